Background: an optimization exercise with open tools, aiming at small area, a short achievable clock period and few clock cycles. Do not read the settings as production practice.
Where RTL was checked, it was by simulation tests only, not by an equivalence proof against the original.
Order is by start time. A run may have started before the one above it ended, and the first run may already hold edits.
The series may have gaps, and a smaller design here may also do less where the tests do not look.
No functional check of the RTL was part of runs 4 to 13.
The flow treats the clock pin as an ideal source, which a real chip does not have.
Power and IR drop assume default switching activity.

File: design.v
module pool1_top (
    input  wire        clk,
    input  wire        rst,
    input  wire [31:0] in_data,
    input  wire        in_valid,
    output wire        in_read,
    output wire [31:0] out_data,
    output wire        out_write,
    input  wire        out_ready
);
    localparam W = 29;
    reg  [8:0]        cnt;       
    reg               odd;       
    reg  [16*W-1:0]   seg_a;
    reg  [192*W-1:0]  seg_b;
    reg  [16*W-1:0]   seg_c;
    reg  [W-1:0]      res;
    reg               res_v;
    wire ph = cnt[4];            
    wire ok   = ~(odd & ph) | ~res_v | out_ready;
    wire fire = in_valid & ok;
    assign in_read   = fire;
    assign out_write = res_v & out_ready;
    assign out_data  = {3'b000, res};
    wire [W-1:0] x = in_data[31] ? {W{1'b0}} :
                     (|in_data[30:29]) ? {W{1'b1}} : in_data[W-1:0];
    wire [W-1:0] a15  = seg_a[16*W-1 -: W];
    wire [W-1:0] c223 = seg_c[16*W-1 -: W];
    wire [W-1:0] m_a  = (a15  >= x) ? a15  : x;
    wire [W-1:0] m_c  = (c223 >= x) ? c223 : x;
    wire en_a = fire & (~odd | ph);
    wire en_b = fire & ~(odd ^ ph);
    wire en_c = fire & (odd | ~ph);
    always @(posedge clk) begin
        if (rst) begin
            cnt   <= 9'd0;
            odd   <= 1'b0;
            res_v <= 1'b0;
        end else begin
            if (fire) begin
                if (cnt == 9'd447) begin
                    cnt <= 9'd0;
                    odd <= ~odd;
                end else begin
                    cnt <= cnt + 9'd1;
                end
            end
            res_v <= (fire & odd & ph) | (res_v & ~out_ready);
        end
    end
    always @(posedge clk) begin
        if (en_a)
            seg_a <= {seg_a[15*W-1:0], ph ? m_a : x};
        if (en_b)
            seg_b <= {seg_b[191*W-1:0], a15};
        if (en_c)
            seg_c <= {seg_c[15*W-1:0], (odd & ~ph) ? m_c : seg_b[192*W-1 -: W]};
        if (fire & odd & ph)
            res <= (m_c[W-1 -: 3] == 3'b111) ? {W{1'b0}} : m_c;
    end
endmodule
File: run.sh
#!/bin/bash
# synth_recipe.tcl (not shown) runs the flow's synth.tcl, then flattens the netlist and writes it again
# the make line also repeats each setting of config.mk as NAME=value (left out here)
make -C /OpenROAD-flow-scripts/flow DESIGN_CONFIG=/design/flow/config.mk WORK_HOME=/design/flow/orfs CLKGATE_MAP_FILE= SYNTH_SCRIPT=/design/flow/synth_recipe.tcl finish
File: config.mk
export PLATFORM = sky130hd
export DESIGN_NAME = pool1_top
export DESIGN_NICKNAME = pool1_top
export VERILOG_FILES = /design/flow/design.v
export SDC_FILE = /design/flow/constraint.sdc
export NUM_CORES = 8
export LEC_CHECK = 0
export CAP_MARGIN = 20
export CORE_MARGIN = 2
export CORE_UTILIZATION = 40
export SLEW_MARGIN = 20
File: constraint.sdc
create_clock -name core_clock -period 11.0 [get_ports {clk}]
set_input_delay 2.2000 -clock core_clock [delete_from_list [all_inputs] [get_ports {clk}]]
set_output_delay 2.2000 -clock core_clock [all_outputs]
set_load 0.01 [all_outputs]
==> flow_summary.yaml, run 1 <==
critical_path:
  crit_path_end_kind: "primary output"
  critPathRequiredTime_ns: 8.80
  cp_common_cell: "clkdlybuf4s50_1"
  critPathKind: "input port to primary output"
  cp.arrival_ns: 4.03
  slowest_stage: "clkdlybuf4s50_1"
  cp_top_family: "buffers and inverters"
  cp_max_fo: 7
  slowest_delay_ns: 0.57
  cp_cell_sequence: "clkdlybuf4s50_1 -> nand3b_1 -> nand2_1 -> clkinv_1 -> clkdlybuf4s50_1"
  critPathBufInv: 3
  start_kind: "input port"
finish:
  syn_to_final_growth_pct: 14.4
  drive_gt1_share_pct: 10.7
  fin_nets: 7881
  fin_cells: 14915
clocking:
  cts_sinks: 6536
  cts_resized: 0
  clkTransAtPathRegs_ns: 0.06
  hold_buffers: 0
  post_cts_buffers: 0
  cts_root_buffer: "clkbuf_16"
  clk_latency_ns: 1.03
  cts-buffers-inserted: 619
  cts_max_path_buffers: 4
  cts_tree: "built"
  ctsHtreeMaxLevel: 6
sta:
  period_share_pct: 56.7
  post-route-min-period_ns: 6.23
  hold_viol: 0
  rsz0062_at_grt: "no"
  setup_violations: 0
  finalSetupTns_ns: 0
  worst_pin_slew_ns: 1.14
  slew_violations: 0
  finClkSkew_ns: 0.104
  slew_headroom_pct: 24.3
  fmax_mhz: 160
power:
  power_frac_seq_pct: 57.8
  irDropWorstVdd_mv: 0.179
  switching_share_pct: 19.3
  p_int_mw: 39.2
  clkPwrFrac_pct: 40.9
  pwr-share-comb_pct: 1.3
  p_sw_mw: 9.36
  power_density_nw_per_um2: 213
  leakagePower_nw: 62.7
placed_design:
  dp_cells: 13815
  routabilityCongestion: 0.780
  dp_hpwl_mm: 135
  io_buffers: 66
grt:
  antenna_found_initial: 23
  grt_max_degree: 218
  grt_pass1_wl_mm: 408
  grt_use_total_pct: 10.4
  grt_pass1_vias: 66369
  grt.overflow.total: 0
synthesis:
  synthTopCellsByArea: "edfxtp_1 98%, ha_1 0.39%, nor2_1 0.19%, a221o_1 0.15%, mux2i_1 0.14%"
  yosysTopAreaCell: "edfxtp_1"
  yosysSeqAreaShare_pct: 98.2
  synth_most_common_cell: "edfxtp_1"
  synth_seq_cells: 6536
  yosysUniqueCellTypes: 47
  syn_inst: 7069
  synth_area_um2: 200000
  netlist.area_leader.share_pct: 98.1
  syn_avg_cell_area_um2: 28.3
  ys.flop_type: "edfxtp_1"
  synth_edf_count: 6525
  yosys-top-cells-count: "6525 x edfxtp_1, 102 x nor2_1, 62 x ha_1"
  async_reset_ff_share_pct: 0
  yosysWarnings: 1
status:
  status: "complete, no violations"
routing:
  wirelength_mm: 276
  first_pass_iters: 6
  wire_per_inst_um: 18.5
  drcViolationCount: 0
  detail_route.iter0.violations: 7358
  drtAntennaViolNets: 0
  vias: 67576
  vias_per_cell: 4.53
hold_path:
  hold_class: "flip-flop to flip-flop"
floorplanning:
  core_um2: 497000
  start_util_pct: 40.2
  boundaryPins: 70
  rows: 259
  die_area_um2: 505000
  die_h_um: 711
  dieWidth_um: 711
flow_run:
  maxCapViolCount: 0
[power by group through the flow]
stage / Clock, mW / Combinational (mW) / Sequential [mW]
after CTS: 20.6 / 0.674 / 28.1
after global placement: 0 / 0.655 / 28.6
after detailed placement: 0 / 0.679 / 28.6
after global routing: 21.6 / 0.738 / 28.1
final: 19.9 / 0.656 / 28.1
after floorplan: 0 / 0.448 / 30.1
[cell families after synthesis]
logic type               after synthesis  share of synthesized area, %
AND/OR/NAND/NOR                      190                         0.431
adder cells (fa/ha/maj)               62                         0.388
XOR/XNOR                               8                        0.0351
AO/OA/AOI/OAI                        168                         0.626
buffers and inverters                 77                         0.172
other                                  1                       0.00188
flip-flops                          6536                          98.2
multiplexers                          27                         0.135
[placed cells by master, fill, tap and decap left out, types with 27 or more instances in the layout]
cell,instances
clkdlybuf4s50_1,66
a22o_1,29
ha_1,61
clkinv_2,84
nor2_1,100
inv_1,33
clkbuf_16,631
a221o_1,29
bufinv_16,29
a21oi_1,49
buf_12,29
edfxtp_1,6525
clkinv_1,129
mux2i_1,27
clkbuf_1,162
buf_4,35
nand3_1,39
o31ai_1,27
[through the flow]
step	setup WS, ns	instance area, um^2	utilization (%)	power (mW)	hold slack, ns
floorplan	-30.52	200000	-	30.6	0.400
global placement	4.08	209000	42.1	29.3	0.400
detailed placement	4.12	209000	42.1	29.3	0.405
CTS	4.79	228000	45.9	49.4	0.338
global route	4.67	229000	45.9	50.4	0.349
finish	4.77	229000	45.9	48.6	0.343
[final cells by class]
class / instances / area (um^2)
sequential: 6536 / 196000
antenna: 7 / 17.5
tap: 6655 / 8330
fill: 39963 / 269000
multi-input combinational: 458 / 3300
clock inverter: 298 / 2600
inverter: 34 / 128
clock buffer: 793 / 16400
timing repair buffer: 134 / 1600
[registers in the layout (all words and copies together) (netlist names)]
signal and count:
cnt 9, odd 1, res 29, res_v 1, seg_a 464, seg_b 5568, seg_c 464
[final timing paths]
kind / cells past startpoint / startpoint / slack (ns) / to
max reg2reg: 5 / odd$_SDFFE_PP0P_ / 7.16 / seg_b[1153]$_DFFE_PP_
min: 0 / seg_b[4632]$_DFFE_PP_ / 0.34 / seg_b[4661]$_DFFE_PP_
min reg2reg: 0 / seg_b[4632]$_DFFE_PP_ / 0.34 / seg_b[4661]$_DFFE_PP_
max: 5 / out_ready / 4.77 / in_read
[metal layers]
layer | GRT usage (%) | vias up | routed length [um]
met4 | 3.83 | 0 | 8440
met5 | 0 | - | 0
met1 | 16.6 | 35372 | 140000
met3 | 2.04 | 573 | 12700
met2 | 14.1 | 1321 | 114000
li1 | - | 30310 | -
Testbench counts, summed over its fixed seeds: cycles 301,064.
==> inputs of run 2 (changes only) <==
--- a/config.mk
+++ b/config.mk
@@ -9,3 +9,4 @@
 export CORE_MARGIN = 2
 export CORE_UTILIZATION = 40
+export SETUP_SLACK_MARGIN = 5
 export SLEW_MARGIN = 20
==> run 2 against run 1 <==
  * First-iteration DRC count is 0.46% higher
  * Critical path type unchanged
  * Total power hardly changed
  * Worst setup slack improved by 0.33 ns
  * Combinational power barely moved
==> flow_summary.yaml, run 2 <==
status:
  status: "complete, no violations"
placed_design:
  dp_hpwl_mm: 135
  dp_cells: 13815
  routabilityCongestion: 0.780
  io_buffers: 66
critical_path:
  cp.arrival_ns: 3.70
  r2r_cells: 5
  cp_cell_sequence: "clkdlybuf4s50_1 -> nand3b_1 -> nand2_4 -> clkinv_2 -> clkdlybuf4s50_1"
  critPathRequiredTime_ns: 8.80
  crit_path_end_kind: "primary output"
  critPathKind: "input port to primary output"
  critPathBufInv: 3
  slowest_stage: "clkdlybuf4s50_1"
  slowest_delay_ns: 0.51
  cp.depth: 5
  cp_top_family: "buffers and inverters"
  start_kind: "input port"
  cp_max_fo: 7
  cp_common_cell: "clkdlybuf4s50_1"
sta:
  finClkSkew_ns: 0.105
  fmax_mhz: 169
  worst_pin_slew_ns: 1.21
  period_share_pct: 53.7
  slew_violations: 0
  setup_violations: 0
  finalSetupTns_ns: 0
  rsz0062_at_grt: "no"
  post-route-min-period_ns: 5.90
  hold_viol: 0
  slew_headroom_pct: 19.4
grt:
  grt_pass1_wl_mm: 408
  grt_pass1_vias: 66369
  grt_use_total_pct: 10.4
  antenna_found_initial: 23
  grt.overflow.total: 0
  grt_max_degree: 218
power:
  irDropWorstVdd_mv: 0.179
  pwr-share-comb_pct: 1.3
  clkPwrFrac_pct: 40.9
  p_sw_mw: 9.36
  leakagePower_nw: 62.7
  p_int_mw: 39.2
  power_density_nw_per_um2: 213
  power_frac_seq_pct: 57.8
  switching_share_pct: 19.3
finish:
  syn_to_final_growth_pct: 14.4
  final_cell_mix: "6525 x edfxtp_1, 631 x clkbuf_16, 162 x clkbuf_1"
  drive_gt1_share_pct: 10.7
  fin_nets: 7881
  top_regs: "seg_b (5568), seg_a (464), seg_c (464)"
  fillers: 39965
  final_common_cell: "edfxtp_1"
  fin_cells: 14917
  largest_reg_flops: 5568
  top_register: "seg_b"
clocking:
  cts_root_buffer: "clkbuf_16"
  ctsHtreeMaxLevel: 6
  cts_max_path_buffers: 4
  cts_tree: "built"
  post_cts_buffers: 0
  cts-buffers-inserted: 619
  clk_latency_ns: 1.03
  hold_buffers: 0
  cts_sinks: 6536
  clkTransAtPathRegs_ns: 0.06
synthesis:
  synth_seq_cells: 6536
  yosysWarnings: 1
  synth_edf_count: 6525
  yosysTopAreaCell: "edfxtp_1"
  synth_compound_area_share_pct: 0.626
  synth_xor_area_share_pct: 0.0351
  yosys-top-cells-count: "6525 x edfxtp_1, 102 x nor2_1, 62 x ha_1"
  synth-simple-area-share_pct: 0.431
  synthAdderAreaFrac_pct: 0.388
  yosysSeqAreaShare_pct: 98.2
  synthTopCellsByArea: "edfxtp_1 98%, ha_1 0.39%, nor2_1 0.19%, a221o_1 0.15%, mux2i_1 0.14%"
  synth_most_common_cell: "edfxtp_1"
  async_reset_ff_share_pct: 0
  synth_top_family_by_area: "compound AO/OA/AOI/OAI gates"
  syn_avg_cell_area_um2: 28.3
  syn_inst: 7069
  synth_area_um2: 200000
  netlist.area_leader.share_pct: 98.1
  yosysUniqueCellTypes: 47
  ys.flop_type: "edfxtp_1"
  synth_mux_area_share_pct: 0.135
routing:
  first_pass_iters: 7
  drcViolationCount: 0
  wire_per_inst_um: 18.5
  vias_per_cell: 4.52
  detail_route.iter0.violations: 7392
  drtAntennaViolNets: 0
  vias: 67494
  wirelength_mm: 275
floorplanning:
  core_um2: 497000
  boundaryPins: 70
  dieWidth_um: 711
  die_area_um2: 505000
  die_h_um: 711
  rows: 259
  start_util_pct: 40.2
flow_run:
  maxCapViolCount: 0
hold_path:
  holdPathStages: 0
  hold_class: "flip-flop to flip-flop"
run 2: cell counts after synthesis:
No cell type changed its count.
run 2: area by class of cell:
type                    count  area, um^2  area share (%)
multi-input cells         458        3310            1.45
clock inverters           298        2600            1.14
well taps                6655        8330            3.64
inverters                  34         129          0.0564
clock buffers             793       16400            7.17
repair buffers            134        1610           0.702
flip-flops and latches   6536      196000            85.8
diodes                      9        22.5         0.00985
run 2: final timing paths:
kind | startpoint | to | slack, ns
max | out_ready | in_read | 5.10
min | seg_b[4632]$_DFFE_PP_ | seg_b[4661]$_DFFE_PP_ | 0.34
max reg2reg | odd$_SDFFE_PP0P_ | seg_b[1616]$_DFFE_PP_ | 7.18
min reg2reg | seg_b[4632]$_DFFE_PP_ | seg_b[4661]$_DFFE_PP_ | 0.34
run 2: per-stage QoR:
stage / worst slack, ns / util, % / hold slack, ns / area [um^2] / total power, mW
final: 5.10 / 45.9 / 0.342 / 229000 / 48.6
after global routing: 5.01 / 45.9 / 0.349 / 229000 / 50.4
after CTS: 5.05 / 45.9 / 0.338 / 228000 / 49.4
after detailed placement: 4.12 / 42.1 / 0.405 / 209000 / 29.3
after global placement: 4.08 / 42.1 / 0.400 / 209000 / 29.3
after floorplan: -30.52 / - / 0.400 / 200000 / 30.6
run 2: kinds of logic after synthesis:
kind of cell,Yosys count
flip-flops,6536
AND/OR/NAND/NOR,190
AO/OA/AOI/OAI,168
buffers and inverters,77
adder cells (fa/ha/maj),62
multiplexers,27
XOR/XNOR,8
other,1
run 2: repair_timing:
action,in CTS,in global routing
gates cloned,0,0
setup endpoints to repair,1,2
gates resized for setup,2,2
run 2: power by group through the flow:
stage | sequential, mW | clock [mW] | combinational [mW]
floorplan | 30.1 | 0 | 0.448
global placement | 28.6 | 0 | 0.655
detailed placement | 28.6 | 0 | 0.679
CTS | 28.1 | 20.6 | 0.674
global route | 28.1 | 21.6 | 0.738
finish | 28.1 | 19.9 | 0.656
run 2: layer usage:
layer / routed length (um) / up-vias / share of wire (%) / track usage, %
li1: - / 30304 / - / -
met1: 140000 / 35277 / 51 / 16.6
met2: 114000 / 1332 / 41 / 14.1
met3: 13000 / 581 / 4.7 / 2.04
met5: 0 / - / 0 / 0
met4: 8450 / 0 / 3.1 / 3.83
run 2: worst register-to-register path, stage by stage (launching register included):
cell,delay [ns]
dfxtp_1,0.44
inv_1,0.11
ha_1,0.30
and3_4,0.70
buf_4,0.87
buf_12,0.72
==> inputs of run 3 (changes only) <==
--- a/config.mk
+++ b/config.mk
@@ -9,4 +9,5 @@
 export CORE_MARGIN = 2
 export CORE_UTILIZATION = 40
-export SETUP_SLACK_MARGIN = 5
+export CTS_BUF_LIST = sky130_fd_sc_hd__clkbuf_4 sky130_fd_sc_hd__clkbuf_8
+export CTS_CLUSTER_SIZE = 30
 export SLEW_MARGIN = 20
==> run 3 against run 2 <==
  * Still clean
  * First-iteration DRC count decreased by 4.7%
  * Sequential power barely moved
  * Die area did not move
  * Sequential share of layout area grew 0.36 points
  * Wire length grew 2.1%
  * Total power decreased by 3.4%
  * Synthesized area is the same
  * Critical path type unchanged
  * Largest power group unchanged
==> flow_summary.yaml, run 3 <==
finish:
  drive_gt1_share_pct: 17.1
  final_cell_mix: "6525 x edfxtp_1, 945 x clkbuf_8, 304 x clkbuf_4"
  final_common_cell: "edfxtp_1"
  syn_to_final_growth_pct: 13.9
  top_register: "seg_b"
  largest_reg_flops: 5568
  top_regs: "seg_b (5568), seg_a (464), seg_c (464)"
  fin_nets: 8200
  utilization_pct: 45.8
placed_design:
  dp_hpwl_mm: 135
  routabilityCongestion: 0.780
  io_buffers: 66
  pre_cts_ws_ns: 4.12
sta:
  finClkSkew_ns: 0.180
  rsz0062_at_grt: "no"
  post-route-min-period_ns: 6.24
  finalSetupTns_ns: 0
  period_share_pct: 56.7
  slew_violations: 0
  fmax_mhz: 160
  hold_viol: 0
  worst_pin_slew_ns: 1.22
  slew_headroom_pct: 18.7
  worst_slack_ns: 4.76
  setup_violations: 0
synthesis:
  netlist.area_leader.share_pct: 98.1
  syn_avg_cell_area_um2: 28.3
  yosysTopAreaCell: "edfxtp_1"
  synth_seq_cells: 6536
  syn_inst: 7069
  yosysUniqueCellTypes: 47
  yosysWarnings: 1
  synth_most_common_cell: "edfxtp_1"
  yosys-top-cells-count: "6525 x edfxtp_1, 102 x nor2_1, 62 x ha_1"
  yosysSeqAreaShare_pct: 98.2
  synth_area_um2: 200000
  async_reset_ff_share_pct: 0
  synthTopCellsByArea: "edfxtp_1 98%, ha_1 0.39%, nor2_1 0.19%, a221o_1 0.15%, mux2i_1 0.14%"
  ys.flop_type: "edfxtp_1"
  synth_edf_count: 6525
critical_path:
  cp_common_cell: "clkdlybuf4s50_1"
  critPathBufInv: 3
  cp_top_family: "buffers and inverters"
  cp_cell_sequence: "clkdlybuf4s50_1 -> nand3b_1 -> nand2_1 -> clkinv_1 -> clkdlybuf4s50_1"
  cp_max_fo: 7
  start_kind: "input port"
  slowest_delay_ns: 0.57
  critPathKind: "input port to primary output"
  slowest_stage: "clkdlybuf4s50_1"
  critPathRequiredTime_ns: 8.80
  cp.arrival_ns: 4.04
  crit_path_end_kind: "primary output"
  reg2reg_slack_ns: 7.05
routing:
  wire_per_inst_um: 18.1
  wirelength_mm: 281
  first_pass_iters: 7
  drcViolationCount: 0
  vias: 69357
  vias_per_cell: 4.47
  detail_route.iter0.violations: 7048
  drtAntennaViolNets: 0
floorplanning:
  rows: 259
  boundaryPins: 70
  die_area_um2: 505000
  dieWidth_um: 711
  die_h_um: 711
  start_util_pct: 40.2
  core_um2: 497000
power:
  power_density_nw_per_um2: 206
  leakagePower_nw: 63.0
  irDropWorstVdd_mv: 0.164
clocking:
  clk_latency_ns: 1.24
  hold_buffers: 0
  cts_root_buffer: "clkbuf_8"
  cts_max_path_buffers: 4
  cts_resized: 0
  cts_tree: "built"
  clkTransAtPathRegs_ns: 0.06
  cts_sinks: 6536
  post_cts_buffers: 0
  cts-buffers-inserted: 938
  ctsHtreeMaxLevel: 6
grt:
  grt_max_degree: 218
  antenna_found_initial: 21
  grt.overflow.total: 0
  grt_pass1_wl_mm: 418
  grt_pass1_vias: 69445
  grt_use_total_pct: 10.6
hold_path:
  hold_class: "flip-flop to flip-flop"
flow_run:
  maxCapViolCount: 0
status:
  status: "complete, no violations"
run 3: cell counts after synthesis:
No cell type changed its count.
run 3: per-layer routing:
layer,routed length (um),GRT usage (%)
met1,143000,16.8
met2,118000,14.4
met3,12900,2.30
met4,7170,3.78
met5,85,0
run 3: metrics by stage:
stage	std cells	total power [mW]	instance area, um^2	hold slack (ns)
final	15525	46.9	228000	0.299
after global routing	15523	48.9	228000	0.281
after CTS	15520	47.8	228000	0.274
after detailed placement	13815	29.3	209000	0.405
after global placement	13812	29.3	209000	0.400
after floorplan	7071	30.6	200000	0.400
run 3: cell families (layout without fill, tap and decap cells):
kind of cell,after synthesis,after routing,share of synthesized area [%]
flops,6536,6536,98.2
mux,27,27,0.135
compound gates,168,168,0.626
other cells,1,6,0.00188
xor+xnor,8,8,0.0351
simple gates,190,190,0.431
buf+inv,77,1873,0.172
fa+ha+maj,62,62,0.388
run 3: cell type report:
type	count	area (um^2)
Multi-Input combinational cell	458	3300
Inverter	34	128
Sequential cell	6536	196000
Timing Repair Buffer	134	1600
Tap cell	6655	8330
Clock buffer	1249	15300
Antenna cell	3	7.51
Fill cell	40238	270000
Clock inverter	456	2780
run 3: path summary, 6_finish.rpt:
path | from | to | cells past startpoint
max | out_ready | in_read | 5
min | seg_b[294]$_DFFE_PP_ | seg_b[323]$_DFFE_PP_ | 0
max reg2reg | odd$_SDFFE_PP0P_ | seg_b[1061]$_DFFE_PP_ | 5
min reg2reg | seg_b[294]$_DFFE_PP_ | seg_b[323]$_DFFE_PP_ | 0
run 3: worst register-to-register path, cell delays in order, from the launching register on:
cell and delay [ns]:
dfxtp_1 0.46, inv_1 0.12, ha_1 0.30, and3_4 0.70
buf_12 0.66, buf_12 1.01
run 3: power breakdown:
part | switching [mW] | total (mW) | internal [mW]
sequential | 0.188 | 28.1 | 27.9
clock | 8.68 | 18.2 | 9.52
combinational | 0.551 | 0.655 | 0.104
total | 9.42 | 46.9 | 37.5
==> inputs of run 4 (changes only) <==
--- a/design.v
+++ b/design.v
@@ -17,19 +17,27 @@
     reg  [W-1:0]      res;
     reg               res_v;
+    reg               blk;       
     wire ph = cnt[4];            
-    wire ok   = ~(odd & ph) | ~res_v | out_ready;
-    wire fire = in_valid & ok;
+    wire fire = in_valid & (~blk | out_ready);
     assign in_read   = fire;
     assign out_write = res_v & out_ready;
     assign out_data  = {3'b000, res};
-    wire [W-1:0] x = in_data[31] ? {W{1'b0}} :
-                     (|in_data[30:29]) ? {W{1'b1}} : in_data[W-1:0];
+    wire [W-1:0] xr   = in_data[W-1:0];
+    wire         xneg = in_data[31];
+    wire         xsat = ~in_data[31] & (in_data[30] | in_data[29]);
+    wire [W-1:0] x    = xneg ? {W{1'b0}} : xsat ? {W{1'b1}} : xr;
     wire [W-1:0] a15  = seg_a[16*W-1 -: W];
     wire [W-1:0] c223 = seg_c[16*W-1 -: W];
-    wire [W-1:0] m_a  = (a15  >= x) ? a15  : x;
-    wire [W-1:0] m_c  = (c223 >= x) ? c223 : x;
+    wire         ge_a = a15  >= xr;
+    wire         ge_c = c223 >= xr;
+    wire [W-1:0] m_a  = xsat ? {W{1'b1}} : (xneg | ge_a) ? a15  : xr;
+    wire [W-1:0] m_c  = xsat ? {W{1'b1}} : (xneg | ge_c) ? c223 : xr;
     wire en_a = fire & (~odd | ph);
     wire en_b = fire & ~(odd ^ ph);
     wire en_c = fire & (odd | ~ph);
+    wire       wrap    = cnt == 9'd447;
+    wire [8:0] cnt_n   = ~fire ? cnt : wrap ? 9'd0 : cnt + 9'd1;
+    wire       odd_n   = odd ^ (fire & wrap);
+    wire       res_v_n = (fire & odd & ph) | (res_v & ~out_ready);
     always @(posedge clk) begin
         if (rst) begin
@@ -37,14 +45,10 @@
             odd   <= 1'b0;
             res_v <= 1'b0;
+            blk   <= 1'b0;
         end else begin
-            if (fire) begin
-                if (cnt == 9'd447) begin
-                    cnt <= 9'd0;
-                    odd <= ~odd;
-                end else begin
-                    cnt <= cnt + 9'd1;
-                end
-            end
-            res_v <= (fire & odd & ph) | (res_v & ~out_ready);
+            cnt   <= cnt_n;
+            odd   <= odd_n;
+            res_v <= res_v_n;
+            blk   <= odd_n & cnt_n[4] & res_v_n;
         end
     end
==> flow/run.sh (new file) <==
#!/bin/bash
# Own layout flow: the standard flow, with port buffers of a plain buffer cell,
# larger clock-tree sink clusters and a larger setup repair margin.
export BUFFER_PORTS_ARGS="-buffer_cell sky130_fd_sc_hd__buf_4"
export CTS_ARGS="-sink_clustering_enable -repair_clock_nets -sink_clustering_size 24 -sink_clustering_max_diameter 80 -buf_list sky130_fd_sc_hd__clkbuf_16"
bash standard.sh SETUP_SLACK_MARGIN=7 finish > standard.log 2>&1
==> standard.sh (new file) <==
#!/bin/bash
# synth_recipe.tcl (not shown) runs the flow's synth.tcl, then flattens the netlist and writes it again
# the make line also repeats each setting of config.mk as NAME=value (left out here)
make -C /OpenROAD-flow-scripts/flow DESIGN_CONFIG=/design/flow/config.mk WORK_HOME=/design/flow/orfs CLKGATE_MAP_FILE= SYNTH_SCRIPT=/design/flow/synth_recipe.tcl "${@:-finish}"
--- a/config.mk
+++ b/config.mk
@@ -9,5 +9,4 @@
 export CORE_MARGIN = 2
 export CORE_UTILIZATION = 40
-export CTS_BUF_LIST = sky130_fd_sc_hd__clkbuf_4 sky130_fd_sc_hd__clkbuf_8
-export CTS_CLUSTER_SIZE = 30
+export SETUP_SLACK_MARGIN = 5
 export SLEW_MARGIN = 20
removed: run.sh
==> run 4 against run 3 <==
  * Synthesized area about the same
  * Largest cell class unchanged
  * Synthesized cell count grew 0.47%
  * Flip-flop and latch count is 1 higher
  * Critical path depth is 1 lower
  * Clock power shrank 33%
  * Final area decreased by 4.1%
  * Wire length decreased by 2.6%
  * Utilization decreased by 1.8 points
  * Count of clock-buffer cells in the layout shrank 929
  * Critical path type unchanged
  * Worst setup slack gained 1.5 ns
  * Maximum frequency grew 30%
  * First-iteration DRC count grew 10%
==> flow_summary.yaml, run 4 <==
sta:
  period_share_pct: 43.5
  post-route-min-period_ns: 4.78
  hold_viol: 0
  rsz0062_at_grt: "yes"
  worst_pin_slew_ns: 1.08
  fmax_mhz: 209
  slew_headroom_pct: 27.8
  setup_violations: 0
  finClkSkew_ns: 0.100
  finalSetupTns_ns: 0
  slew_violations: 0
synthesis:
  synth_edf_count: 6525
  ys.flop_type: "edfxtp_1"
  syn_avg_cell_area_um2: 28.1
  async_reset_ff_share_pct: 0
  synth_most_common_cell: "edfxtp_1"
  yosysWarnings: 1
  yosysSeqAreaShare_pct: 98.3
  synth_area_um2: 200000
  syn_inst: 7102
  synthTopCellsByArea: "edfxtp_1 98%, ha_1 0.38%, nand2_1 0.24%, nand3_1 0.16%, a221o_1 0.15%"
  synth_seq_cells: 6537
  yosysUniqueCellTypes: 45
  yosysTopAreaCell: "edfxtp_1"
  yosys-top-cells-count: "6525 x edfxtp_1, 129 x nand2_1, 63 x nand3_1"
  netlist.area_leader.share_pct: 98.2
grt:
  grt_use_total_pct: 10.3
  grt_pass1_vias: 62738
  grt_max_degree: 213
  antenna_found_initial: 23
  grt_pass1_wl_mm: 402
  grt.overflow.total: 0
finish:
  top_register: "seg_b"
  final_common_cell: "edfxtp_1"
  drive_gt1_share_pct: 6.97
  final_cell_mix: "6525 x edfxtp_1, 328 x clkbuf_16, 129 x nand2_1"
  fillers: 40757
  top_regs: "seg_b (5568), seg_a (464), seg_c (464)"
  fin_nets: 7637
  largest_reg_flops: 5568
  syn_to_final_growth_pct: 9.43
power:
  power.total_mw: 40.9
  irDropWorstVdd_mv: 0.151
  leakagePower_nw: 57.2
  power_density_nw_per_um2: 187
critical_path:
  critPathKind: "input port to primary output"
  reg2reg_slack_ns: 7.73
  crit_start: "out_ready"
  crit_path_end_kind: "primary output"
  critPathRequiredTime_ns: 8.80
  cp.arrival_ns: 2.58
  crit_path_end: "in_read"
  cp_max_fo: 3
  r2r_start: "cnt[4]$_SDFF_PP0_"
  r2r_cells: 6
  start_kind: "input port"
  reg2reg_to: "seg_a[88]$_DFFE_PP_"
routing:
  first_pass_iters: 18
  drtAntennaViolNets: 0
  vias: 65846
  wirelength_mm: 274
  wire_per_inst_um: 19.2
  vias_per_cell: 4.62
  detail_route.iter0.violations: 7785
  drcViolationCount: 0
placed_design:
  io_buffers: 66
  dp_hpwl_mm: 136
  routabilityCongestion: 0.780
status:
  status: "complete, no violations"
clocking:
  clk_latency_ns: 0.95
  cts_sinks: 6537
  cts-buffers-inserted: 313
  clkTransAtPathRegs_ns: 0.09
  cts_max_path_buffers: 4
  hold_buffers: 0
  cts_root_buffer: "clkbuf_16"
  cts_tree: "built"
  ctsHtreeMaxLevel: 5
floorplanning:
  core_um2: 497000
  die_area_um2: 505000
  die_h_um: 710
  start_util_pct: 40.1
  rows: 259
  dieWidth_um: 710
  boundaryPins: 70
hold_path:
  hold_class: "flip-flop to flip-flop"
flow_run:
  maxCapViolCount: 0
-- run 4: changes by cell type after synthesis, moves of 26 or more --
cell,delta
a31oi_1,+29
a22o_1,-29
o31ai_1,-26
mux2i_1,-26
nand2_1,+116
nor2_1,-56
-- run 4: per-stage QoR --
stage	area [um^2]	instances	hold WS (ns)	setup WS, ns	utilization (%)
2_1_floorplan	200000	7104	0.400	-30.36	-
3_3_place_gp	209000	13850	0.400	5.02	42.1
3_5_place_dp	209000	13850	0.405	4.94	42.1
4_1_cts	218000	14221	0.315	6.20	43.9
5_1_grt	218000	14237	0.311	6.20	43.9
6_report	218000	14241	0.336	6.22	43.9
-- run 4: cells by family after synthesis --
kind of cell,share of synthesized area [%]
simple gates,0.579
flops,98.3
compound gates,0.501
other cells,0.00188
fa+ha+maj,0.382
buf+inv,0.183
xor+xnor,0.0351
mux,0.00502
-- run 4: where the power goes --
part	switching, mW	internal [mW]
Combinational	0.542	0.106
Sequential	0.177	27.8
Clock	6.97	5.28
-- run 4: final cells by class --
| class | instances | area [um^2] | share of cell area [%] |
|---|---|---|---|
| clock buffer | 320 | 8010 | 3.67 |
| sequential | 6537 | 196000 | 89.8 |
| antenna | 7 | 17.5 | 0.00802 |
| inverter | 40 | 153 | 0.0699 |
| tap | 6655 | 8330 | 3.81 |
| timing repair buffer | 159 | 2090 | 0.957 |
| multi-input combinational | 489 | 3170 | 1.45 |
| clock inverter | 34 | 432 | 0.198 |
-- run 4: layer usage --
metal / up-vias / part of all wire [%] / track usage (%)
li1: 29320 / - / -
met1: 35093 / 52 / 16.9
met2: 1029 / 42 / 14.2
met3: 404 / 4.2 / 1.63
met4: 0 / 2.5 / 2.78
met5: - / 0 / 0
-- run 4: worst min-delay path by stage --
stage	start	to	cells after the start
floorplan	seg_a[71]$_DFFE_PP_	seg_a[100]$_DFFE_PP_	0
global route	seg_b[1046]$_DFFE_PP_	seg_b[1075]$_DFFE_PP_	0
global placement	seg_b[2300]$_DFFE_PP_	seg_b[2329]$_DFFE_PP_	0
finish	seg_b[4380]$_DFFE_PP_	seg_b[4409]$_DFFE_PP_	0
CTS	seg_b[4061]$_DFFE_PP_	seg_b[4090]$_DFFE_PP_	0
detailed placement	seg_a[159]$_DFFE_PP_	seg_a[188]$_DFFE_PP_	0
-- run 4: worst max-delay path: stages --
cell and delay (ns):
buf_8 0.08, inv_4 0.03, a21boi_4 0.15, buf_6 0.12
-- run 4: what timing repair did --
item	in CTS	in global routing
pin swaps	5	3
buffers inserted	12	3
resized for setup	53	19
setup endpoints to repair	4458	2612
cloned	5	9
==> inputs of run 5 (changes only) <==
==> flow/run.sh (replaced) <==
#!/bin/bash
# Own layout flow: the standard flow, with port buffers of a plain buffer cell,
# larger clock-tree sink clusters and a larger setup repair margin.
export BUFFER_PORTS_ARGS="-buffer_cell sky130_fd_sc_hd__buf_4"
export CTS_ARGS="-sink_clustering_enable -repair_clock_nets -sink_clustering_size 30 -sink_clustering_max_diameter 100 -buf_list sky130_fd_sc_hd__clkbuf_16"
bash standard.sh SETUP_SLACK_MARGIN=7 finish > standard.log 2>&1
==> run 5 against run 4 <==
  * Highest routed layer is now met5
  * Still clean on timing, DRC and antenna
  * Sequential power barely moved
  * Clock power fell by 12%
  * Worst setup slack improved by 0.012 ns
  * Critical path depth did not move
==> flow_summary.yaml, run 5 <==
status:
  status: "complete, no violations"
critical_path:
  slowest_delay_ns: 0.14
  slowest_stage: "a21boi_4"
  start_kind: "input port"
  cp_cell_sequence: "buf_8 -> inv_4 -> a21boi_4 -> buf_6"
  cp_max_fo: 2
  reg2reg_to: "seg_b[2146]$_DFFE_PP_"
  r2r_cells: 5
  critPathKind: "input port to primary output"
  reg2reg_slack_ns: 7.72
  cp_top_family: "buffers and inverters"
  cp.arrival_ns: 2.57
  critPathRequiredTime_ns: 8.80
  crit_path_end_kind: "primary output"
  critPathBufInv: 3
  r2r_start: "cnt[4]$_SDFF_PP0_"
clocking:
  cts_root_buffer: "clkbuf_16"
  cts_max_path_buffers: 4
  cts_sinks: 6537
  cts_tree: "built"
  clkTransAtPathRegs_ns: 0.11
  cts-buffers-inserted: 243
  clk_latency_ns: 0.98
  ctsHtreeMaxLevel: 4
  hold_buffers: 0
sta:
  finClkSkew_ns: 0.117
  fmax_mhz: 210
  setup_violations: 0
  hold_viol: 0
  slew_headroom_pct: 29.9
  period_share_pct: 43.4
  post-route-min-period_ns: 4.77
  finalSetupTns_ns: 0
  slew_violations: 0
  rsz0062_at_grt: "yes"
  worst_pin_slew_ns: 1.05
hold_path:
  min_to: "seg_b[5106]$_DFFE_PP_"
  hold_start: "seg_b[5077]$_DFFE_PP_"
  hold_class: "flip-flop to flip-flop"
  holdPathStages: 0
power:
  power.total_mw: 39.3
  power_density_nw_per_um2: 182
  irDropWorstVdd_mv: 0.195
  leakagePower_nw: 56.3
finish:
  fillers: 40949
  final_common_cell: "edfxtp_1"
  top_register: "seg_b"
  largest_reg_flops: 5568
  syn_to_final_growth_pct: 8.44
  fin_nets: 7562
  drive_gt1_share_pct: 5.85
  top_regs: "seg_b (5568), seg_a (464), seg_c (464)"
  final_cell_mix: "6525 x edfxtp_1, 246 x clkbuf_16, 129 x nand2_1"
routing:
  wire_per_inst_um: 19.2
  drcViolationCount: 0
  vias_per_cell: 4.62
  wirelength_mm: 272
  drtAntennaViolNets: 0
  vias: 65420
  detail_route.iter0.violations: 7355
  first_pass_iters: 18
grt:
  grt_pass1_vias: 61958
  antenna_found_initial: 32
  grt_max_degree: 213
  grt_use_total_pct: 10.3
  grt.overflow.total: 0
  grt_pass1_wl_mm: 400
synthesis:
  syn_inst: 7102
  yosys-top-cells-count: "6525 x edfxtp_1, 129 x nand2_1, 63 x nand3_1"
  netlist.area_leader.share_pct: 98.2
  async_reset_ff_share_pct: 0
  synth_edf_count: 6525
  synthTopCellsByArea: "edfxtp_1 98%, ha_1 0.38%, nand2_1 0.24%, nand3_1 0.16%, a221o_1 0.15%"
  ys.flop_type: "edfxtp_1"
  synth_most_common_cell: "edfxtp_1"
  syn_avg_cell_area_um2: 28.1
  yosysUniqueCellTypes: 45
  synth_area_um2: 200000
  yosysWarnings: 1
  yosysSeqAreaShare_pct: 98.3
  synth_seq_cells: 6537
  yosysTopAreaCell: "edfxtp_1"
flow_run:
  maxCapViolCount: 0
floorplanning:
  die_area_um2: 505000
  rows: 259
  dieWidth_um: 710
  start_util_pct: 40.1
  boundaryPins: 70
  core_um2: 497000
  die_h_um: 710
placed_design:
  routabilityCongestion: 0.780
  io_buffers: 66
  dp_hpwl_mm: 136
## run 5: changes by cell type in the layout (fill, tap and decap cells not counted), sizes merged
cell,change
and2,+1
bufinv,+1
clkbuf,-82
diode,+1
clkinv,-4
clkinvlp,-2
buf,-5
inv,+5
bufbuf,+5
## run 5: cell type report
type                    instances  area (um^2)  area share [%]
diodes                          8         20.0         0.00925
clock buffers                 244         6110            2.82
clock inverters                34          357           0.165
inverters                      40          153          0.0705
multi-input cells             490         3180            1.47
flip-flops and latches       6537       196000            90.7
well taps                    6655         8330            3.85
repair buffers                153         2060           0.954
## run 5: report_power, final
part,switching (mW),leakage [nW],total (mW),internal (mW)
clock network,6.64,3.22,10.7,4.06
registers,0.178,50.3,28.0,27.8
logic,0.542,2.81,0.650,0.108
total,7.36,56.3,39.3,32.0
## run 5: worst max path at each step
stage	cells past startpoint	startpoint	end	slack (ns)
4_1_cts	4	out_ready	in_read	6.22
6_report	4	out_ready	in_read	6.23
3_3_place_gp	6	out_ready	seg_b[3194]$_DFFE_PP_	5.02
5_1_grt	4	out_ready	in_read	6.22
3_5_place_dp	6	out_ready	seg_b[3136]$_DFFE_PP_	4.94
2_1_floorplan	3	in_valid	seg_b[0]$_DFFE_PP_	-30.36
## run 5: per-stage QoR
stage / util, % / hold WS, ns / area (um^2) / setup WS [ns] / std cells
after floorplan: - / 0.400 / 200000 / -30.36 / 7104
after global placement: 42.1 / 0.400 / 209000 / 5.02 / 13850
after detailed placement: 42.1 / 0.405 / 209000 / 4.94 / 13850
after CTS: 43.5 / 0.309 / 216000 / 6.22 / 14147
after global routing: 43.5 / 0.333 / 216000 / 6.22 / 14158
final: 43.5 / 0.326 / 216000 / 6.23 / 14161
## run 5: logic make-up after synthesis
kind of cell             after synthesis  synth area share, %
multiplexers                           1              0.00502
adder cells (fa/ha/maj)               61                0.382
AND/OR/NAND/NOR                      267                0.579
AO/OA/AOI/OAI                        145                0.501
XOR/XNOR                               8               0.0351
flip-flops                          6537                 98.3
other                                  1              0.00188
buffers and inverters                 82                0.183
## run 5: layer usage
layer	share of wire, %	track usage (%)
met2	42	14.2
met1	51	16.8
met4	2.3	2.57
met3	4.5	1.75
met5	0.0048	0
## run 5: repair_timing
| item | CTS | global route |
|---|---|---|
| pin swaps | 5 | 3 |
| gates cloned | 12 | 2 |
| resized for setup | 65 | 12 |
| endpoints found under the setup margin | 4458 | 774 |
| endpoints found under the hold margin | 0 | 0 |
| setup buffers | 7 | 3 |
==> inputs of run 6 (changes only) <==
==> design.v (replaced) <==
module pool1_top (
    input  wire        clk,
    input  wire        rst,
    input  wire [31:0] in_data,
    input  wire        in_valid,
    output wire        in_read,
    output wire [31:0] out_data,
    output wire        out_write,
    input  wire        out_ready
);
    localparam W  = 29;
    localparam NR = 14;          
    localparam RW = 16 * W;      
    reg  [NR*RW-1:0]  lb;        
    reg  [8:0]        cnt;       
    reg               odd;       
    reg  [W-1:0]      res;       
    reg               res_v;
    reg  [W-1:0]      sk;        
    reg               sk_v;
    reg  [3:0]        pause;     
    reg               go;        
    wire ph   = cnt[4];          
    wire free = ~odd & (cnt == 9'd0);
    wire run = in_valid & go;
    assign in_read   = run;
    assign out_write = res_v & out_ready;
    assign out_data  = {3'b000, res};
    wire [W-1:0] xr   = in_data[W-1:0];
    wire         xneg = in_data[31];
    wire         xsat = ~in_data[31] & (in_data[30] | in_data[29]);
    wire [W-1:0] x    = xneg ? {W{1'b0}} : xsat ? {W{1'b1}} : xr;
    wire [W-1:0] first = lb[RW-1 -: W];          
    wire [W-1:0] last  = lb[NR*RW-1 -: W];       
    wire         ge_f  = first >= xr;
    wire         ge_l  = last  >= xr;
    wire [W-1:0] m_f   = xsat ? {W{1'b1}} : (xneg | ge_f) ? first : xr;
    wire [W-1:0] m_l   = xsat ? {W{1'b1}} : (xneg | ge_l) ? last  : xr;
    wire shift = run & ~(odd ^ ph);              
    reg  [W-1:0] ring_in [0:NR-1];
    integer k;
    always @(*) begin
        ring_in[0] = (run & ~odd) ? (ph ? m_f : x) : first;
        for (k = 1; k < NR; k = k + 1)
            ring_in[k] = shift ? lb[k*RW-1 -: W] : lb[(k+1)*RW-1 -: W];
        if (run & odd & ~ph)
            ring_in[NR-1] = m_l;
    end
    always @(posedge clk)
        for (k = 0; k < NR; k = k + 1)
            lb[k*RW +: RW] <= {lb[k*RW +: RW-W], ring_in[k]};
    wire         new_r    = run & odd & ph;
    wire [W-1:0] r        = (m_l[W-1 -: 3] == 3'b111) ? {W{1'b0}} : m_l;
    wire         res_free = ~res_v | out_ready;
    always @(posedge clk) begin
        if (res_free)
            res <= sk_v ? sk : r;
        if (new_r & ~(res_free & ~sk_v))
            sk <= r;
    end
    wire       wrap    = cnt == 9'd447;
    wire [8:0] cnt_n   = ~run ? cnt : wrap ? 9'd0 : cnt + 9'd1;
    wire       odd_n   = odd ^ (run & wrap);
    wire       res_v_n = res_free ? (sk_v | new_r) : 1'b1;
    wire       sk_v_n  = res_free ? (sk_v & new_r) : (sk_v | new_r);
    wire [3:0] pause_n = stop ? 4'd15 : (pause != 4'd0) ? pause - 4'd1 : 4'd0;
    wire       stop    = (pause == 4'd0) & ~run & ~free;
    always @(posedge clk) begin
        if (rst) begin
            cnt   <= 9'd0;
            odd   <= 1'b0;
            res_v <= 1'b0;
            sk_v  <= 1'b0;
            pause <= 4'd0;
            go    <= 1'b1;
        end else begin
            cnt   <= cnt_n;
            odd   <= odd_n;
            res_v <= res_v_n;
            sk_v  <= sk_v_n;
            pause <= pause_n;
            go    <= (pause_n == 4'd0) & ~(odd_n & cnt_n[4] & sk_v_n);
        end
    end
endmodule
==> flow/run.sh (replaced) <==
#!/bin/bash
# Own layout flow: the standard flow, with port buffers of a plain buffer cell,
# larger clock-tree sink clusters and a larger setup repair margin.
export BUFFER_PORTS_ARGS="-buffer_cell sky130_fd_sc_hd__buf_4"
export CTS_ARGS="-sink_clustering_enable -repair_clock_nets -sink_clustering_size 24 -sink_clustering_max_diameter 80 -buf_list sky130_fd_sc_hd__clkbuf_16"
bash standard.sh SETUP_SLACK_MARGIN=7 finish > standard.log 2>&1
==> run 6 against run 5 <==
  * Utilization increased by 1.3 points
  * Worst setup slack improved by 0.017 ns
  * Combinational power increased by 12%
  * Highest routed layer unchanged
  * Maximum frequency increased by 0.36%
  * Synthesized area decreased by 30%
  * Register-to-register slack got worse by 0.02 ns
  * Still clean on timing, DRC and antenna
==> flow_summary.yaml, run 6 <==
status:
  status: "complete, no violations"
sta:
  worst_pin_slew_ns: 1.01
  post-route-min-period_ns: 4.76
  finalSetupTns_ns: 0
  setup_violations: 0
  hold_viol: 0
  rsz0062_at_grt: "yes"
  slew_headroom_pct: 32.5
  finClkSkew_ns: 0.100
  period_share_pct: 43.2
  fmax_mhz: 210
  slew_violations: 0
  worst_slack_ns: 6.24
clocking:
  cts_max_path_buffers: 4
  hold_buffers: 0
  ctsHtreeMaxLevel: 5
  clk_latency_ns: 0.92
  cts_tree: "built"
  cts_sinks: 6571
  clkTransAtPathRegs_ns: 0.09
  cts-buffers-inserted: 316
  cts_root_buffer: "clkbuf_16"
synthesis:
  netlist.area_leader.share_pct: 92.8
  synth_seq_cells: 6571
  ys.flop_type: "dfxtp_1"
  yosysTopAreaCell: "dfxtp_1"
  yosysUniqueCellTypes: 55
  synth_area_um2: 140000
  yosys-top-cells-count: "6513 x dfxtp_1, 349 x mux2_2, 78 x nand2_1"
  synth_most_common_cell: "dfxtp_1"
  synth_edf_count: 58
  syn_inst: 7578
  yosysWarnings: 2
  yosysSeqAreaShare_pct: 94.1
  syn_avg_cell_area_um2: 18.5
  synthTopCellsByArea: "dfxtp_1 93%, mux2_2 2.8%, edfxtp_1 1.2%, ha_1 0.53%, mux2i_1 0.42%"
  async_reset_ff_share_pct: 0
grt:
  antenna_found_initial: 19
  grt.overflow.total: 0
  grt_pass1_vias: 49615
  grt_use_total_pct: 10.0
  grt_max_degree: 96
  grt_pass1_wl_mm: 285
flow_run:
  maxCapViolCount: 0
finish:
  utilization_pct: 44.8
  final_common_cell: "dfxtp_1"
  syn_to_final_growth_pct: 11.5
  top_register: "lb"
  drive_gt1_share_pct: 12.0
  final_cell_mix: "6511 x dfxtp_1, 349 x mux2_2, 325 x clkbuf_16"
  top_regs: "lb (6496), res (29), sk (29)"
  fin_cells: 12568
  largest_reg_flops: 6496
  fin_nets: 8014
critical_path:
  reg2reg_slack_ns: 7.70
  cp_top_family: "buffers and inverters"
  cp_max_fo: 2
  slowest_stage: "buf_8"
  cp_common_cell: "buf_8"
  reg2reg_to: "lb[2803]$_DFF_P_"
  slowest_delay_ns: 0.11
  r2r_start: "cnt[4]$_SDFF_PP0_"
  start_kind: "input port"
  critPathKind: "input port to primary output"
  r2r_cells: 6
  critPathBufInv: 3
  critPathRequiredTime_ns: 8.80
  crit_path_end_kind: "primary output"
  cp_cell_sequence: "buf_8 -> nand2_8 -> clkinv_8 -> buf_8"
  cp.arrival_ns: 2.56
routing:
  wirelength_mm: 181
  wire_per_inst_um: 14.4
  vias: 48890
  drtAntennaViolNets: 0
  detail_route.iter0.violations: 2586
  first_pass_iters: 4
  drcViolationCount: 0
  vias_per_cell: 3.89
hold_path:
  hold_class: "flip-flop to flip-flop"
  hold_start: "lb[2626]$_DFF_P_"
  min_to: "lb[2655]$_DFF_P_"
  holdPathStages: 0
power:
  power_density_nw_per_um2: 248
  leakagePower_nw: 62.3
  irDropWorstVdd_mv: 0.175
  power.total_mw: 38.9
placed_design:
  pre_cts_ws_ns: 5.19
  routabilityCongestion: 0.781
  dp_hpwl_mm: 101
  dp_cells: 12173
  io_buffers: 66
floorplanning:
  start_util_pct: 40.2
  dieWidth_um: 597
  rows: 217
  die_h_um: 597
  die_area_um2: 356000
  core_um2: 349000
  boundaryPins: 70
-- run 6: layout make-up --
class                   count  area, um^2
fillers                 29437      193000
flip-flops and latches   6571      132000
multi-input cells         881        8750
clock buffers             322        8060
well taps                4599        5750
repair buffers            112        1170
clock inverters            42         597
inverters                  36         203
diodes                      5        12.5
-- run 6: worst max-delay path by stage --
stage / start / end / cells past startpoint
4_1_cts: in_valid / in_read / 4
6_report: in_valid / in_read / 4
3_3_place_gp: in_data[20] / res[2]$_DFFE_PN_ / 11
3_5_place_dp: in_data[20] / res[5]$_DFFE_PN_ / 11
2_1_floorplan: in_valid / in_read / 2
5_1_grt: in_valid / in_read / 4
-- run 6: report_power, final --
| part | total [mW] | internal [mW] | switching [mW] | leakage [nW] |
|---|---|---|---|---|
| clock network | 12.1 | 5.34 | 6.80 | 4.27 |
| logic | 0.729 | 0.342 | 0.387 | 4.64 |
| registers | 26.0 | 25.4 | 0.623 | 53.4 |
-- run 6: through the flow --
stage               cell area, um^2  hold WS [ns]
detailed placement           147000         0.312
CTS                          156000         0.252
floorplan                    141000         0.310
finish                       157000         0.259
global placement             147000         0.310
global route                 157000         0.268
-- run 6: logic make-up after synthesis --
kind of cell	Yosys count	share of synthesized area (%)
flip-flops	6571	94.1
multiplexers	409	3.23
AO/OA/AOI/OAI	218	1.10
AND/OR/NAND/NOR	181	0.593
buffers and inverters	129	0.412
adder cells (fa/ha/maj)	60	0.534
XOR/XNOR	9	0.0561
other	1	0.00267
-- run 6: per-layer routing --
layer	vias to the layer above	GRT usage [%]	wire [um]
li1	24537	-	-
met1	23376	15.1	95500
met2	643	14.3	71900
met3	326	2.32	8700
met4	8	3.04	4880
met5	-	0	51
-- run 6: repair_timing --
action | 4_1_cts | 5_1_grt
pin swaps | 5 | 9
gates resized for setup | 41 | 36
cloned | 3 | 3
setup endpoints to repair | 418 | 58
buffers inserted | 11 | 8
==> inputs of run 7 (changes only) <==
--- a/design.v
+++ b/design.v
@@ -24,6 +24,6 @@
     wire free = ~odd & (cnt == 9'd0);
     wire run = in_valid & go;
-    assign in_read   = run;
-    assign out_write = res_v & out_ready;
+    pool1_and u_in_read   (.a(in_valid), .b(go),        .y(in_read));
+    pool1_and u_out_write (.a(res_v),    .b(out_ready), .y(out_write));
     assign out_data  = {3'b000, res};
     wire [W-1:0] xr   = in_data[W-1:0];
@@ -84,2 +84,9 @@
     end
 endmodule
+module pool1_and (
+    input  wire a,
+    input  wire b,
+    output wire y
+);
+    assign y = a & b;
+endmodule
--- a/config.mk
+++ b/config.mk
@@ -11,2 +11,3 @@
 export SETUP_SLACK_MARGIN = 5
 export SLEW_MARGIN = 20
+export SYNTH_HIERARCHICAL = 1
==> run 7 against run 6 <==
  * Critical path depth fell by 1
  * Die area rose by 0.62%
  * Final area increased by 1.0%
  * Combinational power down 6.6%
  * Global-route usage is 0.11 points higher
  * Sequential power shrank 4%
  * First-iteration DRC count decreased by 16%
  * Sequential share of layout area decreased by 0.86 points
  * Total power shrank 2.5%
  * Hold slack gained 0.033 ns
  * Synthesized area up 0.63%
  * Via count is 1.8% higher
  * Critical endpoint unchanged
  * Largest power group unchanged
==> flow_summary.yaml, run 7 <==
synthesis:
  syn_inst: 7769
  yosysTopAreaCell: "dfxtp_1"
  synth_area_um2: 141000
  yosysUniqueCellTypes: 45
  netlist.area_leader.share_pct: 92.2
  synthTopCellsByArea: "dfxtp_1 92%, mux2_2 3.2%, edfxtp_1 1.2%, ha_1 0.53%, o21ai_0 0.35%"
  yosysSeqAreaShare_pct: 93.5
  ys.flop_type: "dfxtp_1"
  synth_seq_cells: 6571
  syn_avg_cell_area_um2: 18.2
  synth_edf_count: 58
  synth_most_common_cell: "dfxtp_1"
  yosys-top-cells-count: "6513 x dfxtp_1, 399 x mux2_2, 114 x nor2_1"
  yosysWarnings: 8
  async_reset_ff_share_pct: 0
sta:
  setup_violations: 0
  fmax_mhz: 211
  finalSetupTns_ns: 0
  slew_headroom_pct: 22.7
  worst_pin_slew_ns: 1.16
  period_share_pct: 43.2
  hold_viol: 0
  slew_violations: 0
  rsz0062_at_grt: "yes"
  finClkSkew_ns: 0.0525
  hold_slack_ns: 0.292
  worst_slack_ns: 6.25
  post-route-min-period_ns: 4.75
hold_path:
  hold_class: "flip-flop to flip-flop"
  hold_start: "lb[2878]$_DFF_P_"
placed_design:
  routabilityCongestion: 0.821
  dp_hpwl_mm: 103
  io_buffers: 66
  pre_cts_ws_ns: 4.48
floorplanning:
  start_util_pct: 40.1
  rows: 218
  dieWidth_um: 598
  die_h_um: 598
  boundaryPins: 70
  core_um2: 352000
  die_area_um2: 358000
critical_path:
  cp_max_fo: 2
  critPathKind: "input port to primary output"
  slowest_delay_ns: 0.14
  crit_start: "in_valid"
  slowest_stage: "and2_4"
  cp_top_family: "buffers and inverters"
  reg2reg_slack_ns: 7.79
  cp.arrival_ns: 2.55
  critPathRequiredTime_ns: 8.80
  r2r_start: "lb[6494]$_DFF_P_"
  start_kind: "input port"
  critPathBufInv: 2
  cp_cell_sequence: "buf_12 -> and2_4 -> buf_6"
  crit_path_end_kind: "primary output"
clocking:
  cts-buffers-inserted: 319
  clkTransAtPathRegs_ns: 0.09
  clk_latency_ns: 0.94
  cts_root_buffer: "clkbuf_16"
  cts_max_path_buffers: 4
  cts_tree: "built"
  cts_sinks: 6571
  ctsHtreeMaxLevel: 5
routing:
  wirelength_mm: 185
  drcViolationCount: 0
  first_pass_iters: 5
  wire_per_inst_um: 14.3
  vias_per_cell: 3.85
  drtAntennaViolNets: 0
  vias: 49749
  detail_route.iter0.violations: 2185
finish:
  largest_reg_flops: 6496
  top_regs: "lb (6496), res (29), sk (29)"
  fillers: 29790
  utilization_pct: 45.0
  fin_nets: 8203
  final_cell_mix: "6512 x dfxtp_1, 375 x mux2_2, 327 x clkbuf_16"
  top_register: "lb"
  drive_gt1_share_pct: 12.6
  final_common_cell: "dfxtp_1"
  syn_to_final_growth_pct: 12.0
grt:
  grt_pass1_vias: 51400
  grt_pass1_wl_mm: 290
  grt_max_degree: 112
  grt.overflow.total: 0
  antenna_found_initial: 17
  grt_use_total_pct: 10.1
status:
  status: "complete, no violations"
power:
  power.total_mw: 37.9
  power_density_nw_per_um2: 240
  irDropWorstVdd_mv: 0.154
  leakagePower_nw: 62.5
flow_run:
  maxCapViolCount: 0
[run 7: cell count changes after synthesis, sizes merged, moves of 37 or more]
cell | before | now
buf | 50 | 13
clkbuf | 43 | 97
mux2 | 349 | 399
mux2i | 60 | 10
nor2 | 24 | 114
o21ai | 43 | 99
[run 7: power by group]
part | leakage (nW) | total [mW] | switching [mW] | internal (mW)
registers | 53.2 | 24.9 | 0.281 | 24.6
logic | 4.91 | 0.681 | 0.393 | 0.288
clock network | 4.38 | 12.4 | 6.97 | 5.42
total | 62.5 | 37.9 | 7.64 | 30.3
[run 7: layout make-up]
cell class | count | area, um^2 | share of cell area, %
Clock buffer | 322 | 8060 | 5.09
Sequential cell | 6571 | 132000 | 83.5
Antenna cell | 13 | 32.5 | 0.0206
Clock inverter | 55 | 862 | 0.545
Timing Repair Buffer | 125 | 1360 | 0.859
Inverter | 36 | 165 | 0.104
Tap cell | 4730 | 5920 | 3.74
Multi-Input combinational cell | 1054 | 9770 | 6.17
[run 7: layer usage]
metal | up-vias | track usage (%) | share of wire (%)
li1 | 25156 | - | -
met2 | 564 | 15.4 | 42
met5 | - | 0 | 0.0070
met4 | 2 | 4.59 | 5.0
met3 | 357 | 2.17 | 4.0
met1 | 23670 | 14.0 | 49
[run 7: per-stage QoR]
step                      instance area, um^2  cells
after floorplan                        142000   7771
after global placement                 148000  12483
after detailed placement               148000  12484
after CTS                              158000  12877
after global routing                   158000  12903
final                                  158000  12906
[run 7: cells by family after synthesis]
logic type	synth area share [%]
xor+xnor	0.0558
simple gates	1.20
other cells	0.00265
buf+inv	0.402
compound gates	1.07
mux	3.25
flops	93.5
fa+ha+maj	0.538
[run 7: repair_timing]
action                                 in CTS  in global routing
gates cloned                                3                  6
resized for setup                          72                 76
hold buffers                                0                  0
endpoints found under the hold margin       0                  0
setup buffers                              13                 10
pin swaps                                  12                 21
setup endpoints to repair                 125                 77
[run 7: modules after synthesis (local to each module, per instance)]
| module | cells | area (um^2) | flip-flops and latches |
|---|---|---|---|
| pool1_and | 1 | 6.26 | 0 |
| pool1_top | 7767 | 141000 | 6571 |
[run 7: worst paths after layout]
kind	endpoint	cells after the start
worst max register to register	res[19]$_DFFE_PN_	11
worst min-delay path	lb[2907]$_DFF_P_	0
worst min register to register	lb[2907]$_DFF_P_	0
worst max-delay path	in_read	3
==> inputs of run 8 (changes only) <==
==> design.v (replaced) <==
module pool1_top (
    input  wire        clk,
    input  wire        rst,
    input  wire [31:0] in_data,
    input  wire        in_valid,
    output wire        in_read,
    output wire [31:0] out_data,
    output wire        out_write,
    input  wire        out_ready
);
    localparam W  = 29;
    localparam NR = 14;          
    localparam RW = 16 * W;      
    reg  [NR*RW-1:0]  lb;        
    reg  [8:0]        cnt;       
    reg               odd;       
    reg  [W-1:0]      res;       
    reg               res_v;
    reg  [3:0]        pause;     
    reg               att;       
    reg               nblk;      
    wire ph   = cnt[4];          
    wire free = ~odd & (cnt == 9'd0);
    wire run = in_valid & att & (nblk | out_ready);
    pool1_rd  u_in_read   (.v(in_valid), .r(out_ready), .n(nblk), .g(att),
                           .y(in_read));
    pool1_and u_out_write (.a(res_v),    .b(out_ready), .y(out_write));
    assign out_data  = {3'b000, res};
    wire [W-1:0] xr   = in_data[W-1:0];
    wire         xneg = in_data[31];
    wire         xsat = ~in_data[31] & (in_data[30] | in_data[29]);
    wire [W-1:0] first = lb[RW-1 -: W];          
    wire [W-1:0] last  = lb[NR*RW-1 -: W];       
    wire [W-1:0] op    = odd ? last : ph ? first : {W{1'b0}};
    wire         ge    = op >= xr;
    wire [W-1:0] m     = xsat ? {W{1'b1}} : (xneg | ge) ? op : xr;
    wire shift = run & ~(odd ^ ph);              
    wire [NR*W-1:0] ring_in;
    wire shift_n = ~shift;
    genvar g, i;
    generate
        for (g = 1; g < NR - 1; g = g + 1) begin : g_mid
            for (i = 0; i < W; i = i + 1) begin : g_bit
                pool1_sel u_sel (
                    .a(lb[(g-1)*RW + (RW-W) + i]), .b(lb[g*RW + (RW-W) + i]),
                    .sa(shift), .sb(shift_n), .y(ring_in[g*W + i])
                );
            end
        end
    endgenerate
    assign ring_in[W-1:0] = (run & ~odd) ? m : first;
    assign ring_in[NR*W-1 -: W] = shift ? lb[(NR-1)*RW-1 -: W] :
                                  (run & odd & ~ph) ? m : last;
    integer k;
    always @(posedge clk)
        for (k = 0; k < NR; k = k + 1)
            lb[k*RW +: RW] <= {lb[k*RW +: RW-W], ring_in[k*W +: W]};
    wire         new_r   = run & odd & ph;
    always @(posedge clk)
        if (new_r)
            res <= (m[W-1 -: 3] == 3'b111) ? {W{1'b0}} : m;
    wire       wrap    = cnt == 9'd447;
    wire [8:0] cnt_n   = ~run ? cnt : wrap ? 9'd0 : cnt + 9'd1;
    wire       odd_n   = odd ^ (run & wrap);
    wire       res_v_n = new_r | (res_v & ~out_ready);
    wire       stop    = att & ~run & ~free;
    wire [3:0] pause_n = stop ? 4'd15 : (pause != 4'd0) ? pause - 4'd1 : 4'd0;
    always @(posedge clk) begin
        if (rst) begin
            cnt   <= 9'd0;
            odd   <= 1'b0;
            res_v <= 1'b0;
            pause <= 4'd0;
            att   <= 1'b1;
            nblk  <= 1'b1;
        end else begin
            cnt   <= cnt_n;
            odd   <= odd_n;
            res_v <= res_v_n;
            pause <= pause_n;
            att   <= pause_n == 4'd0;
            nblk  <= ~(odd_n & cnt_n[4] & res_v_n);
        end
    end
endmodule
module pool1_rd (
    input  wire v,
    input  wire r,
    input  wire n,
    input  wire g,
    output wire y
);
    assign y = v & g & (r | n);
endmodule
module pool1_and (
    input  wire a,
    input  wire b,
    output wire y
);
    assign y = a & b;
endmodule
module pool1_sel (
    input  wire a,
    input  wire b,
    input  wire sa,
    input  wire sb,
    output wire y
);
    assign y = (a & sa) | (b & sb);
endmodule
==> flow/run.sh (replaced) <==
#!/bin/bash
# Own layout flow: the standard flow, with port buffers of a plain buffer cell,
# larger clock-tree sink clusters and a larger setup repair margin.
export BUFFER_PORTS_ARGS="-buffer_cell sky130_fd_sc_hd__buf_1"
export CTS_ARGS="-sink_clustering_enable -repair_clock_nets -sink_clustering_size 32 -sink_clustering_max_diameter 80 -buf_list sky130_fd_sc_hd__clkbuf_16 -dont_use_dummy_load"
bash standard.sh SETUP_SLACK_MARGIN=6.4 finish > standard.log 2>&1
==> run 8 against run 7 <==
  * Die area shrank 2.9%
  * Total power decreased by 3.5%
  * Clock skew rose by 0.043 ns
  * Global-route usage down 0.64 points
  * Utilization is 1.3 points lower
  * Highest routed layer is now met4
  * Critical path depth unchanged
  * Combinational power down 19%
  * Final cell count shrank 5.2%
  * Synthesized cell count down 5.0%
  * Final area down 5.7%
  * Hold slack lost 0.029 ns
==> flow_summary.yaml, run 8 <==
sta:
  finClkSkew_ns: 0.0954
  post-route-min-period_ns: 4.84
  worst_slack_ns: 6.16
  slew_headroom_pct: 24.6
  hold_viol: 0
  hold_slack_ns: 0.263
  period_share_pct: 44.0
  rsz0062_at_grt: "yes"
  fmax_mhz: 207
  setup_violations: 0
  worst_pin_slew_ns: 1.13
  slew_violations: 0
  finalSetupTns_ns: 0
synthesis:
  yosys-top-cells-count: "6513 x dfxtp_1, 375 x a22o_1, 77 x a21oi_1"
  yosysWarnings: 7
  yosysTopAreaCell: "dfxtp_1"
  netlist.area_leader.share_pct: 95.0
  synthTopCellsByArea: "dfxtp_1 95%, a22o_1 2.4%, edfxtp_1 0.63%, ha_1 0.28%, a21oi_1 0.28%"
  synth_edf_count: 29
  synth_most_common_cell: "dfxtp_1"
  synth_area_um2: 137000
  yosysSeqAreaShare_pct: 95.6
  syn_inst: 7378
  ys.flop_type: "dfxtp_1"
  yosysUniqueCellTypes: 45
  synth_seq_cells: 6542
  async_reset_ff_share_pct: 0
  syn_avg_cell_area_um2: 18.6
critical_path:
  slowest_stage: "o211a_4"
  critPathKind: "input port to primary output"
  cp_top_family: "buffers and inverters"
  cp.arrival_ns: 2.64
  critPathBufInv: 2
  critPathRequiredTime_ns: 8.80
  start_kind: "input port"
  slowest_delay_ns: 0.22
  cp_cell_sequence: "buf_8 -> o211a_4 -> buf_6"
  cp_max_fo: 4
  crit_path_end_kind: "primary output"
finish:
  final_cell_mix: "6512 x dfxtp_1, 375 x a22o_1, 230 x clkbuf_16"
  top_regs: "lb (6496), res (29), cnt (9)"
  largest_reg_flops: 6496
  final_common_cell: "dfxtp_1"
  fin_nets: 7739
  fin_cells: 12233
  top_register: "lb"
  fin_area_um2: 149000
  utilization_pct: 43.6
  drive_gt1_share_pct: 3.82
  syn_to_final_growth_pct: 8.75
placed_design:
  dp_hpwl_mm: 91.1
  io_buffers: 66
  placed_area_um2: 143000
  dp_cells: 11985
  pre_cts_ws_ns: 4.64
  routabilityCongestion: 0.766
clocking:
  ctsHtreeMaxLevel: 4
  cts_tree: "built"
  cts-buffers-inserted: 230
  hold_buffers: 0
  clkTransAtPathRegs_ns: 0.11
  cts_max_path_buffers: 4
  clk_latency_ns: 0.90
  cts_root_buffer: "clkbuf_16"
  cts_sinks: 6542
grt:
  grt_use_total_pct: 9.51
  antenna_found_initial: 5
  grt_pass1_vias: 47950
  grt_pass1_wl_mm: 268
  grt.overflow.total: 0
  grt_max_degree: 102
hold_path:
  hold_class: "flip-flop to flip-flop"
routing:
  first_pass_iters: 5
  detail_route.iter0.violations: 2445
  drtAntennaViolNets: 0
  vias_per_cell: 3.88
  drcViolationCount: 0
  wirelength_mm: 170
  vias: 47524
  wire_per_inst_um: 13.9
power:
  irDropWorstVdd_mv: 0.141
  power.total_mw: 36.6
  power_density_nw_per_um2: 245
  leakagePower_nw: 58.7
status:
  status: "complete, no violations"
floorplanning:
  die_h_um: 590
  rows: 215
  dieWidth_um: 590
  start_util_pct: 40.1
  core_um2: 342000
  die_area_um2: 348000
  boundaryPins: 70
flow_run:
  maxCapViolCount: 0
==> run 8: cell count changes in the layout (fill, tap and decap cells not counted), sizes merged, moves of 30 or more <==
cell | before | now
nor3 | 62 | 6
clkbuf | 328 | 232
nand2 | 108 | 18
mux2 | 399 | 0
inv | 68 | 32
nor2 | 114 | 43
o21ai | 99 | 39
a2111oi | 30 | 0
a21oi | 34 | 77
a22o | 0 | 375
==> run 8: what timing repair did <==
item / in CTS / in global routing
resized for setup: 11 / 11
pin swaps: 1 / 3
buffers inserted: 2 / 5
endpoints found under the setup margin: 262 / 68
cloned: 2 / 2
==> run 8: metal layers <==
metal  share of wire (%)  vias to the layer above  GRT usage (%)
li1                    -                    23894              -
met1                  51                    22817           13.6
met2                  42                      468           14.4
met3                 3.2                      345           1.63
met4                 4.4                        0           3.65
met5                   0                        -              0
==> run 8: layout make-up <==
class / count / area [um^2]
antenna: 6 / 15.0
clock buffer: 230 / 5760
fill: 29457 / 193000
inverter: 33 / 128
multi-input combinational: 765 / 5860
sequential: 6542 / 131000
tap: 4557 / 5700
timing repair buffer: 98 / 561
timing repair inverter: 2 / 10.0
==> run 8: path summary, 6_finish.rpt <==
path / start / to / slack [ns] / cells past startpoint
min: lb[4922]$_DFF_P_ / lb[4951]$_DFF_P_ / 0.26 / 0
min reg2reg: lb[4922]$_DFF_P_ / lb[4951]$_DFF_P_ / 0.26 / 0
max: out_ready / in_read / 6.16 / 3
max reg2reg: cnt[4]$_SDFF_PP0_ / lb[6037]$_DFF_P_ / 6.44 / 10
==> run 8: Yosys stat by module (local to each module, per instance) <==
module     copies in the design  flip-flops and latches  area (um^2)  cells inside
pool1_top                     1                    6542       134000          7028
pool1_rd                      1                       0         10.0             1
pool1_sel                   348                       0         8.76             1
pool1_and                     1                       0         6.26             1
==> run 8: power breakdown <==
part	leakage, nW	internal [mW]	total, mW	switching [mW]
Clock	2.83	3.77	10.0	6.24
Sequential	53.2	25.5	26.0	0.532
Combinational	2.72	0.153	0.553	0.400
Total	58.7	29.4	36.6	7.17
==> run 8: logic make-up after synthesis <==
family          Yosys count  synth area share [%]
mux                      29                 0.211
xor+xnor                  7                0.0447
fa+ha+maj                31                 0.283
compound gates          540                  3.06
other cells               1               0.00273
flops                  6542                  95.6
buf+inv                  75                 0.228
simple gates            153                 0.560
==> run 8: worst register-to-register path: cells and delay by family, from the launching register on <==
kind	cells	cell delay, ns
compound gates	6	2.67
fa+ha+maj	1	0.28
buf+inv	1	0.33
flops	1	0.56
mux	1	0.32
simple gates	1	0.22
==> inputs of run 9 (changes only) <==
--- a/design.v
+++ b/design.v
@@ -19,10 +19,12 @@
     reg  [3:0]        pause;     
     reg               att;       
-    reg               nblk;      
+    reg               go;        
     wire ph   = cnt[4];          
     wire free = ~odd & (cnt == 9'd0);
-    wire run = in_valid & att & (nblk | out_ready);
-    pool1_rd  u_in_read   (.v(in_valid), .r(out_ready), .n(nblk), .g(att),
-                           .y(in_read));
+    wire run = in_valid & (go | (att & out_ready));
+    wire rd_a, rd_b;
+    pool1_nand2 u_rd_a (.a(in_valid), .b(go),               .y(rd_a));
+    pool1_nand3 u_rd_b (.a(in_valid), .b(att), .c(out_ready), .y(rd_b));
+    pool1_nand2 u_rd   (.a(rd_a),     .b(rd_b),             .y(in_read));
     pool1_and u_out_write (.a(res_v),    .b(out_ready), .y(out_write));
     assign out_data  = {3'b000, res};
@@ -73,5 +75,5 @@
             pause <= 4'd0;
             att   <= 1'b1;
-            nblk  <= 1'b1;
+            go    <= 1'b1;
         end else begin
             cnt   <= cnt_n;
@@ -80,16 +82,22 @@
             pause <= pause_n;
             att   <= pause_n == 4'd0;
-            nblk  <= ~(odd_n & cnt_n[4] & res_v_n);
+            go    <= (pause_n == 4'd0) & ~(odd_n & cnt_n[4] & res_v_n);
         end
     end
 endmodule
-module pool1_rd (
-    input  wire v,
-    input  wire r,
-    input  wire n,
-    input  wire g,
+module pool1_nand2 (
+    input  wire a,
+    input  wire b,
     output wire y
 );
-    assign y = v & g & (r | n);
+    assign y = ~(a & b);
+endmodule
+module pool1_nand3 (
+    input  wire a,
+    input  wire b,
+    input  wire c,
+    output wire y
+);
+    assign y = ~(a & b & c);
 endmodule
 module pool1_and (
==> flow/run.sh (replaced) <==
#!/bin/bash
# Own layout flow: the standard flow (standard.sh, its synthesis
# unchanged), with these settings:
# - port buffers of the smallest plain buffer; timing repair resizes the
#   ones on critical paths,
# - larger clock-tree sink clusters, of clkbuf_16 only, and no dummy loads,
# - a setup repair margin of 6.4 ns, which reaches only the paths from the
#   handshake inputs to the handshake outputs.
# Every tool's output is in the ORFS logs under orfs/logs; make's own output
# is in standard.log.
export BUFFER_PORTS_ARGS="-buffer_cell sky130_fd_sc_hd__buf_1"
export CTS_ARGS="-sink_clustering_enable -repair_clock_nets -sink_clustering_size 32 -sink_clustering_max_diameter 80 -buf_list sky130_fd_sc_hd__clkbuf_16 -dont_use_dummy_load"
bash standard.sh SETUP_SLACK_MARGIN=6.4 finish > standard.log 2>&1
==> run 9 against run 8 <==
  * Clock power barely moved
  * Combinational power fell by 18%
  * Count of clock-buffer cells in the layout is 2 higher
  * Largest cell class unchanged
  * Critical endpoint is now out_write
  * Critical path type unchanged
==> flow_summary.yaml, run 9 <==
grt:
  grt_use_total_pct: 9.44
  grt_pass1_vias: 48086
  grt.overflow.total: 0
  grt_pass1_wl_mm: 267
  antenna_found_initial: 5
  grt_max_degree: 77
synthesis:
  synth_most_common_cell: "dfxtp_1"
  yosysWarnings: 7
  synthAdderAreaFrac_pct: 0.283
  yosysUniqueCellTypes: 43
  synth_mux_area_share_pct: 0.211
  yosys-top-cells-count: "6513 x dfxtp_1, 375 x a22o_1, 77 x a21oi_1"
  syn_avg_cell_area_um2: 18.6
  async_reset_ff_share_pct: 0
  synth-simple-area-share_pct: 0.570
  yosysSeqAreaShare_pct: 95.6
  yosysTopAreaCell: "dfxtp_1"
  synth_xor_area_share_pct: 0.0510
  synth_compound_area_share_pct: 3.04
  netlist.area_leader.share_pct: 95.0
  synthTopCellsByArea: "dfxtp_1 95%, a22o_1 2.4%, edfxtp_1 0.63%, ha_1 0.28%, a21oi_1 0.28%"
  syn_inst: 7382
  synth_edf_count: 29
  synth_area_um2: 137000
  ys.flop_type: "dfxtp_1"
  synth_seq_cells: 6542
  synth_top_family_by_area: "compound AO/OA/AOI/OAI gates"
placed_design:
  placed_area_um2: 143000
  pre_cts_ws_ns: 4.87
  dp_cells: 11987
  io_buffers: 66
  dp_hpwl_mm: 89.7
  routabilityCongestion: 0.780
finish:
  syn_to_final_growth_pct: 8.71
  fillers: 29419
  utilization_pct: 43.6
  top_regs: "lb (6496), res (29), cnt (9)"
  drive_gt1_share_pct: 3.69
  largest_reg_flops: 6496
  final_cell_mix: "6512 x dfxtp_1, 374 x a22o_1, 232 x clkbuf_16"
  fin_area_um2: 149000
  top_register: "lb"
  fin_cells: 12227
  final_common_cell: "dfxtp_1"
  fin_nets: 7735
power:
  power_density_nw_per_um2: 242
  leakagePower_nw: 58.7
  irDropWorstVdd_mv: 0.157
  power.total_mw: 36.1
critical_path:
  cp.arrival_ns: 2.54
  cp_max_fo: 4
  critPathRequiredTime_ns: 8.80
  slowest_delay_ns: 0.13
  critPathKind: "input port to primary output"
  critPathBufInv: 2
  start_kind: "input port"
  crit_path_end_kind: "primary output"
  cp_top_family: "buffers and inverters"
  cp_cell_sequence: "buf_8 -> and2_4 -> buf_6"
  slowest_stage: "and2_4"
routing:
  detail_route.iter0.violations: 2365
  vias: 47401
  first_pass_iters: 4
  drtAntennaViolNets: 0
  wire_per_inst_um: 13.6
  vias_per_cell: 3.88
  wirelength_mm: 167
  drcViolationCount: 0
hold_path:
  hold_class: "flip-flop to flip-flop"
clocking:
  cts_sinks: 6542
  cts_max_path_buffers: 4
  cts_tree: "built"
  clkTransAtPathRegs_ns: 0.11
  cts_root_buffer: "clkbuf_16"
  hold_buffers: 0
  ctsHtreeMaxLevel: 4
  clk_latency_ns: 1.01
  cts-buffers-inserted: 232
sta:
  slew_headroom_pct: 38.6
  rsz0062_at_grt: "yes"
  finalSetupTns_ns: 0
  hold_slack_ns: 0.207
  worst_slack_ns: 6.26
  finClkSkew_ns: 0.157
  worst_pin_slew_ns: 0.921
  hold_viol: 0
  fmax_mhz: 211
  slew_violations: 0
  period_share_pct: 43.1
  setup_violations: 0
  post-route-min-period_ns: 4.74
floorplanning:
  dieWidth_um: 590
  rows: 215
  boundaryPins: 70
  die_h_um: 590
  die_area_um2: 348000
  start_util_pct: 40.1
  core_um2: 342000
flow_run:
  maxCapViolCount: 0
status:
  status: "complete, no violations"
## run 9: area by class of cell
type	count	area [um^2]	area share, %
antenna	4	10.0	0.00671
clock buffer	232	5810	3.89
inverter	34	131	0.0880
multi-input combinational	766	5820	3.90
sequential	6542	131000	87.9
tap	4557	5700	3.82
timing repair buffer	92	522	0.350
## run 9: path summary, 6_finish.rpt
check | start | to | slack (ns) | depth (start not counted)
max | out_ready | out_write | 6.26 | 3
max reg2reg | cnt[4]$_SDFF_PP0_ | lb[14]$_DFF_P_ | 6.62 | 11
min | lb[2018]$_DFF_P_ | lb[2047]$_DFF_P_ | 0.21 | 0
min reg2reg | lb[2018]$_DFF_P_ | lb[2047]$_DFF_P_ | 0.21 | 0
## run 9: cells by family after synthesis
kind of cell,after synthesis
adders and majority gates,31
DFF,6542
muxes,29
AOI/OAI and AO/OA,538
and+or+nand+nor,156
other,1
xor gates and xnor gates,8
buffers and inverters,77
## run 9: layer usage
layer,vias to the layer above,part of all wire (%),GRT usage (%)
li1,23900,-,-
met1,22764,51,13.5
met2,427,41,14.5
met3,310,3.2,1.63
met4,0,4.0,3.16
met5,-,0,0
## run 9: timing repair
action,CTS,global route
endpoints found under the hold margin,0,0
gates resized for setup,15,6
setup buffers,2,0
cloned,0,1
pin swaps,4,1
endpoints found under the setup margin,111,82
## run 9: Yosys stat by module, one instance, submodules excluded
module / copies in the design / area, um^2
pool1_nand2: 2 / 3.75
pool1_nand3: 1 / 5.00
pool1_sel: 348 / 8.76
pool1_top: 1 / 134000
pool1_and: 1 / 6.26
## run 9: report_power, final
| part | total [mW] | switching (mW) | internal, mW |
|---|---|---|---|
| Clock | 10.1 | 6.26 | 3.80 |
| Combinational | 0.455 | 0.326 | 0.128 |
| Sequential | 25.6 | 0.448 | 25.2 |
==> inputs of run 10 (changes only) <==
--- a/design.v
+++ b/design.v
@@ -27,5 +27,7 @@
     pool1_nand3 u_rd_b (.a(in_valid), .b(att), .c(out_ready), .y(rd_b));
     pool1_nand2 u_rd   (.a(rd_a),     .b(rd_b),             .y(in_read));
-    pool1_and u_out_write (.a(res_v),    .b(out_ready), .y(out_write));
+    wire wr_n;
+    pool1_nand2 u_wr_n (.a(res_v), .b(out_ready), .y(wr_n));
+    pool1_inv   u_wr   (.a(wr_n), .y(out_write));
     assign out_data  = {3'b000, res};
     wire [W-1:0] xr   = in_data[W-1:0];
@@ -101,10 +103,9 @@
     assign y = ~(a & b & c);
 endmodule
-module pool1_and (
+module pool1_inv (
     input  wire a,
-    input  wire b,
     output wire y
 );
-    assign y = a & b;
+    assign y = ~a;
 endmodule
 module pool1_sel (
--- a/flow/run.sh
+++ b/flow/run.sh
@@ -6,8 +6,10 @@
 # - larger clock-tree sink clusters, of clkbuf_16 only, and no dummy loads,
 # - a setup repair margin of 6.4 ns, which reaches only the paths from the
-#   handshake inputs to the handshake outputs.
+#   handshake inputs to the handshake outputs,
+# - after clock-tree synthesis, the two handshake output buffers set to buf_6.
 # Every tool's output is in the ORFS logs under orfs/logs; make's own output
 # is in standard.log.
 export BUFFER_PORTS_ARGS="-buffer_cell sky130_fd_sc_hd__buf_1"
 export CTS_ARGS="-sink_clustering_enable -repair_clock_nets -sink_clustering_size 32 -sink_clustering_max_diameter 80 -buf_list sky130_fd_sc_hd__clkbuf_16 -dont_use_dummy_load"
+export POST_CTS_TCL="$PWD/flow/post_cts.tcl"
 bash standard.sh SETUP_SLACK_MARGIN=6.4 finish > standard.log 2>&1
==> flow/post_cts.tcl (new file) <==
# Size the buffers of the handshake outputs for speed: they sit on the
# paths from in_valid/out_ready to in_read/out_write, which set the period.
foreach port {in_read out_write} {
  foreach pin [get_pins -of_objects [get_nets -of_objects [get_ports $port]]] {
    if {[get_property $pin direction] eq "output"} {
      set cell [get_cells -of_objects $pin]
      puts "post_cts: $port driven by [get_full_name $cell] ([get_property $cell ref_name]) -> sky130_fd_sc_hd__buf_6"
      replace_cell $cell sky130_fd_sc_hd__buf_6
    }
  }
}
detailed_placement
==> run 10 against run 9 <==
  * The flow now stops in clock tree synthesis (4_1_cts)
  * Synthesized cell count is essentially flat
  * Synthesized area hardly changed
==> flow_summary.yaml, run 10 <==
status:
  status: "stopped before the end"
  lastStage: "clock tree synthesis (4_1_cts)"
  tool.error: "[ERROR STA-0100] unsupported object type Port."
synthesis:
  yosysTopAreaCell: "dfxtp_1"
  yosys-top-cells-count: "6513 x dfxtp_1, 375 x a22o_1, 77 x a21oi_1"
  synthTopCellsByArea: "dfxtp_1 95%, a22o_1 2.4%, edfxtp_1 0.63%, ha_1 0.28%, a21oi_1 0.28%"
  syn_inst: 7383
  yosysWarnings: 7
  netlist.area_leader.share_pct: 95.0
  synth_seq_cells: 6542
  yosysSeqAreaShare_pct: 95.6
  synth_most_common_cell: "dfxtp_1"
  syn_avg_cell_area_um2: 18.6
  synth_area_um2: 137000
  ys.flop_type: "dfxtp_1"
  synth_edf_count: 29
  yosysUniqueCellTypes: 43
  async_reset_ff_share_pct: 0
floorplanning:
  die_h_um: 590
  start_util_pct: 40.1
  rows: 215
  dieWidth_um: 590
  boundaryPins: 70
clocking:
  cts_sinks: 6542
placed_design:
  routabilityCongestion: 0.793
  io_buffers: 66
  pre_cts_ws_ns: 4.95
  dp_hpwl_mm: 91.2
  dp_cells: 11986
run 10: power groups by stage:
stage | sequential (mW) | combinational (mW) | clock [mW]
detailed placement | 26.2 | 0.460 | 0
global placement | 26.1 | 0.452 | 0
floorplan | 25.9 | 0.276 | 0
run 10: logic make-up after synthesis:
kind of cell | after synthesis | synth area share, %
AO/OA/AOI/OAI | 538 | 3.04
XOR/XNOR | 8 | 0.0510
other | 1 | 0.00273
flip-flops | 6542 | 95.6
multiplexers | 29 | 0.211
buffers and inverters | 78 | 0.238
AND/OR/NAND/NOR | 156 | 0.568
adder cells (fa/ha/maj) | 31 | 0.283
run 10: worst max-delay path by stage:
stage,depth (start not counted),startpoint,to,slack [ns]
after floorplan,7,out_ready,lb[1392]$_DFF_P_,3.20
after global placement,10,in_data[16],res[8]$_SDFFCE_PN0P_,4.56
after detailed placement,11,in_data[8],lb[6043]$_DFF_P_,4.95
run 10: stage by stage:
stage	cell area, um^2	power (mW)
after floorplan	137000	26.2
after global placement	143000	26.6
after detailed placement	143000	26.6
run 10: Yosys stat by module (local to each module, per instance):
module	cells inside	copies in the design	cell area (um^2)
pool1_top	7030	1	134000
pool1_sel	1	348	8.76
pool1_nand3	1	1	5.00
pool1_inv	1	1	3.75
pool1_nand2	1	3	3.75
==> inputs of run 11 (changes only) <==
--- a/design.v
+++ b/design.v
@@ -19,11 +19,16 @@
     reg  [3:0]        pause;     
     reg               att;       
-    reg               go;        
+    reg  [W-1:0]      hq;        
+    reg               hv;
+    reg               rd_any;    
+    reg               rd_rdy;    
     wire ph   = cnt[4];          
     wire free = ~odd & (cnt == 9'd0);
-    wire run = in_valid & (go | (att & out_ready));
+    wire dblk = odd & ph & res_v;
+    wire run  = att & (hv | in_valid) & (~dblk | out_ready);
+    wire take = in_valid & (rd_any | (rd_rdy & out_ready));
     wire rd_a, rd_b;
-    pool1_nand2 u_rd_a (.a(in_valid), .b(go),               .y(rd_a));
-    pool1_nand3 u_rd_b (.a(in_valid), .b(att), .c(out_ready), .y(rd_b));
+    pool1_nand2 u_rd_a (.a(in_valid), .b(rd_any),               .y(rd_a));
+    pool1_nand3 u_rd_b (.a(in_valid), .b(rd_rdy), .c(out_ready), .y(rd_b));
     pool1_nand2 u_rd   (.a(rd_a),     .b(rd_b),             .y(in_read));
     wire wr_n;
@@ -31,7 +36,7 @@
     pool1_inv   u_wr   (.a(wr_n), .y(out_write));
     assign out_data  = {3'b000, res};
-    wire [W-1:0] xr   = in_data[W-1:0];
-    wire         xneg = in_data[31];
-    wire         xsat = ~in_data[31] & (in_data[30] | in_data[29]);
+    wire [W-1:0] xr   = hv ? hq : in_data[W-1:0];
+    wire         xneg = ~hv & in_data[31];
+    wire         xsat = ~hv & ~in_data[31] & (in_data[30] | in_data[29]);
     wire [W-1:0] first = lb[RW-1 -: W];          
     wire [W-1:0] last  = lb[NR*RW-1 -: W];       
@@ -61,11 +66,17 @@
             lb[k*RW +: RW] <= {lb[k*RW +: RW-W], ring_in[k*W +: W]};
     wire         new_r   = run & odd & ph;
-    always @(posedge clk)
+    wire         hold    = take & ~att;      
+    always @(posedge clk) begin
         if (new_r)
             res <= (m[W-1 -: 3] == 3'b111) ? {W{1'b0}} : m;
+        if (hold)
+            hq <= in_data[31] ? {W{1'b0}} :
+                  (in_data[30] | in_data[29]) ? {W{1'b1}} : in_data[W-1:0];
+    end
     wire       wrap    = cnt == 9'd447;
     wire [8:0] cnt_n   = ~run ? cnt : wrap ? 9'd0 : cnt + 9'd1;
     wire       odd_n   = odd ^ (run & wrap);
     wire       res_v_n = new_r | (res_v & ~out_ready);
+    wire       hv_n    = hold | (hv & ~run);
     wire       stop    = att & ~run & ~free;
     wire [3:0] pause_n = stop ? 4'd15 : (pause != 4'd0) ? pause - 4'd1 : 4'd0;
@@ -77,5 +88,7 @@
             pause <= 4'd0;
             att   <= 1'b1;
-            go    <= 1'b1;
+            hv    <= 1'b0;
+            rd_any <= 1'b1;
+            rd_rdy <= 1'b1;
         end else begin
             cnt   <= cnt_n;
@@ -84,5 +97,7 @@
             pause <= pause_n;
             att   <= pause_n == 4'd0;
-            go    <= (pause_n == 4'd0) & ~(odd_n & cnt_n[4] & res_v_n);
+            hv    <= hv_n;
+            rd_any <= ~hv_n & ((pause_n != 4'd0) | ~(odd_n & cnt_n[4] & res_v_n));
+            rd_rdy <= ~hv_n;
         end
     end
--- a/flow/post_cts.tcl
+++ b/flow/post_cts.tcl
@@ -2,5 +2,5 @@
 # paths from in_valid/out_ready to in_read/out_write, which set the period.
 foreach port {in_read out_write} {
-  foreach pin [get_pins -of_objects [get_nets -of_objects [get_ports $port]]] {
+  foreach pin [get_pins -of_objects [get_nets $port]] {
     if {[get_property $pin direction] eq "output"} {
       set cell [get_cells -of_objects $pin]
==> run 11 against run 10 <==
  * The run now finishes clean
  * Synthesized cell count is 2.4% higher
  * Synthesized area is 1.4% higher
==> flow_summary.yaml, run 11 <==
status:
  status: "complete, no violations"
placed_design:
  io_buffers: 66
  routabilityCongestion: 0.758
  dp_hpwl_mm: 96.6
  pre_cts_ws_ns: 5.16
grt:
  antenna_found_initial: 11
  met3_usage_pct: 1.61
  grt_use_total_pct: 9.78
  grt_pass1_vias: 49647
  met1_usage_pct: 13.9
  busiest_layer: "met2"
  grt_max_degree: 134
  grt_pass1_wl_mm: 279
  grt.overflow.total: 0
  grt_util_met2_pct: 15.0
finish:
  fillers: 29597
  fin_nets: 7899
  drive_gt1_share_pct: 3.96
  top_register: "lb"
  final_cell_mix: "6513 x dfxtp_1, 376 x a22o_1, 231 x clkbuf_16"
  syn_to_final_growth_pct: 8.51
  top_regs: "lb (6496), hq (29), res (29)"
  final_common_cell: "dfxtp_1"
  largest_reg_flops: 6496
hold_path:
  holdPathStages: 0
  hold_class: "flip-flop to flip-flop"
synthesis:
  syn_inst: 7563
  yosysWarnings: 7
  ys.flop_type: "dfxtp_1"
  synth_edf_count: 58
  synth_area_um2: 139000
  yosys-top-cells-count: "6515 x dfxtp_1, 376 x a22o_1, 106 x nor2_1"
  synth_most_common_cell: "dfxtp_1"
  yosysTopAreaCell: "dfxtp_1"
  syn_avg_cell_area_um2: 18.4
  yosysUniqueCellTypes: 55
  synth_seq_cells: 6573
  yosysSeqAreaShare_pct: 94.9
  async_reset_ff_share_pct: 0
  synthTopCellsByArea: "dfxtp_1 94%, a22o_1 2.4%, edfxtp_1 1.3%, a21oi_1 0.32%, ha_1 0.29%"
  netlist.area_leader.share_pct: 93.7
sta:
  worst_slack_ns: 6.26
  finalSetupTns_ns: 0
  setup_violations: 0
  post-route-min-period_ns: 4.74
  period_share_pct: 43.1
  slew_violations: 0
  finClkSkew_ns: 0.128
  worst_pin_slew_ns: 1.03
  rsz0062_at_grt: "yes"
  hold_viol: 0
  fmax_mhz: 211
  slew_headroom_pct: 31.4
routing:
  vias_per_cell: 3.94
  drcViolationCount: 0
  detail_route.iter0.violations: 2907
  first_pass_iters: 5
  drtAntennaViolNets: 0
  wire_per_inst_um: 14.1
  wirelength_mm: 175
  vias: 48934
clocking:
  cts_tree: "built"
  clkTransAtPathRegs_ns: 0.11
  cts_sinks: 6573
  clk_latency_ns: 0.96
critical_path:
  crit_path_end_kind: "primary output"
  r2r_cells: 13
  cp.arrival_ns: 2.54
  start_kind: "input port"
  critPathKind: "input port to primary output"
  cp_max_fo: 3
  critPathRequiredTime_ns: 8.80
floorplanning:
  die_area_um2: 353000
  rows: 216
  boundaryPins: 70
  dieWidth_um: 594
  start_util_pct: 40.2
  core_um2: 346000
  die_h_um: 594
flow_run:
  maxCapViolCount: 0
power:
  leakagePower_nw: 59.1
  irDropWorstVdd_mv: 0.166
  power_density_nw_per_um2: 242
[run 11: cell types whose count changed after synthesis, moves of 29 or more]
cell,before,now
nor2_1,47,106
nand3_1,34,67
o21ai_0,39,9
a22oi_1,1,30
edfxtp_1,29,58
o21ai_1,0,29
o22ai_1,29,0
[run 11: final timing paths]
path | end | slack, ns | from
min | lb[2619]$_DFF_P_ | 0.26 | lb[2590]$_DFF_P_
max | in_read | 6.26 | in_valid
min reg2reg | lb[2619]$_DFF_P_ | 0.26 | lb[2590]$_DFF_P_
max reg2reg | lb[6041]$_DFF_P_ | 6.71 | odd$_SDFF_PP0_
[run 11: final cells by class]
class                   count  area, um^2  share of cell area (%)
inverters                  15        60.1                  0.0398
clock buffers             231        5780                    3.83
diodes                      4        10.0                 0.00663
well taps                4578        5730                    3.79
multi-input cells         914        6750                    4.47
flip-flops and latches   6573      132000                    87.5
repair buffers             96         562                   0.372
[run 11: worst max-delay path: stages]
cell and delay (ns):
buf_8 0.10, nand3_4 0.06, nand2_2 0.06, buf_6 0.12
[run 11: per-stage QoR]
stage               hold slack, ns  power [mW]  std cells  instance area (um^2)  utilization (%)
floorplan                    0.310        26.5       7565                139000                -
global placement             0.310        26.9      12175                145000             41.9
detailed placement           0.312        27.0      12175                145000             41.9
global route                 0.246        37.9      12411                151000             43.6
finish                       0.257        36.5      12411                151000             43.6
[run 11: power breakdown]
group | internal [mW] | switching [mW] | leakage [nW]
clock | 3.79 | 6.27 | 2.85
combinational | 0.155 | 0.423 | 2.88
sequential | 25.4 | 0.464 | 53.3
[run 11: cell families (layout without fill, tap and decap cells)]
kind of cell | Yosys count | after routing | share of synthesized area (%)
other | 1 | 7 | 0.00269
multiplexers | 30 | 30 | 0.219
XOR/XNOR | 8 | 8 | 0.0503
AND/OR/NAND/NOR | 250 | 250 | 0.886
flip-flops | 6573 | 6573 | 94.9
AO/OA/AOI/OAI | 591 | 591 | 3.33
buffers and inverters | 78 | 342 | 0.281
adder cells (fa/ha/maj) | 32 | 32 | 0.288
[run 11: Yosys stat by module, one instance, submodules excluded]
module	times used	cell area, um^2	cells inside	flops+latches
pool1_inv	1	3.75	1	0
pool1_nand2	3	3.75	1	0
pool1_nand3	1	5.00	1	0
pool1_sel	348	8.76	1	0
pool1_top	1	136000	7210	6573
[run 11: layer usage]
metal  vias up  wire length (um)
met5         -                 0
met4         0              6690
met3       353              5600
met2       556             74400
met1     23453             88700
li1      24572                 -
==> inputs of run 12 (changes only) <==
--- a/design.v
+++ b/design.v
@@ -19,6 +19,6 @@
     reg  [3:0]        pause;     
     reg               att;       
-    reg  [W-1:0]      hq;        
-    reg               hv;
+    reg  [W-1:0]      iw;        
+    reg               iv;
     reg               rd_any;    
     reg               rd_rdy;    
@@ -26,5 +26,5 @@
     wire free = ~odd & (cnt == 9'd0);
     wire dblk = odd & ph & res_v;
-    wire run  = att & (hv | in_valid) & (~dblk | out_ready);
+    wire run  = att & iv & (~dblk | out_ready);
     wire take = in_valid & (rd_any | (rd_rdy & out_ready));
     wire rd_a, rd_b;
@@ -36,12 +36,8 @@
     pool1_inv   u_wr   (.a(wr_n), .y(out_write));
     assign out_data  = {3'b000, res};
-    wire [W-1:0] xr   = hv ? hq : in_data[W-1:0];
-    wire         xneg = ~hv & in_data[31];
-    wire         xsat = ~hv & ~in_data[31] & (in_data[30] | in_data[29]);
     wire [W-1:0] first = lb[RW-1 -: W];          
     wire [W-1:0] last  = lb[NR*RW-1 -: W];       
     wire [W-1:0] op    = odd ? last : ph ? first : {W{1'b0}};
-    wire         ge    = op >= xr;
-    wire [W-1:0] m     = xsat ? {W{1'b1}} : (xneg | ge) ? op : xr;
+    wire [W-1:0] m     = (op >= iw) ? op : iw;
     wire shift = run & ~(odd ^ ph);              
     wire [NR*W-1:0] ring_in;
@@ -66,10 +62,9 @@
             lb[k*RW +: RW] <= {lb[k*RW +: RW-W], ring_in[k*W +: W]};
     wire         new_r   = run & odd & ph;
-    wire         hold    = take & ~att;      
     always @(posedge clk) begin
         if (new_r)
             res <= (m[W-1 -: 3] == 3'b111) ? {W{1'b0}} : m;
-        if (hold)
-            hq <= in_data[31] ? {W{1'b0}} :
+        if (take)
+            iw <= in_data[31] ? {W{1'b0}} :
                   (in_data[30] | in_data[29]) ? {W{1'b1}} : in_data[W-1:0];
     end
@@ -78,5 +73,5 @@
     wire       odd_n   = odd ^ (run & wrap);
     wire       res_v_n = new_r | (res_v & ~out_ready);
-    wire       hv_n    = hold | (hv & ~run);
+    wire       iv_n    = take | (iv & ~run);
     wire       stop    = att & ~run & ~free;
     wire [3:0] pause_n = stop ? 4'd15 : (pause != 4'd0) ? pause - 4'd1 : 4'd0;
@@ -88,5 +83,5 @@
             pause <= 4'd0;
             att   <= 1'b1;
-            hv    <= 1'b0;
+            iv    <= 1'b0;
             rd_any <= 1'b1;
             rd_rdy <= 1'b1;
@@ -97,7 +92,7 @@
             pause <= pause_n;
             att   <= pause_n == 4'd0;
-            hv    <= hv_n;
-            rd_any <= ~hv_n & ((pause_n != 4'd0) | ~(odd_n & cnt_n[4] & res_v_n));
-            rd_rdy <= ~hv_n;
+            iv    <= iv_n;
+            rd_any <= ~iv_n | ((pause_n == 4'd0) & ~(odd_n & cnt_n[4] & res_v_n));
+            rd_rdy <= pause_n == 4'd0;
         end
     end
==> run 12 against run 11 <==
  * First-iteration DRC count decreased by 4.5%
  * Synthesized cell count decreased by 0.15%
  * Flip-flop and latch count down 1
  * Largest power group unchanged
  * Count of clock-buffer cells in the layout is 1 higher
  * Register-to-register slack worse by 0.03 ns
  * Utilization down 0.051 points
  * Still clean on timing, DRC and antenna
  * Global-route usage about the same
  * Synthesized area fell by 0.19%
  * Sequential power is 5% lower
  * Largest cell class unchanged
  * Via count fell by 0.19%
  * Hold slack got worse by 0.024 ns
==> flow_summary.yaml, run 12 <==
flow_run:
  maxCapViolCount: 0
finish:
  drive_gt1_share_pct: 3.70
  largest_reg_flops: 6496
  fin_cells: 12394
  top_register: "lb"
  utilization_pct: 43.6
  top_regs: "lb (6496), iw (29), res (29)"
  final_common_cell: "dfxtp_1"
  fin_area_um2: 151000
  syn_to_final_growth_pct: 8.51
  fin_nets: 7885
  final_cell_mix: "6513 x dfxtp_1, 377 x a22o_1, 232 x clkbuf_16"
critical_path:
  slowest_delay_ns: 0.10
  cp_max_fo: 3
  critPathBufInv: 2
  start_kind: "input port"
  crit_path_end_kind: "primary output"
  cp_top_family: "buffers and inverters"
  cp.depth: 4
  cp_common_cell: "buf_6"
  critPathRequiredTime_ns: 8.80
  reg2reg_slack_ns: 6.68
  slowest_stage: "buf_6"
  critPathKind: "input port to primary output"
  r2r_cells: 10
  cp.arrival_ns: 2.55
  cp_cell_sequence: "buf_6 -> nand3_2 -> nand2_2 -> buf_6"
synthesis:
  synth_seq_cells: 6572
  synth_most_common_cell: "dfxtp_1"
  yosys-top-cells-count: "6514 x dfxtp_1, 377 x a22o_1, 107 x nand2_1"
  yosysSeqAreaShare_pct: 95.1
  ys.flop_type: "dfxtp_1"
  synthTopCellsByArea: "dfxtp_1 94%, a22o_1 2.4%, edfxtp_1 1.3%, o31ai_1 0.32%, nand2_1 0.29%"
  yosysWarnings: 7
  synth_edf_count: 58
  syn_inst: 7552
  netlist.area_leader.share_pct: 93.9
  syn_avg_cell_area_um2: 18.4
  yosysTopAreaCell: "dfxtp_1"
  synth_area_um2: 139000
  yosysUniqueCellTypes: 45
  async_reset_ff_share_pct: 0
sta:
  finalSetupTns_ns: 0
  worst_pin_slew_ns: 1.17
  fmax_mhz: 211
  slew_violations: 0
  finClkSkew_ns: 0.0931
  setup_violations: 0
  period_share_pct: 43.2
  slew_headroom_pct: 21.8
  post-route-min-period_ns: 4.75
  rsz0062_at_grt: "yes"
  hold_viol: 0
floorplanning:
  die_h_um: 593
  boundaryPins: 70
  core_um2: 346000
  dieWidth_um: 593
  rows: 216
  die_area_um2: 352000
  start_util_pct: 40.2
hold_path:
  holdPathStages: 0
  hold_class: "flip-flop to flip-flop"
grt:
  grt.overflow.total: 0
  grt_pass1_wl_mm: 277
  grt_max_degree: 151
  grt_pass1_vias: 49155
  antenna_found_initial: 15
  grt_use_total_pct: 9.80
power:
  pwr-share-comb_pct: 1.2
  switching_share_pct: 19.5
  power_frac_seq_pct: 70.1
  p_sw_mw: 6.86
  power_density_nw_per_um2: 234
  irDropWorstVdd_mv: 0.158
  p_int_mw: 28.4
  clkPwrFrac_pct: 28.7
  leakagePower_nw: 59.1
clocking:
  cts_tree: "built"
  cts_sinks: 6572
  clkTransAtPathRegs_ns: 0.10
  clk_latency_ns: 0.92
placed_design:
  routabilityCongestion: 0.779
  dp_hpwl_mm: 95.9
  io_buffers: 66
  dp_cells: 12158
  placed_area_um2: 145000
routing:
  vias_per_cell: 3.94
  detail_route.iter0.violations: 2776
  drtAntennaViolNets: 0
  wire_per_inst_um: 14.1
  vias: 48841
  first_pass_iters: 5
  drcViolationCount: 0
  wirelength_mm: 175
status:
  status: "complete, no violations"
-- run 12: worst register-to-register path: cells and delay by family, from the launching register on --
family / cells / cell delay, ns
and+or+nand+nor: 5 / 1.82
DFF: 1 / 1.02
adders and majority gates: 1 / 0.33
AOI/OAI and AO/OA: 3 / 0.69
buffers and inverters: 1 / 0.36
-- run 12: cells by family after synthesis --
family          count (synthesis)  share of synthesized area (%)
mux                            29                          0.209
flops                        6572                           95.1
simple gates                  227                          0.699
buf+inv                        95                          0.294
xor+xnor                        8                         0.0504
compound gates                588                           3.35
fa+ha+maj                      32                          0.288
other cells                     1                        0.00270
-- run 12: power by group through the flow --
stage / clock (mW) / sequential, mW / combinational (mW)
floorplan: 0 / 25.1 / 0.242
global placement: 0 / 25.2 / 0.418
detailed placement: 0 / 25.3 / 0.428
global route: 11.3 / 24.8 / 0.465
finish: 10.1 / 24.7 / 0.427
-- run 12: layout make-up --
| class | count | area [um^2] |
|---|---|---|
| fillers | 29778 | 195000 |
| flip-flops and latches | 6572 | 132000 |
| multi-input cells | 888 | 6470 |
| clock buffers | 232 | 5810 |
| well taps | 4578 | 5730 |
| repair buffers | 88 | 480 |
| inverters | 35 | 135 |
| diodes | 1 | 2.50 |
-- run 12: modules after synthesis (local to each module, per instance) --
module       times used  flops+latches  cells  area (um^2)
pool1_top             1           6572   7199       136000
pool1_nand2           3              0      1         3.75
pool1_nand3           1              0      1         5.00
pool1_sel           348              0      1         8.76
pool1_inv             1              0      1         3.75
-- run 12: worst paths after layout --
path | from | to
hold / removal | lb[2907]$_DFF_P_ | lb[2936]$_DFF_P_
hold reg to reg | lb[2907]$_DFF_P_ | lb[2936]$_DFF_P_
setup reg to reg | odd$_SDFF_PP0_ | lb[9]$_DFF_P_
setup / recovery | in_valid | in_read
-- run 12: routing by layer --
metal | global-route usage (%) | wire (um) | vias up
li1 | - | - | 24478
met1 | 14.1 | 88900 | 23410
met2 | 14.8 | 73600 | 572
met3 | 1.65 | 5630 | 381
met4 | 3.84 | 7020 | 0
met5 | 0 | 0 | -
-- run 12: through the flow --
stage                     hold slack (ns)  worst slack, ns  power, mW
final                               0.233             6.25       35.2
after global routing                0.244             6.24       36.5
after detailed placement            0.312             5.38       25.7
after global placement              0.310             5.45       25.7
after floorplan                     0.310             3.50       25.4
==> inputs of run 13 (changes only) <==
--- a/flow/run.sh
+++ b/flow/run.sh
@@ -7,5 +7,6 @@
 # - a setup repair margin of 6.4 ns, which reaches only the paths from the
 #   handshake inputs to the handshake outputs,
-# - after clock-tree synthesis, the two handshake output buffers set to buf_6.
+# - after clock-tree synthesis, the two handshake output buffers set to
+#   buf_6 and the latest input of each NAND on those paths on its fastest pin.
 # Every tool's output is in the ORFS logs under orfs/logs; make's own output
 # is in standard.log.
==> flow/post_cts.tcl (replaced) <==
# After clock-tree synthesis, on the paths from the handshake inputs
# (in_valid, out_ready) to the handshake outputs (in_read, out_write), which
# set the period:
# - the two output buffers become buf_6;
# - on each NAND gate of those paths the latest input goes to the fastest pin
#   (A, then B, then C); the inputs of a NAND are interchangeable.
proc pc_driver {net} {
  foreach pin [get_pins -of_objects $net] {
    if {[get_property $pin direction] eq "output"} { return [get_cells -of_objects $pin] }
  }
  return ""
}
proc pc_arrival {pin} {
  set a 0
  foreach p {arrival_max_rise arrival_max_fall} {
    set v [get_property $pin $p]
    if {$v ne "" && $v ne "INF" && $v > $a} { set a $v }
  }
  return $a
}
set gates {}
foreach port {in_read out_write} {
  set ob [pc_driver [get_nets $port]]
  replace_cell $ob sky130_fd_sc_hd__buf_6
  set frontier [list $ob]
  for {set lvl 0} {$lvl < 3} {incr lvl} {
    set next {}
    foreach c $frontier {
      foreach ip [get_pins -of_objects $c -filter "direction==input"] {
        set d [pc_driver [get_nets -of_objects $ip]]
        if {$d ne ""} { lappend gates [get_full_name $d]; lappend next $d }
      }
    }
    set frontier $next
  }
}
set block [ord::get_db_block]
foreach g [lsort -unique $gates] {
  set inst [$block findInst $g]
  set mname [[$inst getMaster] getName]
  if {![regexp {__nand[23]_} $mname]} continue
  set pins {}
  foreach it [$inst getITerms] {
    if {[$it isInputSignal]} { lappend pins [[$it getMTerm] getName] }
  }
  set pins [lsort $pins]
  set byarr {}
  foreach p $pins {
    set net [[$inst findITerm $p] getNet]
    lappend byarr [list [pc_arrival [get_pins $g/$p]] $net]
  }
  set byarr [lsort -real -decreasing -index 0 $byarr]
  foreach p $pins { [$inst findITerm $p] disconnect }
  set i 0
  foreach p $pins {
    [$inst findITerm $p] connect [lindex [lindex $byarr $i] 1]
    incr i
  }
  set names {}
  foreach e $byarr { lappend names "[[lindex $e 1] getName]@[lindex $e 0]" }
  puts "post_cts: $g ($mname) pins [join $pins ,] <- [join $names { }]"
}
detailed_placement
==> run 13 against run 12 <==
  * Wire length barely moved
  * Combinational power barely moved
  * Critical endpoint unchanged
  * Largest cell class unchanged
  * Sequential share of layout area barely moved
  * Highest routed layer unchanged
  * Largest power group unchanged
  * Still clean
==> flow_summary.yaml, run 13 <==
finish:
  top_register: "lb"
  fin_nets: 7885
  top_regs: "lb (6496), iw (29), res (29)"
  largest_reg_flops: 6496
  drive_gt1_share_pct: 3.71
  final_cell_mix: "6513 x dfxtp_1, 377 x a22o_1, 232 x clkbuf_16"
  syn_to_final_growth_pct: 8.51
  final_common_cell: "dfxtp_1"
placed_design:
  io_buffers: 66
  pre_cts_ws_ns: 5.38
  routabilityCongestion: 0.779
  dp_hpwl_mm: 95.9
sta:
  slew_violations: 0
  fmax_mhz: 211
  worst_slack_ns: 6.26
  hold_viol: 0
  finalSetupTns_ns: 0
  slew_headroom_pct: 21.8
  finClkSkew_ns: 0.0935
  worst_pin_slew_ns: 1.17
  post-route-min-period_ns: 4.74
  period_share_pct: 43.1
  setup_violations: 0
  rsz0062_at_grt: "yes"
routing:
  drtAntennaViolNets: 0
  first_pass_iters: 7
  vias_per_cell: 3.94
  drcViolationCount: 0
  wire_per_inst_um: 14.1
  detail_route.iter0.violations: 2745
  wirelength_mm: 175
  vias: 48848
critical_path:
  crit_start: "out_ready"
  r2r_start: "odd$_SDFF_PP0_"
  cp.arrival_ns: 2.54
  crit_path_end_kind: "primary output"
  critPathKind: "input port to primary output"
  critPathRequiredTime_ns: 8.80
  reg2reg_slack_ns: 6.66
  start_kind: "input port"
  cp_max_fo: 3
synthesis:
  synth_edf_count: 58
  yosysUniqueCellTypes: 45
  yosysSeqAreaShare_pct: 95.1
  synthTopCellsByArea: "dfxtp_1 94%, a22o_1 2.4%, edfxtp_1 1.3%, o31ai_1 0.32%, nand2_1 0.29%"
  yosysWarnings: 7
  synth_seq_cells: 6572
  yosys-top-cells-count: "6514 x dfxtp_1, 377 x a22o_1, 107 x nand2_1"
  synth_area_um2: 139000
  syn_avg_cell_area_um2: 18.4
  synth_most_common_cell: "dfxtp_1"
  syn_inst: 7552
  async_reset_ff_share_pct: 0
  yosysTopAreaCell: "dfxtp_1"
  netlist.area_leader.share_pct: 93.9
  ys.flop_type: "dfxtp_1"
clocking:
  clk_latency_ns: 0.92
  clkTransAtPathRegs_ns: 0.10
  cts_tree: "built"
  cts_sinks: 6572
floorplanning:
  dieWidth_um: 593
  start_util_pct: 40.2
  die_h_um: 593
  rows: 216
  core_um2: 346000
  die_area_um2: 352000
  boundaryPins: 70
power:
  irDropWorstVdd_mv: 0.158
  leakagePower_nw: 59.1
  power_density_nw_per_um2: 234
status:
  status: "complete, no violations"
hold_path:
  hold_start: "lb[2907]$_DFF_P_"
  hold_class: "flip-flop to flip-flop"
grt:
  grt_max_degree: 151
  grt.overflow.total: 0
  grt_pass1_wl_mm: 277
  antenna_found_initial: 15
  grt_pass1_vias: 49155
  grt_use_total_pct: 9.80
flow_run:
  maxCapViolCount: 0
## run 13: cell counts after synthesis
No cell type changed its count.
## run 13: logic make-up (layout without fill, tap and decap cells)
logic type	after synthesis	count (layout)	synth area share (%)
buffers and inverters	95	355	0.294
adders and majority gates	32	32	0.288
AOI/OAI and AO/OA	588	588	3.35
muxes	29	29	0.209
xor gates and xnor gates	8	8	0.0504
DFF	6572	6572	95.1
other	1	4	0.00270
and+or+nand+nor	227	228	0.699
## run 13: path summary, 6_finish.rpt
kind                                    endpoint  cells after the start
worst max-delay path                     in_read                      4
worst max register to register     lb[9]$_DFF_P_                     10
worst min-delay path            lb[2936]$_DFF_P_                      0
worst min register to register  lb[2936]$_DFF_P_                      0
## run 13: worst max-delay path: stages
cell,delay (ns)
buf_8,0.10
nand3_2,0.07
nand2_2,0.05
buf_6,0.11
## run 13: report_power, final
part	total (mW)	internal [mW]	switching [mW]
clock	10.1	3.80	6.30
sequential	24.7	24.5	0.228
combinational	0.427	0.0915	0.336
## run 13: per-module statistics from Yosys (local to each module, per instance)
module	cells	flip-flops and latches	times used	cell area, um^2
pool1_nand2	1	0	3	3.75
pool1_inv	1	0	1	3.75
pool1_top	7199	6572	1	136000
pool1_nand3	1	0	1	5.00
pool1_sel	1	0	348	8.76
## run 13: layout make-up
class / count / area, um^2
Inverter: 35 / 135
Antenna cell: 1 / 2.50
Sequential cell: 6572 / 132000
Timing Repair Buffer: 88 / 480
Tap cell: 4578 / 5730
Multi-Input combinational cell: 888 / 6470
Fill cell: 29779 / 195000
Clock buffer: 232 / 5810
## run 13: per-stage QoR
step                      hold WS (ns)  utilization [%]  cell area, um^2  total power, mW  std cells
after global placement           0.310             41.9           145000             25.7      12158
final                            0.233             43.6           151000             35.2      12394
after detailed placement         0.312             41.9           145000             25.7      12158
after global routing             0.244             43.6           151000             36.5      12394
after floorplan                  0.310                -           139000             25.4       7554
## run 13: per-layer routing
metal | vias up | part of all wire (%) | global-route usage [%]
met5 | - | 0 | 0
met4 | 0 | 4.0 | 3.84
met3 | 384 | 3.2 | 1.65
met2 | 575 | 42 | 14.8
met1 | 23412 | 51 | 14.1
li1 | 24477 | - | -
==> inputs of run 14 (changes only) <==
--- a/design.v
+++ b/design.v
@@ -22,13 +22,12 @@
     reg               iv;
     reg               rd_any;    
-    reg               rd_rdy;    
     wire ph   = cnt[4];          
     wire free = ~odd & (cnt == 9'd0);
     wire dblk = odd & ph & res_v;
     wire run  = att & iv & (~dblk | out_ready);
-    wire take = in_valid & (rd_any | (rd_rdy & out_ready));
+    wire take = in_valid & (rd_any | (att & out_ready));
     wire rd_a, rd_b;
     pool1_nand2 u_rd_a (.a(in_valid), .b(rd_any),               .y(rd_a));
-    pool1_nand3 u_rd_b (.a(in_valid), .b(rd_rdy), .c(out_ready), .y(rd_b));
+    pool1_nand3 u_rd_b (.a(in_valid), .b(att),    .c(out_ready), .y(rd_b));
     pool1_nand2 u_rd   (.a(rd_a),     .b(rd_b),             .y(in_read));
     wire wr_n;
@@ -85,5 +84,4 @@
             iv    <= 1'b0;
             rd_any <= 1'b1;
-            rd_rdy <= 1'b1;
         end else begin
             cnt   <= cnt_n;
@@ -94,5 +92,4 @@
             iv    <= iv_n;
             rd_any <= ~iv_n | ((pause_n == 4'd0) & ~(odd_n & cnt_n[4] & res_v_n));
-            rd_rdy <= pause_n == 4'd0;
         end
     end
==> run 14 against run 13 <==
  * Clock skew grew 0.019 ns
  * Sequential share of layout area barely moved
  * Hold slack worse by 0.0033 ns
  * Synthesized cell count unchanged
  * Wire length is essentially flat
==> flow_summary.yaml, run 14 <==
grt:
  grt.overflow.total: 0
  grt_use_total_pct: 9.83
  grt_pass1_vias: 49107
  grt_pass1_wl_mm: 277
  antenna_found_initial: 1
  grt_max_degree: 163
placed_design:
  routabilityCongestion: 0.787
  pre_cts_ws_ns: 5.77
  placed_area_um2: 145000
  dp_hpwl_mm: 95.8
  io_buffers: 66
power:
  leakagePower_nw: 59.1
  power_density_nw_per_um2: 234
  pwr-share-comb_pct: 1.2
  power_frac_seq_pct: 70.1
  irDropWorstVdd_mv: 0.151
  clkPwrFrac_pct: 28.6
  p_sw_mw: 6.87
  switching_share_pct: 19.5
  power.total_mw: 35.2
  p_int_mw: 28.4
sta:
  worst_slack_ns: 6.18
  period_share_pct: 43.9
  slew_headroom_pct: 29.0
  finalSetupTns_ns: 0
  post-route-min-period_ns: 4.82
  hold_slack_ns: 0.229
  finClkSkew_ns: 0.113
  rsz0062_at_grt: "yes"
  slew_violations: 0
  worst_pin_slew_ns: 1.06
  setup_violations: 0
  hold_viol: 0
  fmax_mhz: 207
clocking:
  cts_sinks: 6572
  cts_tree: "built"
  clkTransAtPathRegs_ns: 0.11
  clk_latency_ns: 0.95
synthesis:
  synth_seq_cells: 6572
  netlist.area_leader.share_pct: 93.9
  yosysSeqAreaShare_pct: 95.1
  synthTopCellsByArea: "dfxtp_1 94%, a22o_1 2.4%, edfxtp_1 1.3%, o31ai_1 0.32%, nand2_1 0.29%"
  yosysUniqueCellTypes: 44
  ys.flop_type: "dfxtp_1"
  async_reset_ff_share_pct: 0
  synth_most_common_cell: "dfxtp_1"
  yosysTopAreaCell: "dfxtp_1"
  synth_area_um2: 139000
  yosys-top-cells-count: "6514 x dfxtp_1, 377 x a22o_1, 107 x nand2_1"
  yosysWarnings: 7
  syn_avg_cell_area_um2: 18.4
  syn_inst: 7552
  synth_edf_count: 58
critical_path:
  slowest_stage: "buf_6"
  r2r_start: "odd$_SDFF_PP0_"
  reg2reg_slack_ns: 6.47
  slowest_delay_ns: 0.10
  cp.arrival_ns: 2.62
  cp_common_cell: "buf_6"
  cp_cell_sequence: "buf_1 -> buf_6 -> nand3_2 -> nand2_2 -> buf_6"
  critPathKind: "input port to primary output"
  reg2reg_to: "res[26]$_SDFFCE_PN0P_"
  start_kind: "input port"
  cp_top_family: "buffers and inverters"
  critPathRequiredTime_ns: 8.80
  critPathBufInv: 3
  r2r_cells: 12
  crit_path_end_kind: "primary output"
  cp_max_fo: 3
finish:
  drive_gt1_share_pct: 3.69
  final_cell_mix: "6513 x dfxtp_1, 377 x a22o_1, 232 x clkbuf_16"
  final_common_cell: "dfxtp_1"
  syn_to_final_growth_pct: 8.51
  top_regs: "lb (6496), iw (29), res (29)"
  largest_reg_flops: 6496
  fin_nets: 7883
  fin_area_um2: 151000
  top_register: "lb"
floorplanning:
  die_area_um2: 352000
  start_util_pct: 40.2
  boundaryPins: 70
  core_um2: 346000
  rows: 216
  die_h_um: 593
  dieWidth_um: 593
hold_path:
  holdPathStages: 0
  hold_class: "flip-flop to flip-flop"
  hold_start: "lb[6155]$_DFF_P_"
  min_to: "lb[6184]$_DFF_P_"
routing:
  highest_layer: "met4"
  vias_per_cell: 3.93
  detail_route.iter0.violations: 2502
  wirelength_met1_mm: 87.4
  wirelength_mm: 175
  wire_per_inst_um: 14.1
  met2_length_mm: 75.2
  vias: 48722
  route.met3.wl_mm: 5.64
  drcViolationCount: 0
  drtAntennaViolNets: 0
  first_pass_iters: 5
status:
  status: "complete, no violations"
flow_run:
  maxCapViolCount: 0
## run 14: cell count changes after synthesis
cell     change
a31oi_2      +1
buf_1        -3
nor4_1       +1
a31oi_4      -1
buf_6        +1
buf_2        +1
buf_4        +1
nor4_2       -1
## run 14: area by class of cell
type | instances | area, um^2
fill | 29604 | 195000
sequential | 6572 | 132000
multi-input combinational | 888 | 6470
clock buffer | 232 | 5810
tap | 4578 | 5730
timing repair buffer | 86 | 477
inverter | 35 | 135
antenna | 2 | 5.00
## run 14: worst max-delay path by stage
| stage | startpoint | to | slack, ns | depth (start not counted) |
|---|---|---|---|---|
| floorplan | out_ready | lb[1392]$_DFF_P_ | 3.50 | 6 |
| global placement | out_ready | lb[6043]$_DFF_P_ | 5.80 | 9 |
| detailed placement | out_ready | lb[6048]$_DFF_P_ | 5.77 | 9 |
| global route | out_ready | in_read | 6.14 | 5 |
| finish | out_ready | in_read | 6.18 | 5 |
## run 14: power groups by stage
stage	Combinational (mW)	Sequential, mW	Clock [mW]
detailed placement	0.436	25.3	0
global placement	0.422	25.2	0
floorplan	0.242	25.1	0
finish	0.430	24.7	10.1
global route	0.466	24.8	11.3
## run 14: kinds of logic after synthesis
group	synth area share, %
DFF	95.1
AOI/OAI and AO/OA	3.35
and+or+nand+nor	0.694
buffers and inverters	0.303
adders and majority gates	0.288
muxes	0.209
xor gates and xnor gates	0.0504
other	0.00270
## run 14: per-stage QoR
stage	std cells	utilization, %
after detailed placement	12156	41.9
after floorplan	7554	-
final	12393	43.6
after global routing	12393	43.6
after global placement	12155	41.9
## run 14: per-module statistics from Yosys, one instance, submodules excluded
module	flip-flops and latches	cells	cell area [um^2]	times used
pool1_inv	0	1	3.75	1
pool1_nand2	0	1	3.75	3
pool1_nand3	0	1	5.00	1
pool1_sel	0	1	8.76	348
pool1_top	6572	7199	136000	1
## run 14: metal layers
layer,vias to the layer above,track usage (%)
met5,-,0
li1,24466,-
met1,23380,13.8
met2,525,15.2
met3,351,1.66
met4,0,4.00
Testbench counts for the RTL of run 14, summed over its fixed seeds: cycles 301,072.
==> inputs of run 15 (changes only) <==
--- a/flow/run.sh
+++ b/flow/run.sh
@@ -7,4 +7,7 @@
 # - a setup repair margin of 6.4 ns, which reaches only the paths from the
 #   handshake inputs to the handshake outputs,
+# - after global placement, the buffers of in_valid and out_ready drive only
+#   the gates that make in_read and out_write; their other loads get a second
+#   buffer on the same input,
 # - after clock-tree synthesis, the two handshake output buffers set to
 #   buf_6 and the latest input of each NAND on those paths on its fastest pin.
@@ -13,4 +16,5 @@
 export BUFFER_PORTS_ARGS="-buffer_cell sky130_fd_sc_hd__buf_1"
 export CTS_ARGS="-sink_clustering_enable -repair_clock_nets -sink_clustering_size 32 -sink_clustering_max_diameter 80 -buf_list sky130_fd_sc_hd__clkbuf_16 -dont_use_dummy_load"
+export POST_GLOBAL_PLACE_TCL="$PWD/flow/post_gp.tcl"
 export POST_CTS_TCL="$PWD/flow/post_cts.tcl"
 bash standard.sh SETUP_SLACK_MARGIN=6.4 finish > standard.log 2>&1
==> flow/post_gp.tcl (new file) <==
# After global placement: keep the buffers of the handshake inputs (in_valid,
# out_ready) for the gates that make in_read and out_write, which set the
# period. Those gates are fed straight from the input buffer; every other
# load of the input moves to a second buffer on the same input port.
proc gp_driver {net} {
  foreach pin [get_pins -of_objects $net] {
    if {[get_property $pin direction] eq "output"} { return [get_cells -of_objects $pin] }
  }
  return ""
}
# the gates within three levels before the two output ports' buffers
set fast {}
foreach port {in_read out_write} {
  set frontier [list [gp_driver [get_nets $port]]]
  for {set lvl 0} {$lvl < 3} {incr lvl} {
    set next {}
    foreach c $frontier {
      foreach ip [get_pins -of_objects $c -filter "direction==input"] {
        set d [gp_driver [get_nets -of_objects $ip]]
        if {$d eq ""} continue
        set ref [get_property $d ref_name]
        if {[regexp {__(nand[23]|inv)_} $ref]} { lappend fast [get_full_name $d]; lappend next $d }
      }
    }
    set frontier $next
  }
}
set fast [lsort -unique $fast]
puts "post_gp: handshake gates $fast"
set block [ord::get_db_block]
set bmaster [[ord::get_db] findMaster sky130_fd_sc_hd__buf_4]
foreach port {in_valid out_ready} {
  set pnet [$block findNet $port]
  set ibuf ""
  foreach it [$pnet getITerms] { set ibuf [$it getInst] }
  if {$ibuf eq ""} continue
  set onet [[$ibuf findITerm X] getNet]
  # nets reached from the input buffer through buffers only
  set nets [list $onet]
  set all {}
  while {[llength $nets]} {
    set n [lindex $nets 0]; set nets [lrange $nets 1 end]
    foreach l [$n getITerms] {
      if {[$l isOutputSignal]} continue
      set li [$l getInst]
      if {[regexp {__(buf|clkbuf)_} [[$li getMaster] getName]]} {
        set xo [[$li findITerm X] getNet]
        if {$xo ne "NULL"} { lappend nets $xo }
      } else {
        lappend all $l
      }
    }
  }
  # every non-buffer load: fast gates on the input buffer, the rest behind a new buffer
  set nn [odb::dbNet_create $block "${port}_int"]
  set nb [odb::dbInst_create $block $bmaster "${port}_int_buf"]
  set loc [$ibuf getLocation]
  $nb setLocation [lindex $loc 0] [lindex $loc 1]
  $nb setPlacementStatus PLACED
  [$nb findITerm A] connect $pnet
  [$nb findITerm X] connect $nn
  set nf 0; set no 0
  foreach l $all {
    $l disconnect
    if {[lsearch $fast [[$l getInst] getName]] >= 0} { $l connect $onet; incr nf } else { $l connect $nn; incr no }
  }
  puts "post_gp: $port: $nf handshake loads on [$ibuf getName], $no other loads on ${port}_int_buf"
}
# buffers left without loads
foreach inst [$block getInsts] {
  if {![regexp {__(buf|clkbuf)_} [[$inst getMaster] getName]]} continue
  set xo [[$inst findITerm X] getNet]
  if {$xo eq "NULL"} continue
  set loads 0
  foreach l [$xo getITerms] { if {![$l isOutputSignal]} { incr loads } }
  if {$loads == 0 && [llength [$xo getBTerms]] == 0} {
    puts "post_gp: removing unloaded [$inst getName]"
    odb::dbInst_destroy $inst
    odb::dbNet_destroy $xo
  }
}
==> run 15 against run 14 <==
  * Final area unchanged
  * Critical endpoint unchanged
  * Still clean
  * Synthesized cell count stayed put
  * Die area is the same
  * Global-route usage barely moved
  * Clock skew decreased by 0.0056 ns
==> flow_summary.yaml, run 15 <==
finish:
  syn_to_final_growth_pct: 8.51
  final_common_cell: "dfxtp_1"
  final_cell_mix: "6513 x dfxtp_1, 377 x a22o_1, 231 x clkbuf_16"
  multi_input_area_um2: 6480
  seqCellArea_um2: 132000
  top_regs: "lb (6496), iw (29), res (29)"
  drive_gt1_share_pct: 3.70
  top_register: "lb"
  utilization_pct: 43.6
  fillers: 29524
  fin_nets: 7882
  largest_reg_flops: 6496
power:
  power_density_nw_per_um2: 233
  irDropWorstVdd_mv: 0.136
  leakagePower_nw: 59.1
critical_path:
  critPathRequiredTime_ns: 8.80
  cp_cell_sequence: "buf_6 -> nand3_2 -> nand2_2 -> buf_6"
  critPathKind: "input port to primary output"
  cp.arrival_ns: 2.54
  crit_path_end_kind: "primary output"
  slowest_stage: "buf_6"
  cp_max_fo: 2
  slowest_delay_ns: 0.12
  critPathBufInv: 2
  cp_top_family: "buffers and inverters"
  start_kind: "input port"
  cp_common_cell: "buf_6"
synthesis:
  synthTopCellsByArea: "dfxtp_1 94%, a22o_1 2.4%, edfxtp_1 1.3%, o31ai_1 0.32%, nand2_1 0.29%"
  syn_avg_cell_area_um2: 18.4
  syn_inst: 7552
  synth_edf_count: 58
  yosys-top-cells-count: "6514 x dfxtp_1, 377 x a22o_1, 107 x nand2_1"
  yosysSeqAreaShare_pct: 95.1
  synth_area_um2: 139000
  yosysUniqueCellTypes: 44
  synth_seq_cells: 6572
  ys.flop_type: "dfxtp_1"
  yosysWarnings: 7
  yosysTopAreaCell: "dfxtp_1"
  netlist.area_leader.share_pct: 93.9
  synth_most_common_cell: "dfxtp_1"
  async_reset_ff_share_pct: 0
sta:
  hold_viol: 0
  slew_violations: 0
  period_share_pct: 43.1
  rsz0062_at_grt: "yes"
  finalSetupTns_ns: 0
  finClkSkew_ns: 0.107
  worst_pin_slew_ns: 1.09
  setup_violations: 0
  fmax_mhz: 211
  slew_headroom_pct: 27.6
  post-route-min-period_ns: 4.74
hold_path:
  hold_class: "flip-flop to flip-flop"
routing:
  drtAntennaViolNets: 0
  wirelength_mm: 175
  vias_per_cell: 3.92
  drcViolationCount: 0
  first_pass_iters: 7
  wire_per_inst_um: 14.1
  vias: 48622
  detail_route.iter0.violations: 2664
placed_design:
  io_buffers: 66
  dp_hpwl_mm: 95.5
grt:
  grt_pass1_wl_mm: 277
  grt_use_total_pct: 9.81
  antenna_found_initial: 2
  grt.overflow.total: 0
  grt_pass1_vias: 49490
  grt_max_degree: 163
floorplanning:
  die_h_um: 593
  core_um2: 346000
  start_util_pct: 40.2
  boundaryPins: 70
  die_area_um2: 352000
  rows: 216
  dieWidth_um: 593
clocking:
  cts_tree: "built"
  clkTransAtPathRegs_ns: 0.10
  cts_sinks: 6572
  clk_latency_ns: 0.91
status:
  status: "complete, no violations"
flow_run:
  maxCapViolCount: 0
==> run 15: kinds of logic (layout without fill, tap and decap cells) <==
family	Yosys count	after routing	synth area share, %
buffers and inverters	95	352	0.303
AND/OR/NAND/NOR	227	228	0.694
other	1	5	0.00270
XOR/XNOR	8	8	0.0504
AO/OA/AOI/OAI	588	588	3.35
multiplexers	29	29	0.209
flip-flops	6572	6572	95.1
adder cells (fa/ha/maj)	32	32	0.288
==> run 15: power breakdown <==
part | leakage, nW | switching (mW) | internal, mW
Combinational | 3.12 | 0.341 | 0.0908
Clock | 2.85 | 6.26 | 3.79
Sequential | 53.1 | 0.236 | 24.5
Total | 59.1 | 6.84 | 28.4
==> run 15: per-layer routing <==
layer	share of wire (%)	GRT usage [%]	routed length (um)	vias up
met5	0	0	0	-
met4	3.9	3.85	6840	0
met3	3.3	1.65	5800	326
met2	43	15.2	74700	538
met1	50	13.7	87500	23298
li1	-	-	-	24460
==> run 15: metrics by stage <==
step / instance area [um^2] / hold slack, ns / power, mW / instances / worst slack (ns)
floorplan: 139000 / 0.310 / 25.4 / 7554 / 3.50
finish: 151000 / 0.214 / 35.2 / 12392 / 6.26
global placement: 145000 / 0.310 / 25.7 / 12155 / 5.80
detailed placement: 145000 / 0.312 / 25.7 / 12157 / 5.85
global route: 151000 / 0.199 / 36.5 / 12392 / 6.24
==> run 15: cell type report, without the clock buffers <==
class                           instances  area share (%)
Timing Repair Buffer                   84           0.318
Antenna cell                            2         0.00332
Buffer                                  2         0.00996
Multi-Input combinational cell        888            4.30
Inverter                               35          0.0896
Tap cell                             4578            3.80
Sequential cell                      6572            87.6
==> run 15: Yosys stat by module (local to each module, per instance) <==
module | cells | times used | flops+latches
pool1_top | 7199 | 1 | 6572
pool1_inv | 1 | 1 | 0
pool1_nand2 | 1 | 3 | 0
pool1_sel | 1 | 348 | 0
pool1_nand3 | 1 | 1 | 0
==> run 15: final timing paths <==
path                           endpoint         startpoint  cells past startpoint  slack (ns)
hold reg to reg        lb[3343]$_DFF_P_   lb[3314]$_DFF_P_                      0        0.21
setup / recovery                in_read           in_valid                      4        6.26
setup reg to reg  res[26]$_SDFFCE_PN0P_  cnt[4]$_SDFF_PP0_                     11        6.68
hold / removal         lb[3343]$_DFF_P_   lb[3314]$_DFF_P_                      0        0.21
==> inputs of run 16 (changes only) <==
--- a/design.v
+++ b/design.v
@@ -16,18 +16,19 @@
     reg               odd;       
     reg  [W-1:0]      res;       
-    reg               res_v;
+    reg               res_v;     
+    reg               hr;        
     reg  [3:0]        pause;     
     reg               att;       
-    reg  [W-1:0]      iw;        
-    reg               iv;
     reg               rd_any;    
+    reg               rd_rdy;    
     wire ph   = cnt[4];          
     wire free = ~odd & (cnt == 9'd0);
     wire dblk = odd & ph & res_v;
-    wire run  = att & iv & (~dblk | out_ready);
-    wire take = in_valid & (rd_any | (att & out_ready));
+    wire run  = att & (hr | in_valid) & (~dblk | out_ready);
+    wire take = in_valid & (rd_any | (rd_rdy & out_ready));
+    wire hold = take & ~att;
     wire rd_a, rd_b;
     pool1_nand2 u_rd_a (.a(in_valid), .b(rd_any),               .y(rd_a));
-    pool1_nand3 u_rd_b (.a(in_valid), .b(att),    .c(out_ready), .y(rd_b));
+    pool1_nand3 u_rd_b (.a(in_valid), .b(rd_rdy), .c(out_ready), .y(rd_b));
     pool1_nand2 u_rd   (.a(rd_a),     .b(rd_b),             .y(in_read));
     wire wr_n;
@@ -35,8 +36,12 @@
     pool1_inv   u_wr   (.a(wr_n), .y(out_write));
     assign out_data  = {3'b000, res};
+    wire [W-1:0] xr   = hr ? res : in_data[W-1:0];
+    wire         xneg = ~hr & in_data[31];
+    wire         xsat = ~hr & ~in_data[31] & (in_data[30] | in_data[29]);
     wire [W-1:0] first = lb[RW-1 -: W];          
     wire [W-1:0] last  = lb[NR*RW-1 -: W];       
     wire [W-1:0] op    = odd ? last : ph ? first : {W{1'b0}};
-    wire [W-1:0] m     = (op >= iw) ? op : iw;
+    wire         ge    = op >= xr;
+    wire [W-1:0] m     = xsat ? {W{1'b1}} : (xneg | ge) ? op : xr;
     wire shift = run & ~(odd ^ ph);              
     wire [NR*W-1:0] ring_in;
@@ -61,16 +66,15 @@
             lb[k*RW +: RW] <= {lb[k*RW +: RW-W], ring_in[k*W +: W]};
     wire         new_r   = run & odd & ph;
-    always @(posedge clk) begin
+    always @(posedge clk)
         if (new_r)
             res <= (m[W-1 -: 3] == 3'b111) ? {W{1'b0}} : m;
-        if (take)
-            iw <= in_data[31] ? {W{1'b0}} :
-                  (in_data[30] | in_data[29]) ? {W{1'b1}} : in_data[W-1:0];
-    end
+        else if (hold)
+            res <= in_data[31] ? {W{1'b0}} :
+                   (in_data[30] | in_data[29]) ? {W{1'b1}} : in_data[W-1:0];
     wire       wrap    = cnt == 9'd447;
     wire [8:0] cnt_n   = ~run ? cnt : wrap ? 9'd0 : cnt + 9'd1;
     wire       odd_n   = odd ^ (run & wrap);
     wire       res_v_n = new_r | (res_v & ~out_ready);
-    wire       iv_n    = take | (iv & ~run);
+    wire       hr_n    = hold | (hr & ~run);
     wire       stop    = att & ~run & ~free;
     wire [3:0] pause_n = stop ? 4'd15 : (pause != 4'd0) ? pause - 4'd1 : 4'd0;
@@ -82,6 +86,7 @@
             pause <= 4'd0;
             att   <= 1'b1;
-            iv    <= 1'b0;
+            hr    <= 1'b0;
             rd_any <= 1'b1;
+            rd_rdy <= 1'b1;
         end else begin
             cnt   <= cnt_n;
@@ -90,6 +95,8 @@
             pause <= pause_n;
             att   <= pause_n == 4'd0;
-            iv    <= iv_n;
-            rd_any <= ~iv_n | ((pause_n == 4'd0) & ~(odd_n & cnt_n[4] & res_v_n));
+            hr    <= hr_n;
+            rd_any <= ~hr_n & ((pause_n == 4'd0) ? ~(odd_n & cnt_n[4] & res_v_n)
+                                                 : ~res_v_n);
+            rd_rdy <= ~hr_n;
         end
     end
==> run 16 against run 15 <==
  * Global-route usage rose by 0.11 points
  * Via count rose by 1.9%
  * Sequential power is 8.1% higher
  * Critical path depth stayed put
  * Still clean on timing, DRC and antenna
  * Clock power about the same
  * Worst setup slack better by 0.0026 ns
  * Utilization about the same
  * Final area shrank 0.10%
  * Die area fell by 0.15%
  * Maximum frequency about the same
  * Largest power group unchanged
==> flow_summary.yaml, run 16 <==
status:
  status: "complete, no violations"
synthesis:
  syn_avg_cell_area_um2: 18.3
  synth_edf_count: 29
  synth-simple-area-share_pct: 1.11
  yosysTopAreaCell: "dfxtp_1"
  yosys-top-cells-count: "6515 x dfxtp_1, 348 x a22o_1, 102 x nand2_1"
  synthTopCellsByArea: "dfxtp_1 94%, a22o_1 2.2%, edfxtp_1 0.63%, ha_1 0.29%, nand2_1 0.28%"
  synth_compound_area_share_pct: 3.34
  syn_inst: 7583
  synth_area_um2: 139000
  synth_seq_cells: 6544
  synth_xor_area_share_pct: 0.0505
  yosysSeqAreaShare_pct: 94.6
  synth_mux_area_share_pct: 0.202
  ys.flop_type: "dfxtp_1"
  yosysWarnings: 7
  async_reset_ff_share_pct: 0
  yosysUniqueCellTypes: 57
  synth_top_family_by_area: "compound AO/OA/AOI/OAI gates"
  synth_most_common_cell: "dfxtp_1"
  netlist.area_leader.share_pct: 94.0
  synthAdderAreaFrac_pct: 0.289
finish:
  largest_reg_flops: 6496
  syn_to_final_growth_pct: 8.56
  drive_gt1_share_pct: 4.41
  top_regs: "lb (6496), res (29), cnt (9)"
  final_common_cell: "dfxtp_1"
  fin_cells: 12419
  top_register: "lb"
  fin_nets: 7907
  final_cell_mix: "6513 x dfxtp_1, 348 x a22o_1, 232 x clkbuf_16"
floorplanning:
  dieWidth_um: 593
  start_util_pct: 40.1
  die_area_um2: 352000
  die_h_um: 593
  rows: 216
  boundaryPins: 70
  core_um2: 346000
clocking:
  cts_tree: "built"
  clk_latency_ns: 0.93
  clkTransAtPathRegs_ns: 0.10
  cts_sinks: 6544
sta:
  setup_violations: 0
  finalSetupTns_ns: 0
  rsz0062_at_grt: "yes"
  period_share_pct: 43.1
  hold_viol: 0
  slew_violations: 0
  finClkSkew_ns: 0.108
  fmax_mhz: 211
  slew_headroom_pct: 22.5
  worst_pin_slew_ns: 1.16
  post-route-min-period_ns: 4.74
grt:
  antenna_found_initial: 13
  grt.overflow.total: 0
  grt_use_total_pct: 9.92
  grt_max_degree: 165
  grt_pass1_vias: 50379
  grt_pass1_wl_mm: 282
routing:
  vias: 49556
  wirelength_mm: 176
  drcViolationCount: 0
  detail_route.iter0.violations: 2793
  first_pass_iters: 8
  wire_per_inst_um: 14.2
  drtAntennaViolNets: 0
  vias_per_cell: 3.99
critical_path:
  critPathKind: "input port to primary output"
  slowest_stage: "buf_6"
  cp.arrival_ns: 2.54
  cp_common_cell: "buf_6"
  start_kind: "input port"
  critPathRequiredTime_ns: 8.80
  cp_cell_sequence: "buf_6 -> nand3_2 -> nand2_2 -> buf_6"
  crit_path_end_kind: "primary output"
  slowest_delay_ns: 0.11
  cp_max_fo: 2
placed_design:
  dp_hpwl_mm: 95.4
  io_buffers: 66
  dp_cells: 12178
flow_run:
  maxCapViolCount: 0
power:
  power_density_nw_per_um2: 250
  irDropWorstVdd_mv: 0.157
  power.total_mw: 37.6
  leakagePower_nw: 59.0
hold_path:
  hold_class: "flip-flop to flip-flop"
==> run 16: cell count changes after synthesis, moves of 17 or more <==
cell      change
a22o_1       -29
clkbuf_1     +17
edfxtp_1     -29
nand4_1      +24
nor2_1       -59
nor3_1       +46
o21ai_0      +31
o21ai_1      -58
o221a_2      +27
o22ai_1      +29
o311ai_1     +28
o31ai_1      -57
or4_1        +29
==> run 16: worst paths after layout <==
| kind | depth (start not counted) | from | endpoint | slack [ns] |
|---|---|---|---|---|
| worst max-delay path | 4 | out_ready | in_read | 6.26 |
| worst min register to register | 0 | lb[3523]$_DFF_P_ | lb[3552]$_DFF_P_ | 0.23 |
| worst max register to register | 13 | cnt[4]$_SDFF_PP0_ | res[2]$_DFFE_PP_ | 6.63 |
| worst min-delay path | 0 | lb[3523]$_DFF_P_ | lb[3552]$_DFF_P_ | 0.23 |
==> run 16: per-layer routing <==
metal	routed length (um)	global-route usage, %	vias to the layer above	share of wire [%]
met1	88800	14.1	23757	50
li1	-	-	24706	-
met5	0	0	-	0
met2	74000	15.0	718	42
met4	7510	4.21	0	4.3
met3	6130	1.66	375	3.5
==> run 16: cell families (layout without fill, tap and decap cells) <==
group                      count (synthesis)  in the layout
AOI/OAI and AO/OA                        570            570
xor gates and xnor gates                   8              8
adders and majority gates                 32             32
buffers and inverters                    117            368
DFF                                     6544           6544
muxes                                     28             28
other                                      1              7
and+or+nand+nor                          283            284
==> run 16: layout make-up, without the clock buffers <==
class	count	area, um^2
fillers	29394	195000
flip-flops and latches	6544	131000
multi-input cells	925	7070
well taps	4578	5730
repair buffers	94	536
inverters	39	150
plain buffers	2	15.0
diodes	4	10.0
repair inverters	1	5.00
==> run 16: worst max-delay path, delay by kind of cell <==
kind / cells / cell delay, ns
simple gates: 2 / 0.13
buf+inv: 2 / 0.21
==> run 16: stage by stage <==
stage                     hold slack (ns)  area (um^2)  setup WS, ns  utilization, %
after floorplan                     0.310       139000          3.30               -
after global placement              0.310       145000          4.53            41.8
after detailed placement            0.312       145000          4.44            41.8
after global routing                0.216       151000          6.26            43.6
final                               0.233       151000          6.26            43.6
==> run 16: report_power, final <==
group,internal (mW),switching (mW)
clock network,3.80,6.25
logic,0.244,0.620
registers,26.0,0.685
total,30.0,7.56
==> run 16: modules after synthesis, one instance, submodules excluded <==
module / cell area (um^2) / copies in the design
pool1_inv: 3.75 / 1
pool1_nand2: 3.75 / 3
pool1_nand3: 5.00 / 1
pool1_sel: 8.76 / 348
pool1_top: 136000 / 1
Testbench counts for the RTL of run 16, summed over its fixed seeds: cycles 301,064.

==> port drivers added, routing unchanged <==
How much do the figures lean on ideal ports? The routed layouts below were timed once more, with nothing changed but the port constraints. Step 1: set_driving_cell puts a clkbuf_16 on clk and a buf_2 on each other input, an assumption about the parent block. Step 2 times the ports against the registers' clock, not the clock port: input delays grow and output delays shrink by t, the midpoint of the rising clock arrivals with the driver on. Three values: ideal ports, drivers, drivers and shift; two values: the first two.
| run | shift t [ns] | setup slack, ns | worst hold slack (ns) | pins driven straight from the clock port |
|---|---|---|---|---|
| run 1 | 1.083 | 4.765 / 4.743 / 4.210 | 0.343 / 0.343 / 0.343 | 1 |
| run 2 | 1.083 | 5.096 / 5.074 / 4.414 | 0.342 / 0.342 / 0.342 | 1 |
| run 3 | 1.256 | 4.765 / 4.743 / 4.274 | 0.299 / 0.299 / 0.299 | 1 |
| run 4 | 1.020 | 6.216 / 6.164 / 5.861 | 0.336 / 0.336 / 0.336 | 1 |
| run 5 | 1.031 | 6.227 / 6.176 / 5.908 | 0.326 / 0.326 / 0.326 | 1 |
| run 6 | 0.972 | 6.244 / 6.198 / 5.959 | 0.259 / 0.259 / 0.259 | 1 |
| run 7 | 1.004 | 6.250 / 6.204 / 5.795 | 0.292 / 0.292 / 0.292 | 1 |
| run 8 | 0.976 | 6.162 / 6.119 / 5.347 | 0.263 / 0.263 / 0.263 | 1 |
| run 9 | 1.009 | 6.257 / 6.219 / 5.543 | 0.207 / 0.207 / 0.207 | 1 |
| run 11 | 0.968 | 6.260 / 6.211 / 5.524 | 0.257 / 0.257 / 0.257 | 1 |
| run 12 | 0.952 | 6.251 / 6.190 / 5.468 | 0.233 / 0.233 / 0.233 | 1 |
| run 13 | 0.952 | 6.258 / 6.208 / 5.461 | 0.233 / 0.233 / 0.233 | 1 |
| run 14 | 0.978 | 6.175 / 6.144 / 5.615 | 0.229 / 0.229 / 0.229 | 1 |
| run 15 | 0.964 | 6.261 / 6.204 / 5.793 | 0.214 / 0.214 / 0.214 | 1 |
| run 16 | 0.979 | 6.264 / 6.213 / 5.512 | 0.233 / 0.233 / 0.233 | 1 |
After both steps setup and hold are still met in every run listed. For run 8, which loses most, drivers alone change the setup slack by -0.043 ns; drivers and shift together by -0.815 ns.
